What follows belongs to an exercise in optimizing a design on an open flow for small area, a short achievable clock period and few clock cycles; a production flow would make more cautious choices. RTL that was checked went through simulation tests only; none was proved equivalent to the original. Runs are listed by start time; runs that overlapped did not see each other's results, and the first one shown may already differ from the original design. Some runs may be left out. An edit can pass the tests and still lose a function that they never use. Function not checked in run 3: the RTL went through the layout flow alone. No activity file was given, so power comes from the tool's default toggle rates.

<file path="flow/run.sh">
#!/bin/bash
# synth_recipe.tcl (not shown) runs the flow's synth.tcl, then flattens the netlist and writes it again
# the make line also repeats each setting of config.mk as NAME=value (left out here)
make -C /OpenROAD-flow-scripts/flow DESIGN_CONFIG=/design/flow/config.mk WORK_HOME=/design/flow/orfs CLKGATE_MAP_FILE= SYNTH_SCRIPT=/design/flow/synth_recipe.tcl finish
</file>
<file path="flow/config.mk">
export PLATFORM = sky130hd
export DESIGN_NAME = TopLevel
export DESIGN_NICKNAME = TopLevel
export VERILOG_FILES = /design/flow/design.v
export SDC_FILE = /design/flow/constraint.sdc
export NUM_CORES = 4
export LEC_CHECK = 0
export CAP_MARGIN = 20
export CORE_MARGIN = 2
export CORE_UTILIZATION = 45
export SLEW_MARGIN = 20
</file>
<file path="flow/constraint.sdc">
create_clock -name core_clock -period 130.0 [get_ports {clk}]
set_input_delay 26.0000 -clock core_clock [delete_from_list [all_inputs] [get_ports {clk}]]
set_output_delay 26.0000 -clock core_clock [all_outputs]
set_load 0.01 [all_outputs]
</file>
<file path="flow/design.v">
module Register_file (
    input  logic        clk,
    input  logic        we,
    input  logic [4:0]  waddr,
    input  logic [31:0] wdata,
    input  logic [4:0]  raddr1,
    input  logic [4:0]  raddr2,
    output logic [31:0] rdata1,
    output logic [31:0] rdata2
);
    logic [31:0] regs [1:31];
    always_ff @(posedge clk)
        if (we && waddr != 5'd0) regs[waddr] <= wdata;
    always_comb begin
        rdata1 = (raddr1 == 5'd0) ? 32'd0 : regs[raddr1];
        rdata2 = (raddr2 == 5'd0) ? 32'd0 : regs[raddr2];
    end
endmodule
module mdu (
    input  logic        clk,
    input  logic        rst,
    input  logic        start,       
    input  logic [2:0]  f3,
    input  logic [31:0] a,
    input  logic [31:0] b,
    output logic        done,        
    output logic [31:0] result
);
    logic        busy;
    logic [2:0]  cnt;
    logic [32:0] H;      
    logic [31:0] L;      
    wire is_div = f3[2];
    wire sa = (f3[1:0] == 2'b01) | (f3[1:0] == 2'b10);    
    wire sb = (f3[1:0] == 2'b01);                         
    wire signed [32:0] a_val  = {sa & a[31], a};
    wire        [7:0]  mchunk = busy ? L[7:0] : b[7:0];
    wire signed [8:0]  m      = {busy & (cnt == 3'd3) & sb & L[7], mchunk};
    wire signed [32:0] h_in   = busy ? H : 33'sd0;
    wire signed [41:0] t      = h_in + a_val * m;
    wire mul_zero = (a == 32'd0) | (b == 32'd0);
    wire sgn   = ~f3[0];
    wire a_neg = sgn & a[31];
    wire b_neg = sgn & b[31];
    wire [31:0] ua = a_neg ? -a : a;
    wire [31:0] ud = b_neg ? -b : b;
    wire b_zero = (b == 32'd0);
    wire a_lt   = ua < ud;
    function automatic [63:0] divstep(input [31:0] r, input [31:0] q, input [31:0] d);
        logic [32:0] tt, dd;
        tt = {r, q[31]};
        dd = tt - {1'b0, d};
        if (!dd[32]) divstep = {dd[31:0], q[30:0], 1'b1};
        else         divstep = {tt[31:0], q[30:0], 1'b0};
    endfunction
    logic [63:0] s1, s2, s3, s4;
    always_comb begin
        s1 = divstep(H[31:0], L, ud);
        s2 = divstep(s1[63:32], s1[31:0], ud);
        s3 = divstep(s2[63:32], s2[31:0], ud);
        s4 = divstep(s3[63:32], s3[31:0], ud);
    end
    wire        q_neg = sgn & (a[31] ^ b[31]);
    wire [31:0] dx    = f3[1] ? s4[63:32] : s4[31:0];
    wire        dneg  = f3[1] ? a_neg : q_neg;
    wire [31:0] dres  = dneg ? -dx : dx;
    always_comb begin
        if (!busy) begin
            if (is_div) begin
                done   = start & (b_zero | a_lt);
                result = f3[1] ? a : {32{b_zero}};
            end else begin
                done   = start & mul_zero;
                result = 32'd0;
            end
        end else begin
            if (is_div) begin
                done   = (cnt == 3'd7);
                result = dres;
            end else begin
                done   = (cnt == 3'd3);
                result = (f3[1:0] == 2'b00) ? {t[7:0], L[31:8]} : t[39:8];
            end
        end
    end
    always_ff @(posedge clk) begin
        if (rst)
            busy <= 1'b0;
        else if (busy) begin
            if (done) busy <= 1'b0;
        end else if (start & ~done)
            busy <= 1'b1;
        if (!busy) cnt <= is_div ? 3'd0 : 3'd1;
        else       cnt <= cnt + 3'd1;
        if (is_div) begin
            if (!busy) begin H <= 33'd0; L <= ua; end
            else begin H <= {1'b0, s4[63:32]}; L <= s4[31:0]; end
        end else begin
            H <= t[40:8];
            L <= {t[7:0], busy ? L[31:8] : b[31:8]};
        end
    end
endmodule
module TopLevel (
    input  logic        clk,
    input  logic        rst,
    output logic [31:0] imem_addr,
    input  logic [31:0] imem_rdata,
    output logic        dmem_we,
    output logic [3:0]  dmem_mask,
    output logic [31:0] dmem_addr,
    output logic [31:0] dmem_wdata,
    input  logic [31:0] dmem_rdata
);
    logic [31:2] pc_f;           
    logic [31:2] pc_x;           
    logic [31:2] ir;             
    logic        v_x;            
    logic [31:0] res_m;          
    logic [31:0] sd_m;           
    logic [3:0]  mask_m;
    logic        we_m;           
    logic        wen_m;          
    logic        ld_m;           
    logic [4:0]  rd_m;
    logic [2:0]  lf3_m;          
    assign imem_addr  = {pc_f, 2'b00};
    assign dmem_we    = we_m;
    assign dmem_mask  = mask_m;
    assign dmem_addr  = res_m;
    assign dmem_wdata = sd_m;
    wire [4:0] opc      = ir[6:2];
    wire       op_lui   = (opc == 5'b01101);
    wire       op_auipc = (opc == 5'b00101);
    wire       op_jal   = (opc == 5'b11011);
    wire       op_jalr  = (opc == 5'b11001);
    wire       op_br    = (opc == 5'b11000);
    wire       op_load  = (opc == 5'b00000);
    wire       op_store = (opc == 5'b01000);
    wire       op_imm   = (opc == 5'b00100);
    wire       op_reg   = (opc == 5'b01100);
    wire [2:0] f3       = ir[14:12];
    wire [4:0] rd       = ir[11:7];
    wire [4:0] rs1      = ir[19:15];
    wire [4:0] rs2      = ir[24:20];
    wire       is_mdu   = op_reg & ir[25];
    wire       writes   = (op_lui | op_auipc | op_jal | op_jalr | op_load | op_imm | op_reg) & (rd != 5'd0);
    wire       uses1    = ~(op_lui | op_auipc | op_jal);
    wire       uses2    = op_reg | op_store | op_br;
    wire [31:0] imm_i = {{20{ir[31]}}, ir[31:20]};
    wire [31:0] imm_s = {{20{ir[31]}}, ir[31:25], ir[11:7]};
    wire [31:0] imm_u = {ir[31:12], 12'b0};
    wire [31:2] imm_b = {{19{ir[31]}}, ir[31], ir[7], ir[30:25], ir[11:9]};
    wire [31:2] imm_j = {{11{ir[31]}}, ir[31], ir[19:12], ir[20], ir[30:22]};
    logic [31:0] rf1, rf2, wb;
    Register_file regfile (
        .clk(clk), .we(wen_m), .waddr(rd_m), .wdata(wb),
        .raddr1(rs1), .raddr2(rs2), .rdata1(rf1), .rdata2(rf2));
    wire fwd1 = wen_m & (rd_m == rs1);
    wire fwd2 = wen_m & (rd_m == rs2);
    wire [31:0] rs1v = fwd1 ? res_m : rf1;
    wire [31:0] rs2v = fwd2 ? res_m : rf2;
    wire load_use = ld_m & ((uses1 & (rd_m == rs1)) | (uses2 & (rd_m == rs2)));
    wire [31:0] a_op = op_auipc ? {pc_x, 2'b00} : (op_lui ? 32'd0 : rs1v);
    wire [31:0] b_op = (op_reg | op_br) ? rs2v : (op_store ? imm_s : ((op_lui | op_auipc) ? imm_u : imm_i));
    wire        sub  = op_br | (op_reg & ((f3 == 3'b000 & ir[30]) | f3 == 3'b010 | f3 == 3'b011))
                             | (op_imm & (f3 == 3'b010 | f3 == 3'b011));
    wire [32:0] sum  = {1'b0, a_op} + {1'b0, b_op ^ {32{sub}}} + {32'd0, sub};
    wire        eq   = (sum[31:0] == 32'd0);
    wire        ltu  = ~sum[32];
    wire        lt   = (a_op[31] ^ b_op[31]) ? a_op[31] : sum[31];
    wire        sh_left = ~f3[2];
    logic [31:0] a_rev, sh_in, sh_r, sh_out;
    always_comb for (int i = 0; i < 32; i++) a_rev[i] = a_op[31 - i];
    assign sh_in = sh_left ? a_rev : a_op;
    wire        sh_fill = ir[30] & a_op[31] & ~sh_left;
    assign sh_r = 32'($signed({sh_fill, sh_in}) >>> b_op[4:0]);
    always_comb for (int i = 0; i < 32; i++) sh_out[i] = sh_left ? sh_r[31 - i] : sh_r[i];
    logic [31:0] alu;
    always_comb begin
        case (f3)
            3'b000:  alu = sum[31:0];
            3'b010:  alu = {31'd0, lt};
            3'b011:  alu = {31'd0, ltu};
            3'b100:  alu = a_op ^ b_op;
            3'b110:  alu = a_op | b_op;
            3'b111:  alu = a_op & b_op;
            default: alu = sh_out;
        endcase
    end
    logic        md_done;
    logic [31:0] md_res;
    mdu muldiv (
        .clk(clk), .rst(rst), .start(v_x & is_mdu & ~load_use), .f3(f3),
        .a(rs1v), .b(rs2v), .done(md_done), .result(md_res));
    wire        cond  = (f3[2] ? (f3[1] ? ltu : lt) : eq) ^ f3[0];
    wire        redir = op_jal | op_jalr | (op_br & cond);
    wire [31:2] pc_t  = pc_x + (op_br ? imm_b : imm_j);
    wire [31:2] tgt   = op_jalr ? sum[31:2] : pc_t;
    logic [31:0] xres;
    always_comb begin
        if (op_jal | op_jalr)          xres = {pc_f, 2'b00};    
        else if (is_mdu)               xres = md_res;
        else if (op_reg | op_imm)      xres = alu;
        else                           xres = sum[31:0];
    end
    logic [31:0] sd;
    logic [3:0]  mask;
    always_comb begin
        if (f3[1]) begin
            sd = rs2v; mask = 4'b1111;
        end else if (f3[0]) begin
            sd = {2{rs2v[15:0]}}; mask = sum[1] ? 4'b1100 : 4'b0011;
        end else begin
            sd = {4{rs2v[7:0]}}; mask = 4'b0001 << sum[1:0];
        end
    end
    wire stall = v_x & (load_use | (is_mdu & ~md_done));
    wire go    = v_x & ~stall;
    always_ff @(posedge clk) begin
        if (rst) begin
            pc_f <= 30'd0;
            v_x  <= 1'b0;
        end else if (!stall) begin
            if (go & redir) begin
                pc_f <= tgt;
                v_x  <= 1'b0;
            end else begin
                pc_f <= pc_f + 30'd1;
                v_x  <= 1'b1;
            end
        end
    end
    always_ff @(posedge clk)
        if (!stall) begin
            ir   <= imem_rdata[31:2];
            pc_x <= pc_f;
        end
    always_ff @(posedge clk) begin
        if (rst) begin
            we_m  <= 1'b0;
            wen_m <= 1'b0;
            ld_m  <= 1'b0;
        end else begin
            we_m  <= go & op_store;
            wen_m <= go & writes;
            ld_m  <= go & op_load & writes;
        end
        res_m  <= xres;
        sd_m   <= sd;
        mask_m <= mask;
        rd_m   <= rd;
        lf3_m  <= f3;
    end
    wire [31:0] ld_sh = dmem_rdata >> {res_m[1:0], 3'b000};
    logic [31:0] ldata;
    always_comb begin
        case (lf3_m[1:0])
            2'b00:   ldata = {{24{~lf3_m[2] & ld_sh[7]}},  ld_sh[7:0]};
            2'b01:   ldata = {{16{~lf3_m[2] & ld_sh[15]}}, ld_sh[15:0]};
            default: ldata = dmem_rdata;
        endcase
    end
    assign wb = ld_m ? ldata : res_m;
endmodule
</file>
==> impl_metrics.json, run 1 <==
{
  "status": "no timing/DRC/antenna violations",
  "cts.sinks": 1241,
  "crit_required_ns": 104.00,
  "cp_slowest_stage_delay_ns": 0.85,
  "min_from": "muldiv.cnt[0]$_DFF_P_",
  "cts_buffers": 139,
  "antenna_found_initial": 13,
  "grt.total_usage": 0.3367,
  "ys_warn_count": 3,
  "synth-edff-count": 1052,
  "place_congestion": 1.069,
  "io_pins": 167,
  "path_buf_inv": 1,
  "holdBufCountCts": 0,
  "final_common_cell": "edfxtp_1",
  "cts_tree": "yes",
  "period_share": 0.2187,
  "synth-main-ff-cell": "edfxtp_1",
  "critPathLaunchType": "flop",
  "clock_latency_ns": 0.83,
  "worstPathMaxFanout": 5,
  "die-area_mm2": 0.2021,
  "dp_hpwl_um": 244400,
  "synth_area_per_cell_um2": 11.38,
  "ys_async_sr_fraction": 0,
  "startpoint": "res_m[12]$_DFF_P_",
  "final_layout_size_suffix_gt1_frac": 0.1595,
  "crit_type": "reg -> out",
  "die_h_um": 449.5,
  "cts-root-buf": "clkbuf_16",
  "grt_pass1_vias": 67980,
  "wire_per_inst_um": 32.60,
  "routed-via-count": 70343,
  "min_period_ns": 28.43,
  "critPathTopFamily": "buffers and inverters",
  "drv_slew": 0,
  "area_growth_pct": 11.41,
  "yosysTopAreaCell": "edfxtp_1",
  "drc_errors": 0,
  "setup_violations": 0,
  "rsz0062_at_grt": "no",
  "mappedNetlistArea_mm2": 0.08931,
  "final_core_util": 0.5045,
  "skew_ns": 0.06553,
  "grt_max_degree": 102,
  "slew_headroom": 0.09306,
  "regToRegSetupSlack_ns": 103.00,
  "portBuffers": 162,
  "grt_pass1_wl_um": 491100,
  "maxCapViolCount": 0,
  "hold_violations": 0,
  "layout_common_cells": "edfxtp_1, nand2_1, mux4_2",
  "worstMarginPinSlew_ns": 1.360,
  "cts_htree_levels": 4,
  "synth-seq-cells": 1241,
  "first_iter_violations": 9112,
  "layout.nets": 8622,
  "overflow": 0,
  "die_w_um": 449.5,
  "path_cells": "clkdlybuf4s50_1",
  "synth_area_leaders": "edfxtp_1, mux4_2, fa_1",
  "fin_tns_setup_ns": 0,
  "ctsResizeCount": 0,
  "drtPass1Iterations": 6,
  "route.antenna.remaining_nets": 0,
  "ys_types": 95,
  "core_mm2": 0.1972,
  "synth.top_cell.area_share": 0.3537,
  "seq_area_frac_synth": 0.3961,
  "arrival_ns": 2.43,
  "max-clock-path-buffers": 3,
  "vias_per_cell": 6.601,
  "clk_pin_slew_ns": 0.08,
  "max_freq_ghz": 0.03518,
  "post_cts_buffers": 0,
  "hold_path.class": "reg -> reg",
  "cp_slowest_cell": "clkdlybuf4s50_1",
  "num_rows": 163,
  "end_kind": "output port",
  "syn_inst": 7845,
  "start_util": 0.4529,
  "drt_wl_total_um": 347400
}
[sequential cells by signal, summed over array words and instances, names as in the netlist, 3 cells and up, named ones only]
name,cells
regfile.regs,992
muldiv.H,33
muldiv.L,32
res_m,32
sd_m,32
ir,30
pc_f,30
pc_x,30
rd_m,5
mask_m,4
lf3_m,3
muldiv.cnt,3
[layer usage]
layer / up-vias / global-route usage / share of wire / wire length [µm]
met2: 4172 / 0.5092 / 0.44 / 153400
met4: 6 / 0.2297 / 0.081 / 28060
met5: - / 0 / 0.00011 / 39
met1: 35569 / 0.4342 / 0.38 / 132000
met3: 981 / 0.07229 / 0.098 / 33920
li1: 29615 / - / - / -
[final cells by class]
class                           instances  area, µm²
Clock buffer                          171       3650
Multi-Input combinational cell       5685      51020
Fill cell                           17449      97710
Sequential cell                      1241      35410
Tap cell                             2640       3303
Antenna cell                           11      27.53
Inverter                              411       1544
Timing Repair Buffer                  413       3570
Clock inverter                         84      980.9
[cells by family after synthesis]
family	after synthesis	synth area share
flops	1241	0.3961
compound gates	1781	0.1274
buf+inv	920	0.03963
simple gates	2000	0.1027
mux	917	0.1863
fa+ha+maj	665	0.1164
xor+xnor	320	0.03138
other cells	1	0.00004199
[final timing paths]
kind                                              end  cells after the start
worst min register to register  muldiv.cnt[0]$_DFF_P_                      1
worst max-delay path                    dmem_addr[12]                      1
worst max register to register      res_m[22]$_DFF_P_                     69
worst min-delay path            muldiv.cnt[0]$_DFF_P_                      1
[synthesized netlist by cell type (63+ instances only)]
master and count:
a211oi_1 134, a21o_1 142, a21oi_1 532, a31oi_1 75, and2_1 89, and3_1 63
buf_1 86, clkbuf_1 368, dfxtp_1 189, edfxtp_1 1052, fa_1 277, ha_1 388
inv_1 406, mux2_2 70, mux2i_1 257, mux4_2 589, nand2_1 688, nand2b_1 80
nand3_1 93, nor2_1 604, nor2b_1 105, nor3_1 93, o21ai_0 364, xnor2_1 202
xor2_1 118
[per-stage QoR]
stage	instance area, µm²	hold slack (ns)	worst slack, ns	std cells
2_1_floorplan	89320	0.3628	101.87	7846
3_3_place_gp	94720	0.4429	101.22	10388
3_5_place_dp	94760	0.4455	101.12	10389
4_1_cts	99390	0.4617	101.55	10644
5_1_grt	99480	0.4822	101.58	10645
6_report	99500	0.4733	101.57	10656
Testbench counts, summed over its fixed seeds: cycles 54,020.
Power of run 1 is not shown: default switching activity piles up to over one toggle a cycle in this logic, so the estimate is an artifact.
==> inputs of run 2 (changes only) <==
==> flow/design.v (replaced) <==
module aoi222 (
    input  logic a1, b1, a2, b2, a3, b3,
    output logic y
);
    assign y = ~((a1 & b1) | (a2 & b2) | (a3 & b3));
endmodule
module rdport (
    input  logic [31:1]       sel,      
    input  logic [31:1][31:0] r,
    output logic [31:0]       q
);
    for (genvar n = 0; n < 32; n++) begin : g_bit
        logic [10:0] t;
        for (genvar k = 0; k < 10; k++) begin : g_aoi
            aoi222 u (.a1(sel[3*k+1]), .b1(r[3*k+1][n]),
                      .a2(sel[3*k+2]), .b2(r[3*k+2][n]),
                      .a3(sel[3*k+3]), .b3(r[3*k+3][n]), .y(t[k]));
        end
        assign t[10] = ~(sel[31] & r[31][n]);
        assign q[n]  = ~&t;
    end
endmodule
module Register_file (
    input  logic        clk,
    input  logic        we,
    input  logic [4:0]  waddr,
    input  logic [31:0] wdata,
    input  logic [4:0]  raddr1,
    input  logic [4:0]  raddr2,
    output logic [31:0] rdata1,
    output logic [31:0] rdata2
);
    logic [31:1][31:0] regs;
    always_ff @(posedge clk)
        for (int i = 1; i < 32; i++)
            if (we && waddr == i) regs[i] <= wdata;
    logic [31:1] s1, s2;
    always_comb
        for (int i = 1; i < 32; i++) begin
            s1[i] = (raddr1 == i);
            s2[i] = (raddr2 == i);
        end
    rdport p1 (.sel(s1), .r(regs), .q(rdata1));
    rdport p2 (.sel(s2), .r(regs), .q(rdata2));
endmodule
module add_rc #(parameter int W = 32) (
    input  logic [W-1:0] a,
    input  logic [W-1:0] b,
    input  logic         ci,
    output logic [W-1:0] s,
    output logic         co
);
    logic [W:0] c;
    always_comb begin
        c[0] = ci;
        for (int i = 0; i < W; i++) begin
            s[i]   = a[i] ^ b[i] ^ c[i];
            c[i+1] = (a[i] & b[i]) | (a[i] & c[i]) | (b[i] & c[i]);
        end
        co = c[W];
    end
endmodule
module add_bk #(parameter int W = 32) (
    input  logic [W-1:0] a,
    input  logic [W-1:0] b,
    input  logic         ci,
    output logic [W-1:0] s,
    output logic         co
);
    localparam int LG = (W > 32) ? 6 : (W > 16) ? 5 : (W > 8) ? 4 : (W > 4) ? 3 : 2;    
    logic [W-1:0] g, p, gg, pp;
    always_comb begin
        g  = a & b;
        p  = a ^ b;
        gg = g;
        pp = p;
        gg[0] = g[0] | (p[0] & ci);
        for (int l = 1; (1 << l) <= W; l++)
            for (int j = (1 << l) - 1; j < W; j += (1 << l)) begin
                gg[j] = gg[j] | (pp[j] & gg[j - (1 << (l - 1))]);
                pp[j] = pp[j] & pp[j - (1 << (l - 1))];
            end
        for (int l = LG - 1; l >= 1; l--)
            for (int j = 3 * (1 << (l - 1)) - 1; j < W; j += (1 << l)) begin
                gg[j] = gg[j] | (pp[j] & gg[j - (1 << (l - 1))]);
                pp[j] = pp[j] & pp[j - (1 << (l - 1))];
            end
        s  = p ^ {gg[W-2:0], ci};
        co = gg[W-1];
    end
endmodule
module inc_rc #(parameter int W = 32) (
    input  logic [W-1:0] a,
    input  logic         ci,
    output logic [W-1:0] s
);
    logic [W:0] c;
    always_comb begin
        c[0] = ci;
        for (int i = 0; i < W; i++) begin
            s[i]   = a[i] ^ c[i];
            c[i+1] = a[i] & c[i];
        end
    end
endmodule
module mdu (
    input  logic        clk,
    input  logic        rst,
    input  logic        start,       
    input  logic [2:0]  f3,
    input  logic [31:0] a,
    input  logic [31:0] b,
    output logic        quick,       
    output logic        busy,        
    output logic        wb,          
    output logic [31:0] result,
    output logic        sh_req,      
    output logic [31:0] sh_val,
    output logic [4:0]  sh_amt,
    input  logic [31:0] sh_res
);
    logic [3:0]  cnt;    
    logic [2:0]  fr;     
    logic [32:0] H;      
    logic [31:0] L;      
    logic [31:0] D;      
    logic        rneg, qneg;
    wire sa = (fr[1:0] == 2'b01) | (fr[1:0] == 2'b10);    
    wire sb = (fr[1:0] == 2'b01);                         
    wire        m4 = (cnt == 4'd0) & sb & L[3];
    wire        an = sa & D[31];                          
    logic [5:0] mneg;
    inc_rc #(6) u_mneg (.a(~{m4, m4, L[3:0]} & {6{an}}), .ci(an), .s(mneg));
    localparam int TW = 38;
    logic [TW-1:0] rows [0:6];
    always_comb begin
        rows[0] = {{5{H[32]}}, H};
        for (int i = 0; i < 4; i++)
            rows[i+1] = {{TW-32{1'b0}}, D & {32{L[i]}}} << i;
        rows[5] = {{2{m4}}, ~D & {32{m4}}, 4'd0};
        rows[6] = {mneg, 32'd0} | ({{TW-1{1'b0}}, m4} << 4);    
    end
    logic [TW-1:0] cs_s, cs_c;
    always_comb begin
        cs_s = rows[0];
        cs_c = rows[1];
        for (int r = 2; r <= 6; r++) begin
            logic [TW-1:0] ns, nc;
            ns = cs_s ^ cs_c ^ rows[r];
            nc = ((cs_s & cs_c) | (cs_s & rows[r]) | (cs_c & rows[r])) << 1;
            cs_s = ns;
            cs_c = nc;
        end
    end
    logic [TW-1:0] t;
    logic          t_co;
    add_rc #(TW) u_mcpa (.a(cs_s), .b(cs_c), .ci(1'b0), .s(t), .co(t_co));
    wire sgn   = ~f3[0];
    wire a_neg = sgn & a[31];
    wire b_neg = sgn & b[31];
    logic [31:0] ua, ud;
    inc_rc #(32) u_nega (.a(a ^ {32{a_neg}}), .ci(a_neg), .s(ua));
    inc_rc #(32) u_negb (.a(b ^ {32{b_neg}}), .ci(b_neg), .s(ud));
    wire b_zero = (b == 32'd0);
    function automatic [5:0] bitlen(input [31:0] x);
        bitlen = 6'd0;
        for (int i = 0; i < 32; i++) if (x[i]) bitlen = 6'(i + 1);
    endfunction
    wire [5:0] la = bitlen(ua);
    wire [5:0] ld = bitlen(ud);
    wire       a_short = (la < ld);           
    wire [5:0] n = la - ld;                   
    assign sh_req = f3[2];
    assign sh_val = ud;
    assign sh_amt = {n[4:1], 1'b0};
    logic [32:0] dA;
    logic        geA;
    add_bk #(33) u_subA (.a({1'b0, H[31:0]}), .b(~{D, 1'b0}), .ci(1'b1), .s(dA), .co(geA));
    wire  [31:0] rA = geA ? dA[31:0] : H[31:0];
    logic [31:0] dB;
    logic        geB;
    add_bk #(32) u_subB (.a(rA), .b(~D), .ci(1'b1), .s(dB), .co(geB));
    wire  [31:0] rB = geB ? dB : rA;
    wire  [31:0] qB = {L[29:0], geA, geB};
    wire [31:0] dx   = fr[1] ? rB : qB;
    wire        dneg = fr[1] ? rneg : qneg;
    logic [31:0] dres;
    inc_rc #(32) u_negr (.a(dx ^ {32{dneg}}), .ci(dneg), .s(dres));
    assign quick = f3[2] ? (b_zero | a_short) : ((a == 32'd0) | (b == 32'd0));
    assign wb    = busy & (cnt == 4'd0);
    always_comb begin
        if (!busy) result = (f3[2] & f3[1]) ? a : {32{f3[2] & b_zero}};
        else if (fr[2]) result = dres;
        else result = (fr[1:0] == 2'b00) ? {t[3:0], L[31:4]} : t[35:4];
    end
    always_ff @(posedge clk) begin
        if (rst)
            busy <= 1'b0;
        else if (busy) begin
            if (wb) busy <= 1'b0;
        end else if (start & ~quick)
            busy <= 1'b1;
        if (!busy) begin
            fr   <= f3;
            rneg <= a_neg;
            qneg <= sgn & (a[31] ^ b[31]);
            if (f3[2]) begin
                cnt <= {1'b0, n[4:1]};
                H   <= {1'b0, ua};
                L   <= 32'd0;
                D   <= sh_res;
            end else begin
                cnt <= 4'd7;
                H   <= 33'd0;
                L   <= b;
                D   <= a;
            end
        end else begin
            cnt <= cnt - 4'd1;
            if (fr[2]) begin
                H <= {1'b0, rB};
                L <= qB;
                D <= D >> 2;
            end else begin
                H <= t[36:4];
                L <= {t[3:0], L[31:4]};
            end
        end
    end
endmodule
module TopLevel (
    input  logic        clk,
    input  logic        rst,
    output logic [31:0] imem_addr,
    input  logic [31:0] imem_rdata,
    output logic        dmem_we,
    output logic [3:0]  dmem_mask,
    output logic [31:0] dmem_addr,
    output logic [31:0] dmem_wdata,
    input  logic [31:0] dmem_rdata
);
    logic [31:2] pc_f;           
    logic [31:2] pc_x;           
    logic        pred_x;         
    logic [31:2] ir;             
    logic        v_x;            
    logic [31:0] res_m;          
    logic [31:0] sd_m;           
    logic [3:0]  mask_m;
    logic        we_m;           
    logic        wen_m;          
    logic        ld_m;           
    logic [4:0]  rd_m;
    logic [2:0]  lf3_m;          
    assign imem_addr  = {pc_f, 2'b00};
    assign dmem_we    = we_m;
    assign dmem_mask  = mask_m;
    assign dmem_addr  = res_m;
    assign dmem_wdata = sd_m;
    wire [4:0] opc      = ir[6:2];
    wire       op_lui   = (opc == 5'b01101);
    wire       op_auipc = (opc == 5'b00101);
    wire       op_jal   = (opc == 5'b11011);
    wire       op_jalr  = (opc == 5'b11001);
    wire       op_br    = (opc == 5'b11000);
    wire       op_load  = (opc == 5'b00000);
    wire       op_store = (opc == 5'b01000);
    wire       op_imm   = (opc == 5'b00100);
    wire       op_reg   = (opc == 5'b01100);
    wire [2:0] f3       = ir[14:12];
    wire [4:0] rd       = ir[11:7];
    wire [4:0] rs1      = ir[19:15];
    wire [4:0] rs2      = ir[24:20];
    wire       is_mdu   = op_reg & ir[25];
    wire       writes   = (op_lui | op_auipc | op_jal | op_jalr | op_load | op_imm | op_reg) & (rd != 5'd0);
    wire       uses1    = ~(op_lui | op_auipc | op_jal);
    wire       uses2    = op_reg | op_store | op_br;
    wire [31:0] imm_i = {{20{ir[31]}}, ir[31:20]};
    wire [31:0] imm_s = {{20{ir[31]}}, ir[31:25], ir[11:7]};
    wire [31:0] imm_u = {ir[31:12], 12'b0};
    wire [31:2] imm_b = {{19{ir[31]}}, ir[31], ir[7], ir[30:25], ir[11:9]};
    wire [31:2] imm_j = {{11{ir[31]}}, ir[31], ir[19:12], ir[20], ir[30:22]};
    logic [31:0] rf1, rf2, wb;
    Register_file regfile (
        .clk(clk), .we(wen_m), .waddr(rd_m), .wdata(wb),
        .raddr1(rs1), .raddr2(rs2), .rdata1(rf1), .rdata2(rf2));
    wire fwd1 = wen_m & (rd_m == rs1);
    wire fwd2 = wen_m & (rd_m == rs2);
    wire [31:0] rs1v = fwd1 ? res_m : rf1;
    wire [31:0] rs2v = fwd2 ? res_m : rf2;
    wire load_use = ld_m & ((uses1 & (rd_m == rs1)) | (uses2 & (rd_m == rs2)));
    wire [31:0] a_op = op_auipc ? {pc_x, 2'b00} : (op_lui ? 32'd0 : rs1v);
    wire [31:0] b_op = (op_reg | op_br) ? rs2v : (op_store ? imm_s : ((op_lui | op_auipc) ? imm_u : imm_i));
    wire        sub  = op_br | (op_reg & ((f3 == 3'b000 & ir[30]) | f3 == 3'b010 | f3 == 3'b011))
                             | (op_imm & (f3 == 3'b010 | f3 == 3'b011));
    logic [32:0] sum;
    add_rc #(32) u_alu_add (.a(a_op), .b(b_op ^ {32{sub}}), .ci(sub), .s(sum[31:0]), .co(sum[32]));
    wire        eq   = (sum[31:0] == 32'd0);
    wire        ltu  = ~sum[32];
    wire        lt   = (a_op[31] ^ b_op[31]) ? a_op[31] : sum[31];
    logic        md_shreq;
    logic [31:0] md_shval;
    logic [4:0]  md_shamt;
    wire        md_sh   = is_mdu & md_shreq;
    wire        sh_left = md_sh | ~f3[2];
    wire [31:0] sh_src  = md_sh ? md_shval : a_op;
    wire [4:0]  sh_amt  = md_sh ? md_shamt : b_op[4:0];
    logic [31:0] a_rev, sh_in, sh_r, sh_out;
    always_comb for (int i = 0; i < 32; i++) a_rev[i] = sh_src[31 - i];
    assign sh_in = sh_left ? a_rev : sh_src;
    wire        sh_fill = ir[30] & sh_src[31] & ~sh_left;
    assign sh_r = 32'($signed({sh_fill, sh_in}) >>> sh_amt);
    always_comb for (int i = 0; i < 32; i++) sh_out[i] = sh_left ? sh_r[31 - i] : sh_r[i];
    logic [31:0] alu;
    always_comb begin
        case (f3)
            3'b000:  alu = sum[31:0];
            3'b010:  alu = {31'd0, lt};
            3'b011:  alu = {31'd0, ltu};
            3'b100:  alu = a_op ^ b_op;
            3'b110:  alu = a_op | b_op;
            3'b111:  alu = a_op & b_op;
            default: alu = sh_out;
        endcase
    end
    logic        md_quick, md_busy, md_wb;
    logic [31:0] md_res;
    logic [4:0]  md_rd;          
    wire md_start = is_mdu & ~md_busy & ~load_use & (rd != 5'd0);
    mdu muldiv (
        .clk(clk), .rst(rst), .start(v_x & md_start), .f3(f3),
        .a(rs1v), .b(rs2v), .quick(md_quick), .busy(md_busy), .wb(md_wb), .result(md_res),
        .sh_req(md_shreq), .sh_val(md_shval), .sh_amt(md_shamt), .sh_res(sh_out));
    always_ff @(posedge clk)
        if (!md_busy) md_rd <= rd;
    wire md_hold = md_busy & (is_mdu | (uses1 & (rs1 == md_rd)) | (uses2 & (rs2 == md_rd))
                              | (writes & (rd == md_rd)));
    wire md_away = is_mdu & ~md_quick;
    wire        cond  = (f3[2] ? (f3[1] ? ltu : lt) : eq) ^ f3[0];
    wire        redir = op_jalr | (op_jal & ~pred_x) | (op_br & (cond ^ pred_x));
    logic [31:2] pc_t, pc_n;
    logic        pc_t_co;
    add_rc #(30) u_pc_add (.a(pc_x), .b(pred_x ? 30'd1 : (op_br ? imm_b : imm_j)), .ci(1'b0),
                           .s(pc_t), .co(pc_t_co));
    inc_rc #(30) u_pc_inc (.a(pc_f), .ci(1'b1), .s(pc_n));
    wire [31:2] tgt   = op_jalr ? sum[31:2] : pc_t;
    wire [31:2] link  = pred_x ? pc_t : pc_f;
    logic        predict;
    logic [10:2] pt_lo;
    fetch_predict u_fpred (.fi(imem_rdata), .pc_lo(pc_f[10:2]), .predict(predict), .pt_lo(pt_lo));
    wire [31:2] ptgt = {pc_f[31:11], pt_lo};
    logic [31:0] xres;
    always_comb begin
        if (op_jal | op_jalr)          xres = {link, 2'b00};
        else if (is_mdu)               xres = md_res;
        else if (op_reg | op_imm)      xres = alu;
        else                           xres = sum[31:0];
    end
    logic [31:0] sd;
    logic [3:0]  mask;
    always_comb begin
        if (f3[1]) begin
            sd = rs2v; mask = 4'b1111;
        end else if (f3[0]) begin
            sd = {2{rs2v[15:0]}}; mask = sum[1] ? 4'b1100 : 4'b0011;
        end else begin
            sd = {4{rs2v[7:0]}}; mask = 4'b0001 << sum[1:0];
        end
    end
    wire stall = v_x & (load_use | md_hold | (md_wb & (writes | op_store)));
    wire go    = v_x & ~stall;
    wire md_wr = md_wb;
    logic [31:2] pc_alt, pc_d;
    always_comb begin
        if (rst)             pc_alt = 30'd0;
        else if (stall)      pc_alt = pc_f;
        else if (go & redir) pc_alt = tgt;
        else                 pc_alt = pc_n;
    end
    wire pred_ok = ~rst & ~stall & ~(go & redir);
    pc_select u_pcsel (.sel(predict & pred_ok), .a(ptgt), .b(pc_alt), .y(pc_d));
    always_ff @(posedge clk) begin
        pc_f <= pc_d;
        if (rst)         v_x <= 1'b0;
        else if (!stall) v_x <= ~(go & redir);
    end
    always_ff @(posedge clk)
        if (!stall) begin
            ir   <= imem_rdata[31:2];
            pc_x   <= pc_f;
            pred_x <= predict;
        end
    always_ff @(posedge clk) begin
        if (rst) begin
            we_m  <= 1'b0;
            wen_m <= 1'b0;
            ld_m  <= 1'b0;
        end else begin
            we_m  <= go & op_store;
            wen_m <= md_wr | (go & writes & ~md_away);
            ld_m  <= go & op_load & writes;
        end
        res_m  <= md_wr ? md_res : xres;
        sd_m   <= sd;
        mask_m <= mask;
        rd_m   <= md_wr ? md_rd : rd;
        lf3_m  <= f3;
    end
    wire [31:0] ld_sh = dmem_rdata >> {res_m[1:0], 3'b000};
    logic [31:0] ldata;
    always_comb begin
        case (lf3_m[1:0])
            2'b00:   ldata = {{24{~lf3_m[2] & ld_sh[7]}},  ld_sh[7:0]};
            2'b01:   ldata = {{16{~lf3_m[2] & ld_sh[15]}}, ld_sh[15:0]};
            default: ldata = dmem_rdata;
        endcase
    end
    assign wb = ld_m ? ldata : res_m;
endmodule
module fetch_predict (
    input  logic [31:0] fi,
    input  logic [10:2] pc_lo,
    output logic        predict,
    output logic [10:2] pt_lo
);
    wire        f_br  = (fi[6:2] == 5'b11000) & fi[31] & fi[7];
    wire        f_jal = (fi[6:2] == 5'b11011) & ({fi[19:12], fi[20]} == {9{fi[31]}});
    wire [10:2] f_imm = {fi[30:25], fi[2] ? fi[24:22] : fi[11:9]};
    logic       c;
    add_bk #(9) u_add (.a(pc_lo), .b(f_imm), .ci(1'b0), .s(pt_lo), .co(c));
    assign predict = (f_br | f_jal) & (c == fi[31]);
endmodule
module pc_select (
    input  logic        sel,
    input  logic [31:2] a,
    input  logic [31:2] b,
    output logic [31:2] y
);
    assign y = sel ? a : b;
endmodule
--- a/flow/config.mk
+++ b/flow/config.mk
@@ -10,2 +10,3 @@
 export CORE_UTILIZATION = 45
 export SLEW_MARGIN = 20
+export SYNTH_HIERARCHICAL = 1
==> run 2 against run 1 <==
Global-route usage up 7.1 points. Die area down 13%. Register-to-register slack better by 6.3 ns. Setup slack got worse by 1.1 ns. Flip-flop and latch count grew 34. Core utilization up 0.82 points. Sequential share of layout area is 6.0 points higher. Via count down 6.0%. Non-clock buffer count rose by 40. Routed wire length is 5.0% higher. Synthesized cell count down 16%. Critical endpoint is now pc_f[22]$_DFF_P_.
==> impl_metrics.json, run 2 <==
{
  "status": "no timing/DRC/antenna violations",
  "regToRegSetupSlack_ns": 109.29,
  "ctsResizeCount": 0,
  "holdBufCountCts": 0,
  "cts.sinks": 1275,
  "post_cts_buffers": 0,
  "skew_ns": 0.08649,
  "dp_hpwl_um": 258600,
  "setup_violations": 0,
  "reg2reg_to": "pc_f[22]$_DFF_P_",
  "start_util": 0.4515,
  "drc_errors": 0,
  "routed-via-count": 66110,
  "final_common_cell": "edfxtp_1",
  "clk_pin_slew_ns": 0.08,
  "syn_inst": 6569,
  "layout.nets": 7459,
  "worstPathMaxFanout": 30,
  "ir_worst_vdd_uv": 17.25,
  "cts_htree_levels": 4,
  "reg2reg_from": "ir[21]$_DFFE_PN_",
  "vias_per_cell": 7.166,
  "slew_headroom": 0.06673,
  "die_h_um": 418.4,
  "crit_type": "in -> reg",
  "period_share": 0.2274,
  "rsz0062_at_grt": "no",
  "die-area_mm2": 0.1751,
  "num-fill-cells": 15184,
  "max_freq_ghz": 0.03382,
  "r2r_cells": 58,
  "min_from": "muldiv.cnt[0]$_DFF_P_",
  "portBuffers": 162,
  "area_growth_pct": 13.56,
  "mappedNetlistArea_mm2": 0.07728,
  "drtPass1Iterations": 17,
  "power_leakage_nw": 32.30,
  "route.antenna.remaining_nets": 0,
  "die_w_um": 418.4,
  "dpl_worst_slack_ns": 99.59,
  "hold_violations": 0,
  "min_period_ns": 29.57,
  "grt.total_usage": 0.4078,
  "cts_buffers": 139,
  "place_congestion": 1.093,
  "largest-register": "regfile.regs",
  "grt_max_degree": 74,
  "largest_reg_flops": 992,
  "ys_warn_count": 19,
  "hold_path.class": "reg -> reg",
  "end_kind": "flop",
  "num_rows": 152,
  "clock_latency_ns": 0.84,
  "grt_pass1_wl_um": 497500,
  "drt_wl_total_um": 364800,
  "antenna_found_initial": 36,
  "power.density_mw_per_mm2": 17.52,
  "max-clock-path-buffers": 3,
  "arrival_ns": 30.24,
  "worstHoldEndpoint": "muldiv.cnt[0]$_DFF_P_",
  "layout_common_cells": "edfxtp_1, a222oi_1, nand2_1",
  "hold_depth": 1,
  "cts_tree": "yes",
  "wire_per_inst_um": 39.54,
  "overflow": 0,
  "layout_setup_ws_ns": 100.43,
  "cts-root-buf": "clkbuf_16",
  "io_pins": 167,
  "maxCapViolCount": 0,
  "first_iter_violations": 13327,
  "grt_pass1_vias": 61888,
  "crit_required_ns": 130.67,
  "fin_tns_setup_ns": 0,
  "synth_area_per_cell_um2": 11.76,
  "final_layout_size_suffix_gt1_frac": 0.1367,
  "worstMarginPinSlew_ns": 1.373,
  "biggestRegsByFlops": "regfile.regs x992, muldiv.H x33",
  "core_mm2": 0.1712,
  "critPathLaunchType": "input pin",
  "drv_slew": 0
}
==> run 2: cell count changes in the layout (fill, tap and decap cells not counted), moves of 62 or more <==
cell / previous run / this run
a21o_1: 142 / 24
mux4_2: 589 / 0
ha_1: 387 / 255
nor2b_1: 105 / 25
a222oi_1: 0 / 643
nand4_1: 38 / 164
nor2_1: 568 / 324
a21oi_1: 511 / 289
xor2_1: 118 / 36
o21ai_0: 349 / 267
nand2_1: 687 / 493
a2111o_1: 3 / 65
mux2_2: 70 / 159
a211oi_1: 134 / 69
==> run 2: worst max-delay path by stage <==
stage               cells after the start  slack [ns]          start               end
finish                                 17      100.43  imem_rdata[2]  pc_f[22]$_DFF_P_
global route                           17      100.11  imem_rdata[2]  pc_f[17]$_DFF_P_
CTS                                    17      100.40  imem_rdata[2]  pc_f[16]$_DFF_P_
detailed placement                     17       99.59  imem_rdata[2]  pc_f[16]$_DFF_P_
global placement                       17       99.63  imem_rdata[2]  pc_f[26]$_DFF_P_
floorplan                              16      100.79  imem_rdata[2]  pc_f[10]$_DFF_P_
==> run 2: layout make-up <==
class / instances / area [µm²] / share of cell area
flip-flops and latches: 1275 / 36490 / 0.4158
clock buffers: 185 / 3714 / 0.04231
inverters: 362 / 1359 / 0.01548
clock inverters: 63 / 763.2 / 0.008696
multi-input cells: 4633 / 38780 / 0.4419
diodes: 22 / 55.05 / 0.0006273
repair buffers: 453 / 3807 / 0.04338
well taps: 2233 / 2794 / 0.03183
==> run 2: routing by layer <==
metal / GRT usage / up-vias / part of all wire
met5: 0 / - / 0.00040
met1: 0.5587 / 33114 / 0.39
met2: 0.5574 / 5111 / 0.40
met3: 0.1371 / 936 / 0.14
li1: - / 26927 / -
met4: 0.2388 / 22 / 0.071
==> run 2: stage by stage <==
| step | total power, mW | cell area (µm²) | utilization | hold slack, ns | std cells |
|---|---|---|---|---|---|
| after floorplan | 0.8729 | 77320 | - | 0.4544 | 6580 |
| after global placement | 1.113 | 83200 | 0.4861 | 0.4803 | 8954 |
| after detailed placement | 1.121 | 83210 | 0.4861 | 0.4909 | 8955 |
| after CTS | 1.516 | 87690 | 0.5123 | 0.5016 | 9203 |
| after global routing | 1.588 | 87720 | 0.5125 | 0.5101 | 9206 |
| final | 1.537 | 87770 | 0.5128 | 0.5024 | 9226 |
==> run 2: worst max-delay path: stages <==
cell             delay, ns
clkdlybuf4s50_1       0.64
mux2_2                0.38
inv_1                 0.08
fa_1                  0.17
inv_1                 0.05
fa_1                  0.42
a211oi_2              0.20
o21ai_1               0.12
a31oi_1               0.24
fa_1                  0.26
inv_1                 0.08
nor4_1                0.16
a32oi_1               0.16
a211oi_2              0.19
nor3b_2               0.19
buf_4                 0.51
mux2_4                0.35
==> run 2: where the power goes <==
| group | switching (mW) | internal [mW] | total, mW |
|---|---|---|---|
| combinational | 0.397 | 0.204 | 0.601 |
| sequential | 0.0355 | 0.505 | 0.541 |
| clock | 0.176 | 0.220 | 0.396 |
| total | 0.608 | 0.929 | 1.54 |
Testbench counts for the RTL of run 2, summed over its fixed seeds: cycles 49,680.
==> inputs of run 3 (changes only) <==
--- a/flow/design.v
+++ b/flow/design.v
@@ -348,5 +348,7 @@
     logic        predict;
     logic [10:2] pt_lo;
-    fetch_predict u_fpred (.fi(imem_rdata), .pc_lo(pc_f[10:2]), .predict(predict), .pt_lo(pt_lo));
+    wire x_alu = go & writes & (op_imm | (op_reg & ~is_mdu) | op_lui | op_auipc);
+    fetch_predict u_fpred (.fi(imem_rdata), .pc_lo(pc_f[10:2]), .x_alu(x_alu), .x_rd(rd),
+                           .x_zero(xres == 32'd0), .x_neg(xres[31]), .predict(predict), .pt_lo(pt_lo));
     wire [31:2] ptgt = {pc_f[31:11], pt_lo};
     logic [31:0] xres;
@@ -421,13 +423,26 @@
     input  logic [31:0] fi,
     input  logic [10:2] pc_lo,
+    input  logic        x_alu,       
+    input  logic [4:0]  x_rd,
+    input  logic        x_zero,      
+    input  logic        x_neg,       
     output logic        predict,
     output logic [10:2] pt_lo
 );
-    wire        f_br  = (fi[6:2] == 5'b11000) & fi[31] & fi[7];
+    wire        f_br  = (fi[6:2] == 5'b11000) & (fi[7] == fi[31]);      
     wire        f_jal = (fi[6:2] == 5'b11011) & ({fi[19:12], fi[20]} == {9{fi[31]}});
+    wire        s1 = x_alu & (fi[19:15] == x_rd) & (fi[24:20] == 5'd0);
+    wire        s2 = x_alu & (fi[24:20] == x_rd) & (fi[19:15] == 5'd0);
+    logic       lt, taken;
+    always_comb begin
+        if (s1) lt = fi[13] ? 1'b0 : x_neg;
+        else    lt = fi[13] ? ~x_zero : (~x_neg & ~x_zero);
+        taken = (fi[14] ? lt : x_zero) ^ fi[12];
+    end
+    wire        known = s1 | s2;
     wire [10:2] f_imm = {fi[30:25], fi[2] ? fi[24:22] : fi[11:9]};
     logic       c;
     add_bk #(9) u_add (.a(pc_lo), .b(f_imm), .ci(1'b0), .s(pt_lo), .co(c));
-    assign predict = (f_br | f_jal) & (c == fi[31]);
+    assign predict = ((f_br & (known ? taken : fi[31])) | f_jal) & (c == fi[31]);
 endmodule
 module pc_select (
==> flow/flow/run.sh (new file) <==
#!/bin/bash
set -euo pipefail
bash standard.sh \
  BUFFER_PORTS_ARGS="-buffer_cell sky130_fd_sc_hd__buf_4" \
  SETUP_SLACK_MARGIN=102.5 \
  finish > flow.log 2>&1
==> flow/standard.sh (new file) <==
#!/bin/bash
# synth_recipe.tcl (not shown) runs the flow's synth.tcl, then flattens the netlist and writes it again
# the make line also repeats each setting of config.mk as NAME=value (left out here)
make -C /OpenROAD-flow-scripts/flow DESIGN_CONFIG=/design/flow/config.mk WORK_HOME=/design/flow/orfs CLKGATE_MAP_FILE= SYNTH_SCRIPT=/design/flow/synth_recipe.tcl "${@:-finish}"
removed: flow/run.sh
==> run 3 against run 2 <==
Sequential share of layout area fell by 0.78 points. Routed wire length is 3.1% higher. Power increased by 2.5%. Synthesized area increased by 1.0%. Clock skew decreased by 0.024 ns. Largest cell class unchanged. Setup slack gained 1.3 ns. Synthesized cell count is 4.0% higher. Still clean on timing, DRC and antenna. Highest routed layer unchanged. Via count up 4.1%. Die area increased by 0.99%. Count of clock-buffer cells in the layout rose by 2.
==> impl_metrics.json, run 3 <==
{
  "cp-endpoint": "pc_f[22]$_DFF_P_",
  "antenna_found_initial": 29,
  "worstMarginPinSlew_ns": 1.284,
  "cts_tree": "yes",
  "path_cells": "buf_8 > mux2_4 > inv_2 > fa_2 > inv_2 > fa_2 > a211oi_2 > o21ai_2 > a31oi_2 > fa_2 > inv_2 > xor2_1 > a21oi_2 > and3_4 > buf_12 > mux2_4",
  "dp_hpwl_um": 254800,
  "layoutNonFillerInstCount": 9596,
  "power.density_mw_per_mm2": 17.57,
  "synth_area_per_cell_um2": 11.42,
  "die_h_um": 420.5,
  "min_period_ns": 28.27,
  "maxCapViolCount": 0,
  "setup_violations": 0,
  "reg2reg_to": "pc_f[22]$_DFF_P_",
  "drtPass1Iterations": 14,
  "status": "no timing/DRC/antenna violations",
  "num-fill-cells": 15259,
  "layout_common_cells": "edfxtp_1, a222oi_1, nand2_1",
  "slew_headroom": 0.1197,
  "route.antenna.remaining_nets": 0,
  "largest_reg_flops": 992,
  "startpoint": "imem_rdata[2]",
  "routed-via-count": 68829,
  "portBuffers": 162,
  "clk_pin_slew_ns": 0.06,
  "cp_slowest_cell": "fa_2",
  "io_pins": 167,
  "mappedNetlistArea_mm2": 0.07806,
  "dpl.cell_count": 9236,
  "grt_pass1_vias": 64601,
  "skew_ns": 0.06299,
  "critPathLaunchType": "input pin",
  "first_iter_violations": 13588,
  "final_layout_size_suffix_gt1_frac": 0.1609,
  "max_freq_ghz": 0.03537,
  "largest-register": "regfile.regs",
  "cts_htree_levels": 4,
  "worstPathMaxFanout": 8,
  "syn_inst": 6833,
  "power_leakage_nw": 33.15,
  "hold_path.class": "reg -> reg",
  "r2r_cells": 58,
  "overflow": 0,
  "area_growth_pct": 14.84,
  "clock_latency_ns": 0.84,
  "cts.sinks": 1275,
  "hold_violations": 0,
  "grt.total_usage": 0.4150,
  "biggestRegsByFlops": "regfile.regs x992, muldiv.H x33",
  "num_rows": 152,
  "layout.nets": 7737,
  "arrival_ns": 28.97,
  "drc_errors": 0,
  "place_congestion": 1.061,
  "start_util": 0.4540,
  "final_common_cell": "edfxtp_1",
  "core_mm2": 0.1719,
  "drv_slew": 0,
  "end_kind": "flop",
  "ir_worst_vdd_uv": 11.63,
  "holdWs_ns": 0.4895,
  "period_share": 0.2175,
  "vias_per_cell": 7.173,
  "die-area_mm2": 0.1768,
  "fin_tns_setup_ns": 0,
  "die_w_um": 420.5,
  "cts_buffers": 143,
  "drt_wl_total_um": 376100,
  "wire_per_inst_um": 39.19,
  "regToRegSetupSlack_ns": 107.77,
  "crit_type": "in -> reg",
  "reg2reg_from": "ir[24]$_DFFE_PN_",
  "cts-root-buf": "clkbuf_16",
  "holdBufCountCts": 0,
  "rsz0062_at_grt": "yes",
  "crit_required_ns": 130.71,
  "cp_slowest_stage_delay_ns": 0.35,
  "ys_warn_count": 20,
  "grt_max_degree": 80,
  "grt_pass1_wl_um": 510900,
  "max-clock-path-buffers": 3
}
==> run 3: power by group <==
part | internal, mW | total (mW) | leakage (nW) | switching (mW)
clock network | 0.230 | 0.410 | 2.28 | 0.179
registers | 0.506 | 0.533 | 11.6 | 0.0266
logic | 0.216 | 0.633 | 19.3 | 0.417
==> run 3: how the worst min path moves through the flow <==
stage                           from               endpoint  depth (start not counted)
6_report       muldiv.cnt[0]$_DFF_P_  muldiv.cnt[0]$_DFF_P_                          1
5_1_grt        muldiv.cnt[0]$_DFF_P_  muldiv.cnt[0]$_DFF_P_                          1
4_1_cts        muldiv.cnt[0]$_DFF_P_  muldiv.cnt[0]$_DFF_P_                          1
3_5_place_dp   muldiv.cnt[0]$_DFF_P_  muldiv.cnt[0]$_DFF_P_                          1
3_3_place_gp   muldiv.cnt[0]$_DFF_P_  muldiv.cnt[0]$_DFF_P_                          1
2_1_floorplan       ir[12]$_DFFE_PN_       lf3_m[0]$_DFF_P_                          0
==> run 3: metal layers <==
layer / track usage / routed length (µm) / share of wire
met2: 0.6079 / 159400 / 0.42
met3: 0.1429 / 50720 / 0.13
met1: 0.5006 / 130100 / 0.35
met4: 0.3192 / 35700 / 0.095
met5: 0 / 168 / 0.00045
==> run 3: critical path, delay by kind of cell <==
family	cells	cell delay (ns)
adder cells (fa/ha/maj)	3	0.75
AO/OA/AOI/OAI	4	0.74
multiplexers	2	0.62
buffers and inverters	5	0.40
AND/OR/NAND/NOR	1	0.28
XOR/XNOR	1	0.16
==> run 3: what timing repair did <==
action                                 in CTS  in global routing
setup buffers                              43                  9
setup endpoints to repair                 584                164
endpoints found under the hold margin       0                  0
gates resized for setup                   108                 13
cloned                                     20                  0
pin swaps                                  30                 12
==> run 3: area by class of cell <==
| cell class | count | area (µm²) | share of cell area |
|---|---|---|---|
| antenna | 26 | 65.06 | 0.0007258 |
| timing repair buffer | 473 | 4079 | 0.04550 |
| clock inverter | 75 | 729.5 | 0.008137 |
| inverter | 379 | 1423 | 0.01587 |
| multi-input combinational | 4871 | 39910 | 0.4452 |
| clock buffer | 187 | 3976 | 0.04436 |
| sequential | 1275 | 36580 | 0.4080 |
| tap | 2310 | 2890 | 0.03224 |
==> run 3: stage by stage <==
stage	util	setup WS (ns)	total power, mW	area [µm²]
global route	0.5211	101.70	1.620	89580
finish	0.5214	101.73	1.575	89650
floorplan	-	101.33	0.8610	78340
CTS	0.5201	101.67	1.545	89420
global placement	0.4859	100.16	1.089	83540
detailed placement	0.4860	100.15	1.098	83550
==> inputs of run 4 (changes only) <==
--- a/flow/design.v
+++ b/flow/design.v
@@ -351,5 +351,4 @@
     fetch_predict u_fpred (.fi(imem_rdata), .pc_lo(pc_f[10:2]), .x_alu(x_alu), .x_rd(rd),
                            .x_zero(xres == 32'd0), .x_neg(xres[31]), .predict(predict), .pt_lo(pt_lo));
-    wire [31:2] ptgt = {pc_f[31:11], pt_lo};
     logic [31:0] xres;
     always_comb begin
@@ -380,6 +379,7 @@
         else                 pc_alt = pc_n;
     end
-    wire pred_ok = ~rst & ~stall & ~(go & redir);
-    pc_select u_pcsel (.sel(predict & pred_ok), .a(ptgt), .b(pc_alt), .y(pc_d));
+    wire pred_ok = ~rst & ~stall & ~(go & redir) & ~(&pc_f[10:2]);
+    pc_select u_pcsel (.sel(predict & pred_ok), .a(pt_lo), .b(pc_alt[10:2]), .y(pc_d[10:2]));
+    assign pc_d[31:11] = pc_alt[31:11];
     always_ff @(posedge clk) begin
         pc_f <= pc_d;
@@ -391,5 +391,5 @@
             ir   <= imem_rdata[31:2];
             pc_x   <= pc_f;
-            pred_x <= predict;
+            pred_x <= predict & pred_ok;
         end
     always_ff @(posedge clk) begin
@@ -430,6 +430,5 @@
     output logic [10:2] pt_lo
 );
-    wire        f_br  = (fi[6:2] == 5'b11000) & (fi[7] == fi[31]);      
-    wire        f_jal = (fi[6:2] == 5'b11011) & ({fi[19:12], fi[20]} == {9{fi[31]}});
+    wire        f_br  = (fi[6:2] == 5'b11000) & (fi[7] == fi[31]);
     wire        s1 = x_alu & (fi[19:15] == x_rd) & (fi[24:20] == 5'd0);
     wire        s2 = x_alu & (fi[24:20] == x_rd) & (fi[19:15] == 5'd0);
@@ -441,14 +440,29 @@
     end
     wire        known = s1 | s2;
-    wire [10:2] f_imm = {fi[30:25], fi[2] ? fi[24:22] : fi[11:9]};
-    logic       c;
-    add_bk #(9) u_add (.a(pc_lo), .b(f_imm), .ci(1'b0), .s(pt_lo), .co(c));
-    assign predict = ((f_br & (known ? taken : fi[31])) | f_jal) & (c == fi[31]);
+    logic       c, c_unused;
+    add_bk #(9) u_add (.a(pc_lo), .b({fi[30:25], fi[11:9]}), .ci(1'b0), .s(pt_lo), .co(c_unused));
+    carry9 u_c (.a(pc_lo), .b({fi[30:25], fi[11:9]}), .c(c));
+    assign predict = f_br & (known ? taken : fi[31]) & (c == fi[31]);
+endmodule
+module carry9 (
+    input  logic [8:0] a,
+    input  logic [8:0] b,
+    output logic       c
+);
+    wire [8:0] g = a & b;
+    wire [8:0] p = a | b;
+    logic [2:0] gg, pp;
+    always_comb
+        for (int k = 0; k < 3; k++) begin
+            gg[k] = g[3*k+2] | (p[3*k+2] & g[3*k+1]) | (p[3*k+2] & p[3*k+1] & g[3*k]);
+            pp[k] = p[3*k+2] & p[3*k+1] & p[3*k];
+        end
+    assign c = gg[2] | (pp[2] & gg[1]) | (pp[2] & pp[1] & gg[0]);
 endmodule
 module pc_select (
     input  logic        sel,
-    input  logic [31:2] a,
-    input  logic [31:2] b,
-    output logic [31:2] y
+    input  logic [10:2] a,
+    input  logic [10:2] b,
+    output logic [10:2] y
 );
     assign y = sel ? a : b;
==> flow/flow/run.sh (replaced) <==
#!/bin/bash
set -euo pipefail
bash standard.sh \
  BUFFER_PORTS_ARGS="-buffer_cell sky130_fd_sc_hd__buf_4" \
  CTS_ARGS="-sink_clustering_enable -repair_clock_nets -dont_use_dummy_load -sink_clustering_size 30 -sink_clustering_max_diameter 100" \
  SETUP_SLACK_MARGIN=102 \
  finish > flow.log 2>&1
--- a/flow/config.mk
+++ b/flow/config.mk
@@ -8,5 +8,5 @@
 export CAP_MARGIN = 20
 export CORE_MARGIN = 2
-export CORE_UTILIZATION = 45
+export CORE_UTILIZATION = 52
 export SLEW_MARGIN = 20
 export SYNTH_HIERARCHICAL = 1
==> run 4 against run 3 <==
Synthesized area shrank 0.36%. Sequential share of layout area up 2.4 points. Clock skew up 0.087 ns. Clock power down about 50%. Via count down 2.2%. Count of clock-buffer cells in the layout is 131 lower. Critical path type unchanged. Highest routed layer unchanged.
==> impl_metrics.json, run 4 <==
{
  "die_w_um": 390.8,
  "status": "no timing/DRC/antenna violations",
  "place_congestion": 1.053,
  "swShare": 0.4158,
  "drc_errors": 0,
  "syn_inst": 6770,
  "reg2reg_to": "pc_f[9]$_DFF_P_",
  "routed-via-count": 67344,
  "cts_htree_levels": 2,
  "mappedNetlistArea_mm2": 0.07778,
  "largest_reg_flops": 992,
  "clk_pin_slew_ns": 0.09,
  "power_leakage_nw": 31.18,
  "skew_ns": 0.1498,
  "antenna_found_initial": 32,
  "grt_max_degree": 76,
  "crit_required_ns": 130.42,
  "ir_worst_vdd_uv": 13.32,
  "num_rows": 141,
  "final_layout_size_suffix_gt1_frac": 0.1303,
  "core_mm2": 0.1482,
  "clock_latency_ns": 0.77,
  "dp_hpwl_um": 244500,
  "cts.sinks": 1275,
  "crit_type": "in -> reg",
  "biggestRegsByFlops": "regfile.regs x992, muldiv.H x33",
  "layout.nets": 7539,
  "intPower_uw": 778.0,
  "io_pins": 167,
  "grt.total_usage": 0.4462,
  "hold_depth": 1,
  "die_h_um": 390.8,
  "drv_slew": 0,
  "hold_path.class": "reg -> reg",
  "hold_violations": 0,
  "cp_slowest_cell": "a21oi_4",
  "fin_tns_setup_ns": 0,
  "setup_violations": 0,
  "route.antenna.remaining_nets": 0,
  "reg2reg_from": "ir[21]$_DFFE_PN_",
  "holdBufCountCts": 0,
  "drt_wl_total_um": 353700,
  "vias_per_cell": 7.572,
  "first_iter_violations": 14592,
  "final_common_cell": "edfxtp_1",
  "wire_per_inst_um": 39.77,
  "regToRegSetupSlack_ns": 108.37,
  "worstPathMaxFanout": 24,
  "power.density_mw_per_mm2": 15.78,
  "max-clock-path-buffers": 3,
  "min_from": "muldiv.cnt[0]$_DFF_P_",
  "die-area_mm2": 0.1527,
  "layout_common_cells": "edfxtp_1, a222oi_1, nand2_1",
  "drtPass1Iterations": 12,
  "cts-root-buf": "clkbuf_16",
  "ys_warn_count": 21,
  "grt_pass1_vias": 61774,
  "worstMarginPinSlew_ns": 1.249,
  "portBuffers": 162,
  "cts_buffers": 56,
  "pwr-share-clk": 0.153,
  "cts_tree": "yes",
  "maxCapViolCount": 0,
  "seq_power_share": 0.402,
  "period_share": 0.2158,
  "start_util": 0.5249,
  "end_kind": "flop",
  "cp_slowest_stage_delay_ns": 0.70,
  "p_switching_uw": 553.8,
  "rsz0062_at_grt": "no",
  "num-fill-cells": 12718,
  "worstHoldEndpoint": "muldiv.cnt[0]$_DFF_P_",
  "slew_headroom": 0.1438,
  "path_buf_inv": 2,
  "area_growth_pct": 8.487,
  "r2r_cells": 60,
  "arrival_ns": 28.47,
  "holdWs_ns": 0.4969,
  "synth_area_per_cell_um2": 11.49,
  "grt_pass1_wl_um": 479400,
  "critPathTopFamily": "compound AO/OA/AOI/OAI gates",
  "critPathLaunchType": "input pin",
  "path_cells": "buf_4 > mux2_2 > a21oi_1 > nor3_4 > nor2_1 > o31a_1 > buf_6 > a21oi_4",
  "combPwrFrac": 0.446,
  "largest-register": "regfile.regs",
  "min_period_ns": 28.05,
  "max_freq_ghz": 0.03565,
  "overflow": 0
}
## run 4: final cells by class
class	count	area, µm²	area share
antenna	21	52.55	0.0006228
tap	1930	2415	0.02862
inverter	373	1400	0.01659
timing repair buffer	426	3264	0.03869
sequential	1275	36490	0.4324
clock buffer	56	1401	0.01661
multi-input combinational	4813	39360	0.4664
## run 4: worst max-delay path by stage
stage | start | endpoint | slack, ns | depth (start not counted)
floorplan | dmem_rdata[31] | regfile.regs[117]$_DFFE_PP_ | 102.05 | 7
global placement | dmem_rdata[15] | regfile.regs[213]$_DFFE_PP_ | 101.09 | 8
detailed placement | dmem_rdata[23] | regfile.regs[220]$_DFFE_PP_ | 101.05 | 9
CTS | dmem_rdata[31] | regfile.regs[976]$_DFFE_PP_ | 101.81 | 8
global route | dmem_rdata[23] | regfile.regs[987]$_DFFE_PP_ | 101.95 | 9
finish | dmem_rdata[15] | regfile.regs[987]$_DFFE_PP_ | 101.95 | 8
## run 4: power groups by stage
stage               sequential [mW]  combinational, mW  clock [mW]
finish                        0.535              0.594       0.203
global route                  0.535              0.625       0.215
CTS                           0.533              0.556       0.203
detailed placement            0.542              0.550           0
global placement              0.542              0.541           0
floorplan                     0.530              0.335           0
## run 4: per-layer routing
layer	up-vias	wire length (µm)	track usage
met4	16	19540	0.1916
met1	33481	133900	0.6290
met3	851	63690	0.1899
met5	-	97	0
li1	27237	-	-
met2	5759	136500	0.5939
## run 4: timing repair
item                                    CTS  global route
cloned                                    1             9
setup buffers                             0             7
pin swaps                                 1            12
gates resized for setup                   1             7
endpoints found under the setup margin  310           430
## run 4: per-stage QoR
step | worst slack [ns] | total power, mW | utilization | instance area (µm²) | cells
finish | 101.95 | 1.332 | 0.5694 | 84380 | 8894
detailed placement | 101.05 | 1.093 | 0.5578 | 82660 | 8799
CTS | 101.81 | 1.292 | 0.5673 | 84070 | 8856
floorplan | 102.05 | 0.8652 | - | 77970 | 6781
global route | 101.95 | 1.375 | 0.5691 | 84330 | 8873
global placement | 101.09 | 1.083 | 0.5576 | 82630 | 8799
## run 4: worst register-to-register path: cells and delay by family (launching register included)
kind | cells | cell delay [ns]
buffers and inverters | 6 | 1.40
multiplexers | 2 | 0.49
XOR/XNOR | 2 | 0.32
AND/OR/NAND/NOR | 10 | 3.71
adder cells (fa/ha/maj) | 31 | 12.31
flip-flops | 1 | 0.76
AO/OA/AOI/OAI | 9 | 2.51
Testbench counts for the RTL of run 4, summed over its fixed seeds: cycles 49,025.
==> inputs of run 5 (changes only) <==
==> flow/run.sh (new file) <==
#!/bin/bash
# synth_recipe.tcl (not shown) runs the flow's synth.tcl, then flattens the netlist and writes it again
# the make line also repeats each setting of config.mk as NAME=value (left out here)
make -C /OpenROAD-flow-scripts/flow DESIGN_CONFIG=/design/flow/config.mk WORK_HOME=/design/flow/orfs CLKGATE_MAP_FILE= SYNTH_SCRIPT=/design/flow/synth_recipe.tcl finish
--- a/flow/config.mk
+++ b/flow/config.mk
@@ -8,5 +8,5 @@
 export CAP_MARGIN = 20
 export CORE_MARGIN = 2
-export CORE_UTILIZATION = 52
+export CORE_UTILIZATION = 45
 export SLEW_MARGIN = 20
 export SYNTH_HIERARCHICAL = 1
removed: flow/flow/run.sh
removed: flow/standard.sh
==> run 5 against run 4 <==
Still clean. Global-route usage decreased by 4.0 points. Clock skew decreased by 0.10 ns. Sequential share of layout area decreased by 2.0 points. Routed wire length increased by 3.1%. Non-clock buffer count increased by 8. Register-to-register slack got worse by 0.44 ns. First-iteration DRC count decreased by 13%. Maximum frequency decreased by 3.6%. Die area increased by 15%. Flip-flop and latch count unchanged. Core utilization decreased by 5.5 points. Power increased by 15%.
==> impl_metrics.json, run 5 <==
{
  "clock_latency_ns": 0.83,
  "die_w_um": 419.8,
  "vias_per_cell": 7.075,
  "cts_tree": "yes",
  "drc_errors": 0,
  "dpl.cell_count": 9195,
  "min_period_ns": 29.10,
  "hold_violations": 0,
  "num_rows": 152,
  "dp_hpwl_um": 259100,
  "hold_path.class": "reg -> reg",
  "layout.nets": 7621,
  "first_iter_violations": 12726,
  "overflow": 0,
  "max_freq_ghz": 0.03437,
  "ys_warn_count": 21,
  "holdBufCountCts": 0,
  "final_layout_size_suffix_gt1_frac": 0.1261,
  "final_common_cell": "edfxtp_1",
  "fin_tns_setup_ns": 0,
  "biggestRegsByFlops": "regfile.regs x992, muldiv.H x33",
  "power_mw": 1.537,
  "fin_area_mm2": 0.08841,
  "io_pins": 167,
  "setup_violations": 0,
  "route.antenna.remaining_nets": 0,
  "maxCapViolCount": 0,
  "die_h_um": 419.8,
  "clk_pin_slew_ns": 0.06,
  "worstPathMaxFanout": 19,
  "place_congestion": 1.065,
  "max-clock-path-buffers": 3,
  "slew_headroom": 0.08995,
  "drt_wl_total_um": 364800,
  "grt_pass1_vias": 62623,
  "ir_worst_vdd_uv": 15.17,
  "cts_buffers": 140,
  "grt_max_degree": 73,
  "crit_type": "in -> reg",
  "grt.total_usage": 0.4066,
  "critPathLaunchType": "input pin",
  "ctsResizeCount": 0,
  "core_mm2": 0.1717,
  "layoutNonFillerInstCount": 9477,
  "syn_inst": 6770,
  "layout_common_cells": "edfxtp_1, a222oi_1, nand2_1",
  "status": "no timing/DRC/antenna violations",
  "die-area_mm2": 0.1762,
  "synth_area_per_cell_um2": 11.49,
  "drv_slew": 0,
  "mappedNetlistArea_mm2": 0.07778,
  "largest-register": "regfile.regs",
  "cts.sinks": 1275,
  "drtPass1Iterations": 14,
  "cts-root-buf": "clkbuf_16",
  "routed-via-count": 67051,
  "portBuffers": 162,
  "skew_ns": 0.04660,
  "crit_required_ns": 130.62,
  "rsz0062_at_grt": "no",
  "arrival_ns": 29.71,
  "power_leakage_nw": 32.58,
  "worstMarginPinSlew_ns": 1.327,
  "cts_htree_levels": 4,
  "final_core_util": 0.5148,
  "wire_per_inst_um": 38.49,
  "period_share": 0.2238,
  "area_growth_pct": 13.67,
  "start_util": 0.4529,
  "antenna_found_initial": 33,
  "post_cts_buffers": 0,
  "grt_pass1_wl_um": 498900,
  "placed_cell_area_mm2": 0.08360,
  "end_kind": "flop",
  "largest_reg_flops": 992,
  "power.density_mw_per_mm2": 17.39
}
==> run 5: per-stage QoR <==
step	hold slack [ns]	setup slack, ns
5_1_grt	0.5139	100.91
4_1_cts	0.4925	101.10
3_3_place_gp	0.4727	100.31
2_1_floorplan	0.4362	101.39
6_report	0.4933	100.90
3_5_place_dp	0.4845	100.25
==> run 5: final timing paths <==
kind / cells past startpoint / startpoint / slack (ns) / end
worst max register to register: 62 / ir[21]$_DFFE_PN_ / 107.93 / pc_f[3]$_DFF_P_
worst min-delay path: 1 / muldiv.cnt[0]$_DFF_P_ / 0.49 / muldiv.cnt[0]$_DFF_P_
worst max-delay path: 9 / dmem_rdata[31] / 100.90 / regfile.regs[22]$_DFFE_PP_
worst min register to register: 1 / muldiv.cnt[0]$_DFF_P_ / 0.49 / muldiv.cnt[0]$_DFF_P_
==> run 5: power by group <==
part           total (mW)  leakage [nW]  switching (mW)  internal [mW]
combinational       0.585          18.7           0.388          0.197
clock               0.412          2.30           0.179          0.233
sequential          0.540          11.6          0.0345          0.505
total                1.54          32.6           0.602          0.935
==> run 5: critical path: stages <==
cell	delay, ns
clkdlybuf4s50_1	0.75
mux2_2	0.28
a21oi_1	0.09
nor3_2	0.75
nor2_1	0.18
o31a_1	0.31
buf_4	0.24
a21oi_2	0.70
buf_4	0.38
==> run 5: routing by layer <==
metal / routed length [µm] / vias up / GRT usage
li1: - / 27505 / -
met5: 304 / - / 0.003612
met4: 23490 / 30 / 0.2209
met2: 148400 / 4962 / 0.5674
met3: 51780 / 877 / 0.1417
met1: 140900 / 33677 / 0.5501
==> run 5: layout make-up <==
cell class / count / area (µm²)
antenna: 22 / 55.05
clock buffer: 171 / 3681
clock inverter: 89 / 1064
fill: 15137 / 83320
inverter: 373 / 1400
multi-input combinational: 4803 / 39170
sequential: 1275 / 36490
tap: 2310 / 2890
timing repair buffer: 434 / 3664
==> inputs of run 6 (changes only) <==
--- a/flow/design.v
+++ b/flow/design.v
@@ -252,5 +252,5 @@
     logic        ld_m;           
     logic [4:0]  rd_m;
-    logic [2:0]  lf3_m;          
+    logic [9:0]  lsel_m;         
     assign imem_addr  = {pc_f, 2'b00};
     assign dmem_we    = we_m;
@@ -358,4 +358,17 @@
         else                           xres = sum[31:0];
     end
+    wire        l_b = (f3[1:0] == 2'b00), l_h = (f3[1:0] == 2'b01), l_w = f3[1];
+    wire [1:0]  la  = sum[1:0];
+    wire [9:0]  lsel = {
+        l_b & ~f3[2],                                
+        l_h & ~f3[2],                                
+        l_w,                                         
+        l_h & la[1],                                 
+        (l_h & ~la[1]) | l_w,                        
+        ~l_w & (la == 2'd3),                         
+        ~l_w & (la == 2'd2),                         
+        ~l_w & (la == 2'd1),                         
+        l_w | (la == 2'd0),                          
+        1'b0};                                       
     logic [31:0] sd;
     logic [3:0]  mask;
@@ -407,16 +420,7 @@
         mask_m <= mask;
         rd_m   <= md_wr ? md_rd : rd;
-        lf3_m  <= f3;
+        lsel_m <= (go & op_load & writes & ~md_wr) ? lsel : 10'b00_0000_0001;
     end
-    wire [31:0] ld_sh = dmem_rdata >> {res_m[1:0], 3'b000};
-    logic [31:0] ldata;
-    always_comb begin
-        case (lf3_m[1:0])
-            2'b00:   ldata = {{24{~lf3_m[2] & ld_sh[7]}},  ld_sh[7:0]};
-            2'b01:   ldata = {{16{~lf3_m[2] & ld_sh[15]}}, ld_sh[15:0]};
-            default: ldata = dmem_rdata;
-        endcase
-    end
-    assign wb = ld_m ? ldata : res_m;
+    ld_wb u_ldwb (.sel(lsel_m), .d(dmem_rdata), .r(res_m), .wb(wb));
 endmodule
 module fetch_predict (
@@ -468,2 +472,18 @@
     assign y = sel ? a : b;
 endmodule
+module ld_wb (
+    input  logic [9:0]  sel,
+    input  logic [31:0] d,
+    input  logic [31:0] r,
+    output logic [31:0] wb
+);
+    wire sign_b = (sel[1] & d[7]) | (sel[2] & d[15]) | (sel[3] & d[23]) | (sel[4] & d[31]);
+    wire sign_h = (sel[5] & d[15]) | (sel[6] & d[31]);
+    wire ext_b  = sel[9] & sign_b;
+    wire ext_h  = sel[8] & sign_h;
+    assign wb[7:0]   = ({8{sel[1]}} & d[7:0]) | ({8{sel[2]}} & d[15:8]) | ({8{sel[3]}} & d[23:16])
+                     | ({8{sel[4]}} & d[31:24]) | ({8{sel[0]}} & r[7:0]);
+    assign wb[15:8]  = ({8{sel[5]}} & d[15:8]) | ({8{sel[6]}} & d[31:24]) | {8{ext_b}}
+                     | ({8{sel[0]}} & r[15:8]);
+    assign wb[31:16] = ({16{sel[7]}} & d[31:16]) | {16{ext_h | ext_b}} | ({16{sel[0]}} & r[31:16]);
+endmodule
==> flow/flow/run.sh (new file) <==
#!/bin/bash
set -euo pipefail
bash standard.sh \
  BUFFER_PORTS_ARGS="-buffer_cell sky130_fd_sc_hd__buf_4" \
  CTS_ARGS="-sink_clustering_enable -repair_clock_nets -dont_use_dummy_load -sink_clustering_size 24 -sink_clustering_max_diameter 80" \
  SETUP_SLACK_MARGIN=102.3 \
  finish > flow.log 2>&1
==> flow/standard.sh (new file) <==
#!/bin/bash
# synth_recipe.tcl (not shown) runs the flow's synth.tcl, then flattens the netlist and writes it again
# the make line also repeats each setting of config.mk as NAME=value (left out here)
make -C /OpenROAD-flow-scripts/flow DESIGN_CONFIG=/design/flow/config.mk WORK_HOME=/design/flow/orfs CLKGATE_MAP_FILE= SYNTH_SCRIPT=/design/flow/synth_recipe.tcl "${@:-finish}"
--- a/flow/config.mk
+++ b/flow/config.mk
@@ -8,5 +8,5 @@
 export CAP_MARGIN = 20
 export CORE_MARGIN = 2
-export CORE_UTILIZATION = 45
+export CORE_UTILIZATION = 52
 export SLEW_MARGIN = 20
 export SYNTH_HIERARCHICAL = 1
removed: flow/run.sh
==> run 6 against run 5 <==
Routed wire length is 3.2% higher. Global-route usage increased by 7.3 points. Die area decreased by 13%. Synthesized cell count decreased by 0.32%. Sequential power hardly changed. Clock skew rose by 0.086 ns. Combinational power is essentially flat. Register-to-register slack got worse by 0.17 ns.
==> impl_metrics.json, run 6 <==
{
  "arrival_ns": 28.02,
  "multi_input_area_mm2": 0.03965,
  "ir_worst_vdd_uv": 14.86,
  "area_growth_pct": 9.617,
  "power.density_mw_per_mm2": 15.99,
  "grt_pass1_wl_um": 511100,
  "biggestRegsByFlops": "regfile.regs x992, muldiv.H x33",
  "wire_per_inst_um": 41.73,
  "layout_common_cells": "edfxtp_1, a222oi_1, nand2_1",
  "drv_slew": 0,
  "path_buf_inv": 1,
  "slew_headroom": 0.07658,
  "max_freq_ghz": 0.03589,
  "portBuffers": 162,
  "die_w_um": 392.2,
  "core_mm2": 0.1498,
  "largest-register": "regfile.regs",
  "cts.sinks": 1282,
  "clock_latency_ns": 0.79,
  "setup_violations": 0,
  "grt_pass1_vias": 64318,
  "maxCapViolCount": 0,
  "place_congestion": 1.094,
  "num-fill-cells": 12710,
  "first_iter_violations": 15080,
  "critPathLaunchType": "input pin",
  "status": "no timing/DRC/antenna violations",
  "drc_errors": 0,
  "seqCellArea_mm2": 0.03665,
  "die_h_um": 392.2,
  "dp_hpwl_um": 265200,
  "rsz0062_at_grt": "yes",
  "cts_htree_levels": 3,
  "power_leakage_nw": 31.90,
  "cp_slowest_cell": "nand3_2",
  "overflow": 0,
  "skew_ns": 0.1321,
  "routed-via-count": 68802,
  "die-area_mm2": 0.1538,
  "largest_reg_flops": 992,
  "antenna_found_initial": 38,
  "worstPathMaxFanout": 31,
  "io_pins": 167,
  "drt_wl_total_um": 376400,
  "path_cells": "buf_4 > a22o_4 > o21ai_4 > nand3_2",
  "route.antenna.remaining_nets": 0,
  "hold_violations": 0,
  "max-clock-path-buffers": 3,
  "num_rows": 142,
  "period_share": 0.2143,
  "vias_per_cell": 7.629,
  "clk_pin_slew_ns": 0.06,
  "hold_path.class": "reg -> reg",
  "ys_warn_count": 21,
  "final_common_cell": "edfxtp_1",
  "synth_area_per_cell_um2": 11.61,
  "crit_type": "in -> reg",
  "cts_buffers": 80,
  "power_mw": 1.374,
  "crit_required_ns": 130.16,
  "drtPass1Iterations": 14,
  "syn_inst": 6748,
  "grt.total_usage": 0.4795,
  "cts-root-buf": "clkbuf_16",
  "fin_tns_setup_ns": 0,
  "worstMarginPinSlew_ns": 1.385,
  "cp_slowest_stage_delay_ns": 0.84,
  "cts_tree": "yes",
  "end_kind": "flop",
  "critPathTopFamily": "compound AO/OA/AOI/OAI gates",
  "mappedNetlistArea_mm2": 0.07836,
  "min_period_ns": 27.86,
  "layout.nets": 7599,
  "grt_max_degree": 98,
  "final_layout_size_suffix_gt1_frac": 0.1403,
  "start_util": 0.5232
}
-- run 6: cell type report --
type / instances / area share
multi-input combinational: 4766 / 0.4616
sequential: 1282 / 0.4266
timing repair buffer: 475 / 0.04198
tap: 2016 / 0.02937
clock buffer: 80 / 0.02331
inverter: 377 / 0.01647
antenna: 23 / 0.0006701
-- run 6: metal layers --
metal | global-route usage | wire (µm) | up-vias
met1 | 0.5831 | 127000 | 33831
met2 | 0.7010 | 157000 | 6015
met3 | 0.1649 | 54120 | 1516
li1 | - | - | 27422
met5 | 0 | 126 | -
met4 | 0.3657 | 38200 | 18
-- run 6: power by group --
part           leakage [nW]  switching, mW  internal (mW)  total (mW)
registers              11.6         0.0329          0.508       0.541
clock network         0.986          0.137          0.109       0.245
logic                  19.3          0.392          0.195       0.587
total                  31.9          0.561          0.812        1.37
-- run 6: what timing repair did --
action / in CTS / in global routing
setup endpoints to repair: 240 / 146
gates resized for setup: 13 / 6
gates cloned: 0 / 0
setup buffers: 2 / 0
hold buffers: 0 / 0
pin swaps: 1 / 1
-- run 6: final timing paths --
| kind | startpoint | end | slack, ns | depth (start not counted) |
|---|---|---|---|---|
| setup / recovery | dmem_rdata[31] | regfile.regs[157]$_DFFE_PP_ | 102.14 | 4 |
| hold / removal | muldiv.cnt[0]$_DFF_P_ | muldiv.cnt[0]$_DFF_P_ | 0.51 | 1 |
| setup reg to reg | ir[24]$_DFFE_PN_ | pc_f[9]$_DFF_P_ | 107.76 | 64 |
| hold reg to reg | muldiv.cnt[0]$_DFF_P_ | muldiv.cnt[0]$_DFF_P_ | 0.51 | 1 |
-- run 6: through the flow --
step,cells,utilization,cell area [µm²],worst slack (ns),hold slack [ns]
after global placement,8908,0.5583,83610,101.11,0.4952
final,9019,0.5735,85900,102.14,0.5103
after floorplan,6759,-,78420,102.05,0.4576
after CTS,8993,0.5723,85720,102.10,0.5132
after global routing,8996,0.5731,85840,102.19,0.5198
after detailed placement,8911,0.5586,83660,101.02,0.4956
Testbench counts for the RTL of run 6, summed over its fixed seeds: cycles 49,025.
==> inputs of run 7 (changes only) <==
--- a/flow/config.mk
+++ b/flow/config.mk
@@ -6,7 +6,7 @@
 export NUM_CORES = 4
 export LEC_CHECK = 0
-export CAP_MARGIN = 20
+export CAP_MARGIN = 5
 export CORE_MARGIN = 2
 export CORE_UTILIZATION = 52
-export SLEW_MARGIN = 20
+export SLEW_MARGIN = 5
 export SYNTH_HIERARCHICAL = 1
==> run 7 against run 6 <==
The layout now fails its checks (capacitance limit, slew limit). Clock power decreased by 2%. Routed wire length decreased by 0.23%. Maximum frequency decreased by 0.78%. Count of clock-buffer cells in the layout decreased by 3. Setup slack got worse by 0.22 ns.
==> impl_metrics.json, run 7 <==
{
  "fin_tns_setup_ns": 0,
  "drtPass1Iterations": 14,
  "grt_pass1_wl_um": 509300,
  "seq_power_share": 0.397,
  "die_w_um": 392.2,
  "antenna_found_initial": 37,
  "route.antenna.remaining_nets": 0,
  "grt.met2_usage": 0.6941,
  "vias_per_cell": 7.634,
  "p_switching_uw": 557.9,
  "multi_input_area_mm2": 0.03957,
  "worstMarginPinSlew_ns": 1.583,
  "failed_checks": "capacitance limit, slew limit",
  "dp_hpwl_um": 265300,
  "min_period_ns": 28.08,
  "layout_common_cells": "edfxtp_1, a222oi_1, nand2_1",
  "area_growth_pct": 9.371,
  "setup_violations": 0,
  "crit_type": "in -> reg",
  "end_kind": "flop",
  "num-fill-cells": 12640,
  "min_from": "muldiv.cnt[0]$_DFF_P_",
  "rsz0062_at_grt": "yes",
  "combPwrFrac": 0.427,
  "die-area_mm2": 0.1538,
  "final_common_cell": "edfxtp_1",
  "drc_errors": 0,
  "grt_max_degree": 98,
  "worstPathMaxFanout": 31,
  "holdBufCountCts": 0,
  "reg2reg_from": "ir[20]$_DFFE_PN_",
  "hold_path.class": "reg -> reg",
  "routed-via-count": 68817,
  "largest-register": "regfile.regs",
  "syn_inst": 6748,
  "dpl.cell_count": 8908,
  "layoutNonFillerInstCount": 9014,
  "die_h_um": 392.2,
  "grt_pass1_vias": 64047,
  "num_rows": 142,
  "biggestRegsByFlops": "regfile.regs x992, muldiv.H x33",
  "grt.total_usage": 0.4777,
  "max-clock-path-buffers": 3,
  "layout.nets": 7591,
  "cts.sinks": 1282,
  "ir_worst_vdd_uv": 14.24,
  "power_leakage_nw": 31.82,
  "r2r_cells": 64,
  "start_util": 0.5232,
  "grt.met3_usage": 0.1606,
  "cts-root-buf": "clkbuf_16",
  "crit_required_ns": 130.12,
  "first_iter_violations": 15338,
  "largest_reg_flops": 992,
  "period_share": 0.2160,
  "wire_per_inst_um": 41.66,
  "slew_headroom": -0.05536,
  "hold_depth": 1,
  "ys_warn_count": 21,
  "cts_tree": "yes",
  "clk_pin_slew_ns": 0.10,
  "portBuffers": 162,
  "pwr-share-clk": 0.176,
  "status": "failed layout checks",
  "swShare": 0.4084,
  "seqCellArea_mm2": 0.03665,
  "cts_buffers": 77,
  "critPathLaunchType": "input pin",
  "io_pins": 167,
  "arrival_ns": 28.20,
  "intPower_uw": 808.2,
  "synth_area_per_cell_um2": 11.61,
  "power.density_mw_per_mm2": 15.94,
  "core_mm2": 0.1498,
  "skew_ns": 0.1382,
  "hold_violations": 0,
  "clock_latency_ns": 0.79,
  "grt_busiest_layer": "met2",
  "overflow": 0,
  "reg2reg_to": "pc_f[6]$_DFF_P_",
  "mappedNetlistArea_mm2": 0.07836,
  "maxCapViolCount": 1,
  "max_freq_ghz": 0.03561,
  "worstHoldEndpoint": "muldiv.cnt[0]$_DFF_P_",
  "drt_wl_total_um": 375500,
  "drv_slew": 3,
  "place_congestion": 1.094,
  "regToRegSetupSlack_ns": 107.83,
  "final_layout_size_suffix_gt1_frac": 0.1365,
  "cts_htree_levels": 3,
  "use_met1": 0.5790
}
-- run 7: changes by cell type in the layout (fill, tap and decap cells not counted), sizes merged --
cell / change
buf: -4
diode: +3
clkdlybuf4s18: -1
clkbuf: -3
-- run 7: metal layers --
metal  vias to the layer above  share of wire
met1                     33960           0.34
met2                      5904           0.42
li1                      27439              -
met5                         -        0.00086
met3                      1488           0.14
met4                        26           0.10
-- run 7: cell type report --
| class | count | area share |
|---|---|---|
| well taps | 2016 | 0.02943 |
| flip-flops and latches | 1282 | 0.4276 |
| multi-input cells | 4766 | 0.4617 |
| diodes | 26 | 0.0007592 |
| repair buffers | 470 | 0.04151 |
| clock buffers | 77 | 0.02248 |
| inverters | 377 | 0.01651 |
-- run 7: power groups by stage --
stage	Clock (mW)	Sequential [mW]	Combinational, mW
6_report	0.240	0.543	0.583
5_1_grt	0.253	0.542	0.613
4_1_cts	0.239	0.539	0.561
3_5_place_dp	0	0.548	0.556
3_3_place_gp	0	0.547	0.547
2_1_floorplan	0	0.533	0.331
-- run 7: worst max-delay path, cell delays in order --
cell	delay, ns
buf_4	0.14
a22o_4	0.25
o21ai_4	0.65
nand3_1	1.13
-- run 7: how the worst max path moves through the flow --
| stage | from | endpoint | cells after the start |
|---|---|---|---|
| floorplan | imem_rdata[20] | pc_f[10]$_DFF_P_ | 10 |
| detailed placement | imem_rdata[21] | pc_f[3]$_DFF_P_ | 10 |
| CTS | dmem_rdata[31] | regfile.regs[504]$_DFFE_PP_ | 4 |
| global route | dmem_rdata[31] | regfile.regs[338]$_DFFE_PP_ | 4 |
| global placement | imem_rdata[21] | pc_f[2]$_DFF_P_ | 10 |
| finish | dmem_rdata[31] | regfile.regs[504]$_DFFE_PP_ | 4 |
-- run 7: what timing repair did --
item,CTS,global route
resized for setup,16,4
buffers inserted,2,0
pin swaps,1,1
endpoints found under the setup margin,269,353
-- run 7: through the flow --
| step | hold slack [ns] | util | instance area, µm² | setup slack (ns) | power, mW |
|---|---|---|---|---|---|
| 2_1_floorplan | 0.4576 | - | 78420 | 102.05 | 0.8641 |
| 3_3_place_gp | 0.4952 | 0.5583 | 83610 | 101.11 | 1.095 |
| 3_5_place_dp | 0.4938 | 0.5583 | 83610 | 101.01 | 1.104 |
| 4_1_cts | 0.5168 | 0.5716 | 85610 | 102.08 | 1.339 |
| 5_1_grt | 0.5272 | 0.5718 | 85640 | 101.94 | 1.407 |
| 6_report | 0.5138 | 0.5722 | 85700 | 101.92 | 1.366 |
==> inputs of run 8 (changes only) <==
--- a/flow/design.v
+++ b/flow/design.v
@@ -252,5 +252,5 @@
     logic        ld_m;           
     logic [4:0]  rd_m;
-    logic [9:0]  lsel_m;         
+    logic [13:0] lsel_m;         
     assign imem_addr  = {pc_f, 2'b00};
     assign dmem_we    = we_m;
@@ -359,15 +359,21 @@
     end
     wire        l_b = (f3[1:0] == 2'b00), l_h = (f3[1:0] == 2'b01), l_w = f3[1];
+    wire        l_s = ~f3[2];                        
     wire [1:0]  la  = sum[1:0];
-    wire [9:0]  lsel = {
-        l_b & ~f3[2],                                
-        l_h & ~f3[2],                                
+    wire [3:0]  lane = {la == 2'd3, la == 2'd2, la == 2'd1, la == 2'd0};
+    wire [13:0] lsel = {
+        l_s & l_b & lane[3],                         
+        l_s & l_b & lane[1],                         
         l_w,                                         
         l_h & la[1],                                 
         (l_h & ~la[1]) | l_w,                        
-        ~l_w & (la == 2'd3),                         
-        ~l_w & (la == 2'd2),                         
-        ~l_w & (la == 2'd1),                         
-        l_w | (la == 2'd0),                          
+        l_s & ((l_b & lane[3]) | (l_h & la[1])),     
+        l_s & l_b & lane[2],                         
+        l_s & ((l_b & lane[1]) | (l_h & ~la[1])),    
+        l_s & l_b & lane[0],                         
+        ~l_w & lane[3],                              
+        ~l_w & lane[2],                              
+        ~l_w & lane[1],                              
+        l_w | lane[0],                               
         1'b0};                                       
     logic [31:0] sd;
@@ -420,5 +426,5 @@
         mask_m <= mask;
         rd_m   <= md_wr ? md_rd : rd;
-        lsel_m <= (go & op_load & writes & ~md_wr) ? lsel : 10'b00_0000_0001;
+        lsel_m <= (go & op_load & writes & ~md_wr) ? lsel : 14'd1;
     end
     ld_wb u_ldwb (.sel(lsel_m), .d(dmem_rdata), .r(res_m), .wb(wb));
@@ -473,17 +479,15 @@
 endmodule
 module ld_wb (
-    input  logic [9:0]  sel,
+    input  logic [13:0] sel,
     input  logic [31:0] d,
     input  logic [31:0] r,
     output logic [31:0] wb
 );
-    wire sign_b = (sel[1] & d[7]) | (sel[2] & d[15]) | (sel[3] & d[23]) | (sel[4] & d[31]);
-    wire sign_h = (sel[5] & d[15]) | (sel[6] & d[31]);
-    wire ext_b  = sel[9] & sign_b;
-    wire ext_h  = sel[8] & sign_h;
+    wire ext_lo = (sel[5] & d[7]) | (sel[12] & d[15]) | (sel[7] & d[23]) | (sel[13] & d[31]);
+    wire ext_hi = (sel[5] & d[7]) | (sel[6] & d[15]) | (sel[7] & d[23]) | (sel[8] & d[31]);
     assign wb[7:0]   = ({8{sel[1]}} & d[7:0]) | ({8{sel[2]}} & d[15:8]) | ({8{sel[3]}} & d[23:16])
                      | ({8{sel[4]}} & d[31:24]) | ({8{sel[0]}} & r[7:0]);
-    assign wb[15:8]  = ({8{sel[5]}} & d[15:8]) | ({8{sel[6]}} & d[31:24]) | {8{ext_b}}
+    assign wb[15:8]  = ({8{sel[9]}} & d[15:8]) | ({8{sel[10]}} & d[31:24]) | {8{ext_lo}}
                      | ({8{sel[0]}} & r[15:8]);
-    assign wb[31:16] = ({16{sel[7]}} & d[31:16]) | {16{ext_h | ext_b}} | ({16{sel[0]}} & r[31:16]);
+    assign wb[31:16] = ({16{sel[11]}} & d[31:16]) | {16{ext_hi}} | ({16{sel[0]}} & r[31:16]);
 endmodule
==> flow/flow/run.sh (replaced) <==
#!/bin/bash
set -euo pipefail
bash standard.sh \
  BUFFER_PORTS_ARGS="-buffer_cell sky130_fd_sc_hd__buf_4" \
  CTS_ARGS="-sink_clustering_enable -repair_clock_nets -dont_use_dummy_load -sink_clustering_size 28 -sink_clustering_max_diameter 95" \
  SETUP_SLACK_MARGIN=102.3 \
  finish > flow.log 2>&1
--- a/flow/config.mk
+++ b/flow/config.mk
@@ -6,7 +6,7 @@
 export NUM_CORES = 4
 export LEC_CHECK = 0
-export CAP_MARGIN = 5
+export CAP_MARGIN = 20
 export CORE_MARGIN = 2
 export CORE_UTILIZATION = 52
-export SLEW_MARGIN = 5
+export SLEW_MARGIN = 20
 export SYNTH_HIERARCHICAL = 1
==> run 8 against run 7 <==
Clock power down 11%. Register-to-register slack got worse by 0.14 ns. Via count is 0.50% higher. Synthesized area rose by 0.11%. Critical path depth is 3 lower. The run now finishes clean. Synthesized cell count up 1.1%. Critical endpoint is now dmem_addr[6]. Clock skew rose by 0.020 ns. Power shrank 1.3%.
==> impl_metrics.json, run 8 <==
{
  "critPathTopFamily": "flip-flops",
  "hold_depth": 1,
  "rsz0062_at_grt": "yes",
  "critPathLaunchType": "flop",
  "wire_per_inst_um": 41.51,
  "period_share": 0.2133,
  "mappedNetlistArea_mm2": 0.07844,
  "layout.nets": 7639,
  "regToRegSetupSlack_ns": 107.69,
  "die_h_um": 392.4,
  "layout_setup_ws_ns": 102.27,
  "num-fill-cells": 12726,
  "routed-via-count": 69160,
  "cp_slowest_cell": "dfxtp_1",
  "ys_warn_count": 21,
  "max-clock-path-buffers": 3,
  "worstMarginPinSlew_ns": 1.312,
  "seq_power_share": 0.401,
  "power.density_mw_per_mm2": 15.80,
  "final_layout_size_suffix_gt1_frac": 0.1340,
  "core_mm2": 0.1498,
  "io_pins": 167,
  "maxCapViolCount": 0,
  "crit_required_ns": 104.00,
  "min_from": "muldiv.cnt[0]$_DFF_P_",
  "min_period_ns": 27.73,
  "reg2reg_from": "ir[21]$_DFFE_PN_",
  "power_leakage_nw": 31.75,
  "p_switching_uw": 565.7,
  "syn_inst": 6825,
  "pwr-share-clk": 0.159,
  "clk_pin_slew_ns": 0.06,
  "drc_errors": 0,
  "status": "no timing/DRC/antenna violations",
  "dp_hpwl_um": 274200,
  "r2r_cells": 56,
  "hold_violations": 0,
  "fin_tns_setup_ns": 0,
  "hold_path.class": "reg -> reg",
  "grt.total_usage": 0.4773,
  "slew_headroom": 0.1163,
  "cts.sinks": 1286,
  "final_common_cell": "edfxtp_1",
  "intPower_uw": 783.1,
  "largest-register": "regfile.regs",
  "start_util": 0.5237,
  "combPwrFrac": 0.440,
  "path_buf_inv": 1,
  "die_w_um": 392.4,
  "path_cells": "buf_4",
  "cts_buffers": 61,
  "drt_wl_total_um": 376800,
  "max_freq_ghz": 0.03607,
  "skew_ns": 0.1577,
  "setup_violations": 0,
  "arrival_ns": 1.73,
  "worstHoldEndpoint": "muldiv.cnt[0]$_DFF_P_",
  "layoutNonFillerInstCount": 9077,
  "num_rows": 142,
  "holdBufCountCts": 0,
  "cp_slowest_stage_delay_ns": 0.75,
  "place_congestion": 1.102,
  "route.antenna.remaining_nets": 0,
  "swShare": 0.4194,
  "drtPass1Iterations": 17,
  "first_iter_violations": 15049,
  "drv_slew": 0,
  "cts-root-buf": "clkbuf_16",
  "clock_latency_ns": 0.83,
  "dpl_worst_slack_ns": 101.14,
  "antenna_found_initial": 63,
  "reg2reg_to": "pc_f[4]$_DFF_P_",
  "ir_worst_vdd_uv": 17.91,
  "worstPathMaxFanout": 2,
  "grt_max_degree": 74,
  "layout_common_cells": "edfxtp_1, a222oi_1, nand2_1",
  "end_kind": "output port",
  "power_mw": 1.349,
  "cts_tree": "yes",
  "synth_area_per_cell_um2": 11.49,
  "dpl.cell_count": 8972,
  "overflow": 0,
  "biggestRegsByFlops": "regfile.regs x992, muldiv.H x33",
  "cts_htree_levels": 2,
  "grt_pass1_vias": 63556,
  "crit_type": "reg -> out",
  "vias_per_cell": 7.619,
  "grt_pass1_wl_um": 509800,
  "die-area_mm2": 0.1540,
  "area_growth_pct": 8.802,
  "largest_reg_flops": 992,
  "portBuffers": 162
}
-- run 8: cell types whose count changed in the layout (fill, tap and decap cells not counted), moves of 11 or more --
cell / previous run / this run
nand2_1: 511 / 581
a21oi_1: 264 / 316
o21ai_0: 289 / 322
mux2i_1: 264 / 233
nor2_1: 326 / 299
nor3_1: 65 / 82
clkbuf_16: 77 / 61
a211oi_1: 72 / 57
diode_2: 26 / 41
mux2_2: 103 / 90
nand3_1: 110 / 97
nand4_1: 171 / 182
o211a_1: 5 / 16
or3_1: 20 / 31
-- run 8: final cells by class --
| class | count | area [µm²] | share of cell area |
|---|---|---|---|
| Sequential cell | 1286 | 36720 | 0.4303 |
| Antenna cell | 41 | 102.6 | 0.001202 |
| Timing Repair Buffer | 473 | 3551 | 0.04161 |
| Inverter | 376 | 1421 | 0.01665 |
| Tap cell | 2016 | 2522 | 0.02955 |
| Multi-Input combinational cell | 4824 | 39500 | 0.4628 |
| Clock buffer | 61 | 1526 | 0.01789 |
-- run 8: power groups by stage --
stage          clock network [mW]  registers [mW]  logic, mW
3_5_place_dp                    0           0.547      0.560
2_1_floorplan                   0           0.534      0.325
3_3_place_gp                    0           0.547      0.553
4_1_cts                     0.213           0.538      0.565
6_report                    0.214           0.541      0.593
5_1_grt                     0.226           0.540      0.618
-- run 8: timing repair --
| action | in CTS | in global routing |
|---|---|---|
| resized for setup | 14 | 4 |
| pin swaps | 0 | 2 |
| setup endpoints to repair | 34 | 43 |
| hold endpoints to repair | 0 | 0 |
| cloned | 0 | 1 |
| setup buffers | 0 | 1 |
-- run 8: worst max path at each step --
stage	startpoint	to	slack (ns)	cells past startpoint
floorplan	imem_rdata[9]	pc_f[10]$_DFF_P_	102.13	10
global placement	imem_rdata[11]	pc_f[3]$_DFF_P_	101.18	10
detailed placement	imem_rdata[9]	pc_f[4]$_DFF_P_	101.14	10
CTS	pc_f[8]$_DFF_P_	imem_addr[8]	102.33	1
global route	dmem_rdata[23]	regfile.regs[110]$_DFFE_PP_	102.26	3
finish	res_m[6]$_DFF_P_	dmem_addr[6]	102.27	1
-- run 8: metal layers --
metal	wire length, µm	GRT usage
met5	985	0.01850
met4	29720	0.3002
met3	62650	0.2176
met2	153000	0.6676
met1	130400	0.5947
-- run 8: through the flow --
stage,utilization,area [µm²],hold slack (ns)
floorplan,-,78510,0.4458
finish,0.5698,85350,0.4793
global placement,0.5581,83600,0.4770
detailed placement,0.5582,83610,0.4755
CTS,0.5686,85160,0.4806
global route,0.5692,85250,0.5155
Testbench counts for the RTL of run 8, summed over its fixed seeds: cycles 49,025.

port drivers added, routing unchanged:
How much do the figures lean on ideal ports? The routed layouts below were timed once more, with nothing changed but the port constraints. Step 1 (the two cells are an assumption about what drives the block):
set clk [get_ports {clk}]
set_driving_cell -lib_cell sky130_fd_sc_hd__clkbuf_16 $clk
set_driving_cell -lib_cell sky130_fd_sc_hd__buf_2 [delete_from_list [all_inputs] $clk]
Step 2 also shifts input and output timing later by t, the mid clock arrival at the registers, as if the neighbouring blocks saw the same clock. Three values: ideal, step 1, step 2; two values: the first two.
| run | t, ns | setup WS [ns] | worst setup path at the end | cell pins on the clock port's net |
|---|---|---|---|---|
| run 1 | 0.874 | 101.572 / 101.490 / 101.162 | input to register | 1 |
| run 2 | 0.875 | 100.434 / 100.493 / 99.618 | input to register | 1 |
| run 3 | 0.895 | 101.730 / 101.774 / 100.879 | input to register | 1 |
| run 4 | 0.786 | 101.947 / 101.928 / 101.214 | input to register | 1 |
| run 5 | 0.890 | 100.904 / 100.964 / 100.074 | input to register | 1 |
| run 6 | 0.808 | 102.139 / 102.166 / 101.358 | input to register | 1 |
| run 7 | 0.815 | 101.919 / 101.955 / 101.140 | input to register | 1 |
| run 8 | 0.840 | 102.273 / 102.180 / 101.525 | input to register | 1 |
The setup slack of run 3, which loses most, moves by +0.044 ns with the drivers and by -0.851 ns with both steps.
